This design comes from an exercise in tuning for small area on the open sky130 flow, not from production work. RTL that was checked went through simulation tests only; none was proved equivalent to the original. Runs are listed by start time; runs that overlapped did not see each other's results, and the first one shown may already differ from the original design. Some runs may be left out. An edit can pass the tests and still lose a function that they never use. The RTL of runs 1 and 5 was laid out without a check of its function. The clock input has no modelled driver; a real chip could not lean on it and would need a root buffer or a full tree. Power is estimated from default activity; no workload was simulated.

### flow/design.v
module directional_traffic_controller (
    input wire clk, reset,
    input wire [1:0] north_ml_level, south_ml_level,
    input wire [1:0] east_ml_level, west_ml_level,
    input wire ml_prediction_valid,
    input wire emergency_override,
    input wire [1:0] emergency_direction,
    input wire [7:0] north_queue, south_queue,
    input wire [7:0] east_queue, west_queue,
    output reg [2:0] north_light, south_light, east_light, west_light,
    output reg [3:0] current_phase,
    output reg [31:0] phase_timer,   
    output reg [1:0] current_mode
);
    localparam ONE_SECOND = 50;
    localparam RED = 3'b100, YELLOW = 3'b010, GREEN = 3'b001;
    localparam PHASE_NS_GREEN = 4'd0;
    localparam PHASE_NS_YELLOW = 4'd1;
    localparam PHASE_ALL_RED_1 = 4'd2;
    localparam PHASE_EW_GREEN = 4'd3;
    localparam PHASE_EW_YELLOW = 4'd4;
    localparam PHASE_ALL_RED_2 = 4'd5;
    localparam MODE_NORMAL = 2'b00;
    localparam MODE_ADAPTIVE = 2'b01;
    localparam MODE_EMERGENCY = 2'b10;
    reg [1:0] stored_north_level, stored_south_level;
    reg [1:0] stored_east_level, stored_west_level;
    reg [31:0] green_time_ns, green_time_ew;
    reg [31:0] yellow_time, all_red_time;
    reg [31:0] cycle_counter;
    reg [31:0] phase_duration;
    reg adaptive_mode_active;
    always @(*) begin
        yellow_time = 3 * ONE_SECOND;
        all_red_time = 2 * ONE_SECOND;
        if (adaptive_mode_active) begin
            case (stored_north_level > stored_south_level ? stored_north_level : stored_south_level)
                2'b00: green_time_ns = 30 * ONE_SECOND;
                2'b01: green_time_ns = 40 * ONE_SECOND;
                2'b10: green_time_ns = 50 * ONE_SECOND;
                2'b11: green_time_ns = 60 * ONE_SECOND;
            endcase
            case (stored_east_level > stored_west_level ? stored_east_level : stored_west_level)
                2'b00: green_time_ew = 30 * ONE_SECOND;
                2'b01: green_time_ew = 40 * ONE_SECOND;
                2'b10: green_time_ew = 50 * ONE_SECOND;
                2'b11: green_time_ew = 60 * ONE_SECOND;
            endcase
            if (north_queue > south_queue + 20 || south_queue > north_queue + 20)
                green_time_ns = green_time_ns + (10 * ONE_SECOND);
            if (east_queue > west_queue + 20 || west_queue > east_queue + 20)
                green_time_ew = green_time_ew + (10 * ONE_SECOND);
        end else begin
            green_time_ns = 20 * ONE_SECOND;
            green_time_ew = 20 * ONE_SECOND;
        end
        case(current_phase)
            PHASE_NS_GREEN: phase_duration = green_time_ns;
            PHASE_NS_YELLOW: phase_duration = yellow_time;
            PHASE_ALL_RED_1: phase_duration = all_red_time;
            PHASE_EW_GREEN: phase_duration = green_time_ew;
            PHASE_EW_YELLOW: phase_duration = yellow_time;
            PHASE_ALL_RED_2: phase_duration = all_red_time;
            default: phase_duration = green_time_ns;
        endcase
    end
    always @(posedge clk or posedge reset) begin
        if (reset) begin
            stored_north_level <= 2'b00;
            stored_south_level <= 2'b00;
            stored_east_level <= 2'b00;
            stored_west_level <= 2'b00;
            adaptive_mode_active <= 0;
        end else begin
            if (ml_prediction_valid) begin
                stored_north_level <= north_ml_level;
                stored_south_level <= south_ml_level;
                stored_east_level <= east_ml_level;
                stored_west_level <= west_ml_level;
                adaptive_mode_active <= 1;
            end
        end
    end
    always @(posedge clk or posedge reset) begin
        if (reset) begin
            current_phase <= PHASE_NS_GREEN;
            cycle_counter <= 0;
            phase_timer <= 30;
            current_mode <= MODE_NORMAL;
            north_light <= GREEN;
            south_light <= GREEN;
            east_light <= RED;
            west_light <= RED;
        end else begin
            if (emergency_override) begin
                current_mode <= MODE_EMERGENCY;
                cycle_counter <= 0;
                phase_timer <= 999;
                case (emergency_direction)
                    2'b00: begin   
                        north_light <= GREEN;
                        south_light <= RED;
                        east_light <= RED;
                        west_light <= RED;
                    end
                    2'b01: begin   
                        north_light <= RED;
                        south_light <= GREEN;
                        east_light <= RED;
                        west_light <= RED;
                    end
                    2'b10: begin   
                        north_light <= RED;
                        south_light <= RED;
                        east_light <= GREEN;
                        west_light <= RED;
                    end
                    2'b11: begin   
                        north_light <= RED;
                        south_light <= RED;
                        east_light <= RED;
                        west_light <= GREEN;
                    end
                endcase
            end else begin
                current_mode <= adaptive_mode_active ? MODE_ADAPTIVE : MODE_NORMAL;
                if (cycle_counter == 0) begin
                    phase_timer <= phase_duration / ONE_SECOND;
                end else begin
                    phase_timer <= (phase_duration - cycle_counter) / ONE_SECOND;
                end
                cycle_counter <= cycle_counter + 1;
                case (current_phase)
                    PHASE_NS_GREEN: begin
                        north_light <= GREEN;
                        south_light <= GREEN;
                        east_light <= RED;
                        west_light <= RED;
                        if (cycle_counter >= phase_duration) begin
                            current_phase <= PHASE_NS_YELLOW;
                            cycle_counter <= 0;
                        end
                    end
                    PHASE_NS_YELLOW: begin
                        north_light <= YELLOW;
                        south_light <= YELLOW;
                        east_light <= RED;
                        west_light <= RED;
                        if (cycle_counter >= phase_duration) begin
                            current_phase <= PHASE_ALL_RED_1;
                            cycle_counter <= 0;
                        end
                    end
                    PHASE_ALL_RED_1: begin
                        north_light <= RED;
                        south_light <= RED;
                        east_light <= RED;
                        west_light <= RED;
                        if (cycle_counter >= phase_duration) begin
                            current_phase <= PHASE_EW_GREEN;
                            cycle_counter <= 0;
                        end
                    end
                    PHASE_EW_GREEN: begin
                        north_light <= RED;
                        south_light <= RED;
                        east_light <= GREEN;
                        west_light <= GREEN;
                        if (cycle_counter >= phase_duration) begin
                            current_phase <= PHASE_EW_YELLOW;
                            cycle_counter <= 0;
                        end
                    end
                    PHASE_EW_YELLOW: begin
                        north_light <= RED;
                        south_light <= RED;
                        east_light <= YELLOW;
                        west_light <= YELLOW;
                        if (cycle_counter >= phase_duration) begin
                            current_phase <= PHASE_ALL_RED_2;
                            cycle_counter <= 0;
                        end
                    end
                    PHASE_ALL_RED_2: begin
                        north_light <= RED;
                        south_light <= RED;
                        east_light <= RED;
                        west_light <= RED;
                        if (cycle_counter >= phase_duration) begin
                            current_phase <= PHASE_NS_GREEN;
                            cycle_counter <= 0;
                        end
                    end
                    default: begin
                        current_phase <= PHASE_NS_GREEN;
                        cycle_counter <= 0;
                    end
                endcase
            end
        end
    end
endmodule
### flow/run.sh
#!/bin/bash
# synth_recipe.tcl (not shown) runs the flow's synth.tcl, then flattens the netlist and writes it again
# the make line also repeats each setting of config.mk as NAME=value (left out here)
make -C /OpenROAD-flow-scripts/flow DESIGN_CONFIG=/design/flow/config.mk WORK_HOME=/design/flow/orfs CLKGATE_MAP_FILE= SYNTH_SCRIPT=/design/flow/synth_recipe.tcl finish
### flow/config.mk
export PLATFORM = sky130hd
export DESIGN_NAME = directional_traffic_controller
export DESIGN_NICKNAME = directional_traffic_controller
export VERILOG_FILES = /design/flow/design.v
export SDC_FILE = /design/flow/constraint.sdc
export NUM_CORES = 4
export LEC_CHECK = 0
export CAP_MARGIN = 20
export CORE_MARGIN = 2
export CORE_UTILIZATION = 40
export SLEW_MARGIN = 20
### flow/constraint.sdc
create_clock -name core_clock -period 30.0 [get_ports {clk}]
set_input_delay 6.0000 -clock core_clock [delete_from_list [all_inputs] [get_ports {clk}]]
set_output_delay 6.0000 -clock core_clock [all_outputs]
set_load 0.01 [all_outputs]
==> flow_metrics.env, run 1 <==
export IMPL_clockBufferDepth=2
export IMPL_fmax_mhz=35.2
export IMPL_drv_slew=0
export IMPL_rsz0062_at_grt="no"
export IMPL_post_route_drc_count=0
export IMPL_track_usage=0.221
export IMPL_drt_initial_drc_count=1314
export IMPL_cp_arrival_ns=28.66
export IMPL_gp_congestion=0.928
export IMPL_wire_per_inst_um=17.3
export IMPL_grt_pass1_wl_um=61900
export IMPL_status="finished clean"
export IMPL_post_synth_num_cell_types=133
export IMPL_seq_area_frac_synth=0.164
export IMPL_nFillCells=3099
export IMPL_cp_slowest_cell="a2bb2oi_1"
export IMPL_synth_edff_count=0
export IMPL_critPathKind="input pin to flop"
export IMPL_ios=96
export IMPL_timing_final_crit_share=0.948
export IMPL_period_minus_slack_ns=28.44
export IMPL_clockRootBuffer="clkbuf_16"
export IMPL_grt_max_degree=72
export IMPL_syn_inst=1680
export IMPL_drive_gt1_frac=0.102
export IMPL_htree_levels=3
export IMPL_critPathTopFamily="compound AO/OA/AOI/OAI gates"
export IMPL_dieHeight_um=182
export IMPL_synth_ff_type="dfrtp_1"
export IMPL_end_kind="flop"
export IMPL_antenna_found_initial=0
export IMPL_cts_tree="yes"
export IMPL_cts_sinks=83
export IMPL_synth_area_um2=12700
export IMPL_hpwlAfterDp_um=28500
export IMPL_drt_pass1_iter_count=6
export IMPL_rows=65
export IMPL_numCtsBuffers=9
export IMPL_relSlewSlack=0.335
export IMPL_critical_path_max_stage_delay_ns=0.53
export IMPL_crit_path_start_kind="input pin"
export IMPL_ant_nets=0
export IMPL_fin_tns_setup_ns=0
export IMPL_clk_latency_ns=0.36
export IMPL_avgSynthCellArea_um2=7.57
export IMPL_async_flop_share=1.00
export IMPL_die_area_um2=33200
export IMPL_wl_um=37400
export IMPL_finClkSkew_ns=0.00804
export IMPL_setup_viol=0
export IMPL_area_growth_pct=12.5
export IMPL_fp_coreArea_um2=31400
export IMPL_worst_path_buf_inv=4
export IMPL_path_max_fanout=12
export IMPL_diodes=0
export IMPL_fin_nets=1873
export IMPL_clkTransAtPathRegs_ns=0.07
export IMPL_via_per_inst=6.17
export IMPL_num_vias=13354
export IMPL_hp_class="flop to flop"
export IMPL_worstMarginPinSlew_ns=0.997
export IMPL_die_width_um=182
export IMPL_io_buffer_count=89
export IMPL_yosysWarnings=1
export IMPL_synth_seq_cells=83
export IMPL_drv_cap=0
export IMPL_start_util=0.405
export IMPL_crit_required_ns=30.22
export IMPL_first_global_vias=12339
export IMPL_grt_overflow_total=0
export IMPL_hold_viol=0
[worst reg2reg max path, delay by kind of cell (launching register included)]
family,cells,cell delay [ns]
compound gates,45,12.32
xor+xnor,1,0.15
fa+ha+maj,5,1.51
buf+inv,5,0.76
flops,1,0.36
mux,6,2.35
simple gates,19,4.43
[kinds of logic after synthesis]
family	count (synthesis)	synth area share
muxes	48	0.0423
buffers and inverters	126	0.0458
xor gates and xnor gates	74	0.0510
adders and majority gates	75	0.0734
and+or+nand+nor	657	0.254
DFF	83	0.164
other	1	0.000295
AOI/OAI and AO/OA	616	0.369
[final cells by class]
type	count	area, µm²	share of cell area
inverter	65	246	0.0172
tap	402	503	0.0352
multi-input combinational	1494	10200	0.711
clock inverter	6	53.8	0.00376
sequential	83	2090	0.146
timing repair buffer	104	998	0.0698
clock buffer	10	239	0.0167
[timing repair]
item | CTS | global route
endpoints found under the hold margin | 0 | 0
hold buffers | 0 | 0
resized for setup | 0 | 6
setup buffers | 0 | 3
setup endpoints to repair | 0 | 2
[cell usage in the layout, fill, tap and decap left out, types with 25 or more instances in the layout]
| cell | instances |
|---|---|
| nor3_1 | 48 |
| ha_1 | 69 |
| nand2_1 | 153 |
| nand3_1 | 62 |
| a211oi_1 | 25 |
| clkdlybuf4s50_1 | 88 |
| o21ai_0 | 80 |
| a21o_1 | 30 |
| a21oi_1 | 129 |
| dfrtp_1 | 75 |
| xnor2_1 | 48 |
| nor2_1 | 192 |
| inv_1 | 63 |
| o21ai_1 | 29 |
| and2_1 | 30 |
| xor2_1 | 26 |
[registers in the layout, indices dropped and copies added (netlist names), 3 cells and up]
register and flops:
north_light 3, phase_timer 27, cycle_counter 32, current_phase 3, east_light 3
[routing by layer]
| layer | GRT usage | share of wire |
|---|---|---|
| met1 | 0.306 | 0.47 |
| met2 | 0.373 | 0.48 |
| met3 | 0.0239 | 0.047 |
| met4 | 0.0406 | 0.012 |
| met5 | 0 | 0 |
[synthesized netlist by cell type, types with 21 or more instances]
cell      number  area share
xor2_1        26       0.018
a211oi_1      25       0.015
o211ai_1      22       0.013
a21o_1        30       0.018
xnor2_1       48       0.033
and3_1        21       0.010
a31oi_1       22       0.011
nand3_1       62       0.024
clkbuf_1      23      0.0068
nor2_1       192       0.057
o21ai_1       29       0.011
o21ai_0       80       0.031
buf_4         23       0.014
ha_1          69       0.068
a21oi_1      129       0.051
mux2i_1       23       0.018
dfrtp_1       75        0.15
nand2_1      153       0.045
nand4_1       22       0.011
and2_1        30       0.015
nor3_1        48       0.019
inv_1         64       0.019
[worst paths after layout]
kind                                 startpoint           endpoint  slack [ns]  cells past startpoint
setup reg to reg           stored_west_level[1]     phase_timer[0]        7.95                     81
hold / removal                    west_light[2]      west_light[2]        0.50                      2
max in group asynchronous                 reset  cycle_counter[18]       22.86                      3
min in group asynchronous                 reset    phase_timer[26]        5.90                      2
setup / recovery                  east_queue[2]     phase_timer[0]        1.56                     84
hold reg to reg                   west_light[2]      west_light[2]        0.50                      2
[through the flow]
step                      setup slack, ns  hold slack, ns  cell area [µm²]  utilization  cells
final                                1.56           0.497            14300        0.456   2164
after global routing               0.0618           0.534            14300        0.456   2164
after CTS                            1.04           0.497            14200        0.454   2161
after detailed placement            0.692           0.486            13900        0.444   2145
after global placement               1.25           0.484            13900        0.444   2145
after floorplan                      4.83           0.497            12800            -   1703
Power of run 1 is left out: the tool's default activity adds up to more than one toggle a clock period on the data nets, which glitch-free logic cannot reach.
==> run 2, diff against run 1 <==
==> flow/design.v (replaced) <==
module directional_traffic_controller (
    input wire clk, reset,
    input wire [1:0] north_ml_level, south_ml_level,
    input wire [1:0] east_ml_level, west_ml_level,
    input wire ml_prediction_valid,
    input wire emergency_override,
    input wire [1:0] emergency_direction,
    input wire [7:0] north_queue, south_queue,
    input wire [7:0] east_queue, west_queue,
    output wire [2:0] north_light, south_light, east_light, west_light,
    output wire [3:0] current_phase,
    output wire [31:0] phase_timer,
    output wire [1:0] current_mode
);
    function automatic [8:0] sub8(input [7:0] a, input [7:0] b, input bin);
        integer i;
        reg bw;
        begin
            bw = bin;
            for (i = 0; i < 8; i = i + 1) begin
                sub8[i] = a[i] ^ b[i] ^ bw;
                bw = (~a[i] & (b[i] | bw)) | (b[i] & bw);
            end
            sub8[8] = bw;
        end
    endfunction
    function automatic [7:0] sub7(input [6:0] a, input [6:0] b, input bin);
        integer i;
        reg bw;
        begin
            bw = bin;
            for (i = 0; i < 7; i = i + 1) begin
                sub7[i] = a[i] ^ b[i] ^ bw;
                bw = (~a[i] & (b[i] | bw)) | (b[i] & bw);
            end
            sub7[7] = bw;
        end
    endfunction
    function automatic [6:0] add7(input [6:0] a, input [6:0] b, input cin);
        integer i;
        reg cy;
        begin
            cy = cin;
            for (i = 0; i < 7; i = i + 1) begin
                add7[i] = a[i] ^ b[i] ^ cy;
                cy = (a[i] & b[i]) | (cy & (a[i] | b[i]));
            end
        end
    endfunction
    function automatic [6:0] inc7(input [6:0] a, input cin);
        integer i;
        reg cy;
        begin
            cy = cin;
            for (i = 0; i < 7; i = i + 1) begin
                inc7[i] = a[i] ^ cy;
                cy = cy & a[i];
            end
        end
    endfunction
    reg [2:0] ph;
    reg [5:0] r;
    reg [6:0] q;
    reg       adapt;
    reg [1:0] lvl_ns, lvl_ew;
    reg [6:0] tmr;
    reg       wrapq;
    reg       emq;
    reg       modeq;
    reg       jadv;
    reg [1:0] dirq;
    wire [8:0] ns_s = sub8(north_queue, south_queue, 1'b0);
    wire [8:0] ew_s = sub8(east_queue, west_queue, 1'b0);
    wire imb_ns = ns_s[8] ? ~(ns_s[7:0] > 8'd235) : (ns_s[7:0] > 8'd20);
    wire imb_ew = ew_s[8] ? ~(ew_s[7:0] > 8'd235) : (ew_s[7:0] > 8'd20);
    reg [6:0] d;
    always @(*) begin
        case (ph)
            3'd0: case ({adapt, lvl_ns, imb_ns})
                      4'b1000: d = 7'd30; 4'b1001: d = 7'd40;
                      4'b1010: d = 7'd40; 4'b1011: d = 7'd50;
                      4'b1100: d = 7'd50; 4'b1101: d = 7'd60;
                      4'b1110: d = 7'd60; 4'b1111: d = 7'd70;
                      default: d = 7'd20;
                  endcase
            3'd3: case ({adapt, lvl_ew, imb_ew})
                      4'b1000: d = 7'd30; 4'b1001: d = 7'd40;
                      4'b1010: d = 7'd40; 4'b1011: d = 7'd50;
                      4'b1100: d = 7'd50; 4'b1101: d = 7'd60;
                      4'b1110: d = 7'd60; 4'b1111: d = 7'd70;
                      default: d = 7'd20;
                  endcase
            3'd1, 3'd4: d = 7'd3;
            default: d = 7'd2;
        endcase
    end
    wire       rnz  = |r;
    wire       rhi  = r[5] & (r[4] | (r[3] & r[2] & r[1] & r[0]));   
    wire       rend = r[5] & r[4] & r[0];                            
    wire [7:0] df   = sub7(d, q, rnz);
    wire       wrap = df[7];
    wire       adv  = wrap | (~(|df[6:0]) & ~rnz);
    wire [6:0] tmr_n = wrap ? add7(df[6:0], 7'd81, rnz & ~rhi) : df[6:0];
    wire [1:0] max_ns = (north_ml_level > south_ml_level) ? north_ml_level : south_ml_level;
    wire [1:0] max_ew = (east_ml_level > west_ml_level) ? east_ml_level : west_ml_level;
    always @(posedge clk) begin
        dirq <= emergency_direction;
        if (ml_prediction_valid) begin
            lvl_ns <= max_ns;
            lvl_ew <= max_ew;
        end
    end
    always @(posedge clk or posedge reset) begin
        if (reset) begin
            adapt <= 1'b0;
        end else if (ml_prediction_valid) begin
            adapt <= 1'b1;
        end
    end
    always @(posedge clk or posedge reset) begin
        if (reset) begin
            ph    <= 3'd0;
            r     <= 6'd0;
            q     <= 7'd0;
            tmr   <= 7'd30;
            wrapq <= 1'b0;
            emq   <= 1'b0;
            modeq <= 1'b0;
            jadv  <= 1'b0;
        end else if (emergency_override) begin
            r     <= 6'd0;
            q     <= 7'd0;
            tmr   <= 7'd103;    
            wrapq <= 1'b0;
            emq   <= 1'b1;
            modeq <= 1'b0;
            jadv  <= 1'b0;
        end else begin
            tmr   <= tmr_n;
            wrapq <= wrap;
            emq   <= 1'b0;
            modeq <= adapt;
            jadv  <= adv;
            if (adv) begin
                case (ph)
                    3'd0: ph <= 3'd1;
                    3'd1: ph <= 3'd2;
                    3'd2: ph <= 3'd3;
                    3'd3: ph <= 3'd4;
                    3'd4: ph <= 3'd5;
                    default: ph <= 3'd0;
                endcase
                r  <= 6'd0;
                q  <= 7'd0;
            end else begin
                r  <= rend ? 6'd0 : inc7({1'b0, r}, 1'b1);
                q  <= inc7(q, rend);
            end
        end
    end
    wire ns_g = jadv ? (ph == 3'd1) : (ph == 3'd0);
    wire ns_y = jadv ? (ph == 3'd2) : (ph == 3'd1);
    wire ew_g = jadv ? (ph == 3'd4) : (ph == 3'd3);
    wire ew_y = jadv ? (ph == 3'd5) : (ph == 3'd4);
    assign north_light = emq ? {dirq != 2'd0, 1'b0, dirq == 2'd0} : {~(ns_g | ns_y), ns_y, ns_g};
    assign south_light = emq ? {dirq != 2'd1, 1'b0, dirq == 2'd1} : {~(ns_g | ns_y), ns_y, ns_g};
    assign east_light  = emq ? {dirq != 2'd2, 1'b0, dirq == 2'd2} : {~(ew_g | ew_y), ew_y, ew_g};
    assign west_light  = emq ? {dirq != 2'd3, 1'b0, dirq == 2'd3} : {~(ew_g | ew_y), ew_y, ew_g};
    assign current_phase = {1'b0, ph};
    assign current_mode  = {emq, modeq};
    assign phase_timer = {5'd0, wrapq, 1'b0, wrapq, 3'd0, wrapq, wrapq, wrapq, wrapq,
                          1'b0, wrapq, 1'b0, wrapq, wrapq, wrapq, 1'b0, emq, emq, emq, tmr};
endmodule
==> run 2 against run 1 <==
Flip-flop and latch count fell by 49. Global-route usage fell by 8.4 points. Die area fell by 75%. Register-to-register slack improved by 17 ns. Sequential share of layout area rose by 7.8 points. Final cell count fell by 78%. Synthesized cell count fell by 81%. Wire length fell by 86%. Critical endpoint is now r[5]. Highest routed layer unchanged.
==> flow_metrics.env, run 2 <==
export IMPL_status="finished clean"
export IMPL_clockBufferDepth=2
export IMPL_hold_viol=0
export IMPL_path_max_fanout=17
export IMPL_synth_ff_type="dfrtp_1"
export IMPL_avgSynthCellArea_um2=9.60
export IMPL_synth_area_um2=3050
export IMPL_ctsResizeCount=0
export IMPL_hp_class="flop to flop"
export IMPL_crit_path_start_kind="input pin"
export IMPL_synth_top_cell_area_share=0.197
export IMPL_end_kind="flop"
export IMPL_num_vias=2248
export IMPL_cts_setup_buffers=0
export IMPL_async_flop_share=0.824
export IMPL_final_common_cell="clkdlybuf4s50_1"
export IMPL_setup_viol=0
export IMPL_hpwlAfterDp_um=4500
export IMPL_cp_slowest_cell="nor3_1"
export IMPL_cp_common_cell="fa_1"
export IMPL_reg_largest_list="q: 7 flops, tmr: 7 flops, r: 6 flops"
export IMPL_drv_cap=0
export IMPL_drive_gt1_frac=0.0604
export IMPL_via_per_inst=4.68
export IMPL_clockRootBuffer="clkbuf_8"
export IMPL_drt_initial_drc_count=95
export IMPL_gp_congestion=0.794
export IMPL_die_area_um2=8350
export IMPL_cts_hold_buf=0
export IMPL_period_minus_slack_ns=13.63
export IMPL_synth_top_family_by_area="adder cells"
export IMPL_post_synth_num_cell_types=49
export IMPL_timing_final_crit_share=0.454
export IMPL_grt_pass1_wl_um=9380
export IMPL_grt_overflow_total=0
export IMPL_ios=96
export IMPL_io_buffer_count=82
export IMPL_ir_drop_mv=0.0214
export IMPL_post_route_drc_count=0
export IMPL_drv_slew=0
export IMPL_seq_area_frac_synth=0.284
export IMPL_die_width_um=91.4
export IMPL_synth_seq_cells=34
export IMPL_grt_max_degree=29
export IMPL_netlist_top_cells_area="dfrtp_1 (20%), fa_1 (14%), ha_1 (14%)"
export IMPL_synthSimpleGateAreaFrac=0.146
export IMPL_synth_edff_count=4
export IMPL_fin_tns_setup_ns=0
export IMPL_start_util=0.416
export IMPL_worstMarginPinSlew_ns=0.856
export IMPL_track_usage=0.136
export IMPL_p_per_area_nw_per_um2=58.8
export IMPL_drt_pass1_iter_count=4
export IMPL_layout_cells_non_filler=480
export IMPL_wl_um=5380
export IMPL_first_global_vias=2151
export IMPL_ys_top_cells_by_count="inv_1 (56), ha_1 (33), buf_4 (30), dfrtp_1 (24), fa_1 (21)"
export IMPL_fin_nets=480
export IMPL_numCtsBuffers=5
export IMPL_critical_path_max_stage_delay_ns=0.80
export IMPL_wire_per_inst_um=11.2
export IMPL_diodes=0
export IMPL_yosysWarnings=1
export IMPL_htree_levels=2
export IMPL_clk_latency_ns=0.29
export IMPL_nFillCells=653
export IMPL_clkTransAtPathRegs_ns=0.07
export IMPL_leakage_nw=1.86
export IMPL_dieHeight_um=91.4
export IMPL_place_inst=472
export IMPL_critPathKind="input pin to flop"
export IMPL_rows=31
export IMPL_relSlewSlack=0.425
export IMPL_finClkSkew_ns=0.00830
export IMPL_synth_fa_ha_area_frac=0.273
export IMPL_final_cell_mix="clkdlybuf4s50_1 (82), inv_1 (55), ha_1 (33), dfrtp_1 (24), fa_1 (21)"
export IMPL_fmax_mhz=73.4
export IMPL_yosysTopAreaCell="dfrtp_1"
export IMPL_cts_sinks=34
export IMPL_crit_required_ns=30.23
export IMPL_cts_tree="yes"
export IMPL_area_growth_pct=26.6
export IMPL_synthMuxAreaShare=0.0258
export IMPL_antenna_found_initial=0
export IMPL_synth_compound_gate_area_share=0.0992
export IMPL_ant_nets=0
export IMPL_synth_xor_area_frac=0.0172
export IMPL_post_synth_top_count_cell="inv_1"
export IMPL_fp_coreArea_um2=7330
export IMPL_syn_inst=318
export IMPL_cp_arrival_ns=13.86
export IMPL_rsz0062_at_grt="no"
[run 2: cell types whose count changed after synthesis, sizes merged, moves of 51 or more]
cell	previous run	this run
o21ai	114	11
nand3	64	4
nand2	156	9
dfrtp	75	24
nor2	197	20
a21oi	139	10
[run 2: cells by family (layout without fill, tap and decap cells)]
logic type               after synthesis  after routing
other                                  1             13
buffers and inverters                 95            146
AND/OR/NAND/NOR                       76             76
XOR/XNOR                               6              6
multiplexers                           7              7
AO/OA/AOI/OAI                         45             45
flip-flops                            34             34
adder cells (fa/ha/maj)               54             54
[run 2: per-layer routing]
metal	share of wire	GRT usage
met5	0	0
met4	0.014	0.0429
met3	0.050	0.0299
met2	0.49	0.232
met1	0.45	0.172
[run 2: area by class of cell]
class	count	area, µm²	area share
tap	99	124	0.0320
sequential	34	866	0.224
clock inverter	2	10.0	0.00259
multi-input combinational	201	1760	0.456
inverter	56	210	0.0544
clock buffer	6	72.6	0.0188
timing repair buffer	82	821	0.212
[run 2: final timing paths]
path	start	endpoint	slack, ns	depth (start not counted)
max	south_queue[0]	r[5]	16.37	29
min	r[0]	r[0]	0.55	1
max reg2reg	r[0]	r[5]	25.08	16
min reg2reg	r[0]	r[0]	0.55	1
max in group asynchronous	reset	q[3]	23.54	2
min in group asynchronous	reset	r[3]	6.08	2
[run 2: worst max-delay path, delay by kind of cell]
kind | cells | cell delay, ns
AO/OA/AOI/OAI | 4 | 0.53
adder cells (fa/ha/maj) | 15 | 5.10
buffers and inverters | 7 | 0.84
AND/OR/NAND/NOR | 3 | 1.39
[run 2: per-stage QoR]
stage / setup WS [ns] / hold slack [ns] / instance area [µm²] / power [W] / utilization
global route: 15.69 / 0.576 / 3860 / 0.000251 / 0.527
CTS: 16.31 / 0.545 / 3860 / 0.000231 / 0.527
detailed placement: 16.07 / 0.539 / 3780 / 0.000197 / 0.516
finish: 16.37 / 0.552 / 3860 / 0.000227 / 0.527
global placement: 16.21 / 0.538 / 3780 / 0.000195 / 0.516
floorplan: 17.25 / 0.486 / 3100 / 0.000156 / -
[run 2: report_power, final]
part | internal, W | switching [W] | leakage (nW)
clock | 0.0000160 | 0.0000159 | 0.0450
combinational | 0.0000669 | 0.0000636 | 1.41
sequential | 0.0000557 | 0.00000911 | 0.404
==> run 3, diff against run 2 <==
--- a/flow/config.mk
+++ b/flow/config.mk
@@ -6,4 +6,5 @@
 export NUM_CORES = 4
 export LEC_CHECK = 0
+export ABC_AREA = 1
 export CAP_MARGIN = 20
 export CORE_MARGIN = 2
==> run 3 against run 2 <==
Maximum frequency grew 3.8%. Register-to-register slack gained 0.65 ns. Critical path type unchanged. Combinational power grew 16%. Largest cell class unchanged. Critical endpoint is now q[2]. Count of clock-buffer cells in the layout shrank 1. First-iteration DRC count shrank 23%. Flip-flop and latch count is the same. Highest routed layer unchanged. Synthesized area shrank 0.45%. Synthesized cell count grew 15%. Non-clock buffer count is the same. Wire length grew 0.82%.
==> flow_metrics.env, run 3 <==
export IMPL_status="finished clean"
export IMPL_synth_seq_cells=34
export IMPL_final_common_cell="clkdlybuf4s50_1"
export IMPL_clk_latency_ns=0.29
export IMPL_cp_arrival_ns=13.30
export IMPL_r2r_end="q[2]"
export IMPL_cts_sinks=34
export IMPL_num_vias=2314
export IMPL_fin_nets=532
export IMPL_synth_edff_count=4
export IMPL_synth_area_um2=3040
export IMPL_seq_area_frac_synth=0.285
export IMPL_period_minus_slack_ns=13.13
export IMPL_finClkSkew_ns=0.00564
export IMPL_ir_drop_mv=0.0340
export IMPL_min_from="r[0]"
export IMPL_netlist_top_cells_area="dfrtp_1 (20%), fa_1 (14%), ha_1 (14%)"
export IMPL_async_flop_share=0.824
export IMPL_fin_hold_ws_ns=0.547
export IMPL_first_global_vias=2280
export IMPL_path_max_fanout=8
export IMPL_final_area_um2=3890
export IMPL_drv_slew=0
export IMPL_area_growth_pct=28.1
export IMPL_r2r_setup_slack_ns=25.73
export IMPL_hpwlAfterDp_um=4560
export IMPL_die_width_um=91.2
export IMPL_hp_class="flop to flop"
export IMPL_r2r_cells=23
export IMPL_critical_path_max_stage_delay_ns=0.53
export IMPL_cts_tree="yes"
export IMPL_synth_top_cell_area_share=0.198
export IMPL_power_w=0.000259
export IMPL_hold_viol=0
export IMPL_crit_path_start_kind="input pin"
export IMPL_relSlewSlack=0.584
export IMPL_cp_common_cell="fa_1"
export IMPL_synth_ff_type="dfrtp_1"
export IMPL_htree_levels=2
export IMPL_clockRootBuffer="clkbuf_8"
export IMPL_cp_slowest_cell="fa_1"
export IMPL_ios=96
export IMPL_drv_cap=0
export IMPL_numCtsBuffers=5
export IMPL_placed_cell_area_um2=3780
export IMPL_grt_overflow_total=0
export IMPL_post_synth_top_count_cell="inv_1"
export IMPL_antenna_found_initial=0
export IMPL_dieHeight_um=91.2
export IMPL_final_cell_mix="clkdlybuf4s50_1 (82), inv_1 (81), nand2_1 (45), ha_1 (33), nor2_1 (28)"
export IMPL_fmax_mhz=76.2
export IMPL_post_synth_num_cell_types=35
export IMPL_rsz0062_at_grt="no"
export IMPL_leakage_nw=1.92
export IMPL_die_area_um2=8310
export IMPL_clkTransAtPathRegs_ns=0.08
export IMPL_drt_initial_drc_count=73
export IMPL_setup_viol=0
export IMPL_clockBufferDepth=2
export IMPL_track_usage=0.139
export IMPL_hold_path_end="r[0]"
export IMPL_wl_um=5420
export IMPL_timing_final_crit_share=0.438
export IMPL_avgSynthCellArea_um2=8.33
export IMPL_syn_inst=365
export IMPL_ctsResizeCount=0
export IMPL_start_util=0.417
export IMPL_io_buffer_count=82
export IMPL_diodes=0
export IMPL_drt_pass1_iter_count=4
export IMPL_rows=31
export IMPL_via_per_inst=4.35
export IMPL_reg_largest_list="q: 7 flops, tmr: 7 flops, r: 6 flops"
export IMPL_post_route_drc_count=0
export IMPL_min_path_cells=1
export IMPL_grt_pass1_wl_um=9690
export IMPL_yosysTopAreaCell="dfrtp_1"
export IMPL_gp_congestion=0.830
export IMPL_grt_max_degree=29
export IMPL_fp_coreArea_um2=7290
export IMPL_cts_setup_buffers=0
export IMPL_rr_startpoint="ph[0]"
export IMPL_timing_final_ws_setup_ns=16.87
export IMPL_p_per_area_nw_per_um2=66.6
export IMPL_post_place_ws_ns=16.56
export IMPL_wire_per_inst_um=10.2
export IMPL_cts_hold_buf=0
export IMPL_worstMarginPinSlew_ns=0.618
export IMPL_startpoint="south_queue[0]"
export IMPL_yosysWarnings=1
export IMPL_drive_gt1_frac=0.0531
export IMPL_ant_nets=0
export IMPL_fin_tns_setup_ns=0
export IMPL_critPathKind="input pin to flop"
export IMPL_crit_required_ns=30.18
export IMPL_ys_top_cells_by_count="inv_1 (82), nand2_1 (45), ha_1 (33), buf_4 (32), nor2_1 (28)"
export IMPL_end_kind="flop"
==> run 3: metrics by stage <==
stage | utilization | cells
2_1_floorplan | - | 377
4_1_cts | 0.534 | 532
5_1_grt | 0.534 | 532
3_3_place_gp | 0.518 | 524
6_report | 0.534 | 532
3_5_place_dp | 0.518 | 524
==> run 3: how the worst max path moves through the flow <==
stage               cells after the start  slack, ns    to
floorplan                              37      17.43  r[0]
global placement                       37      16.66  q[1]
detailed placement                     37      16.56  q[6]
CTS                                    37      16.86  q[2]
global route                           38      16.37  q[2]
finish                                 37      16.87  q[2]
==> run 3: cell type report <==
type	count	area (µm²)
Clock buffer	5	68.8
Clock inverter	3	43.8
Fill cell	697	3400
Inverter	84	315
Multi-Input combinational cell	225	1650
Sequential cell	34	866
Tap cell	99	124
Timing Repair Buffer	82	821
==> run 3: layer usage <==
layer	track usage	wire length [µm]
met5	0	0
met4	0.0429	72
met3	0.0315	312
met2	0.238	2520
met1	0.176	2520
==> run 3: report_power, final <==
group          switching [W]  internal, W   total, W
combinational      0.0000799    0.0000715   0.000151
clock              0.0000178    0.0000248  0.0000425
sequential        0.00000894    0.0000565  0.0000654
==> run 3: cell families after synthesis <==
group                    Yosys count  synth area share
other                              1           0.00123
XOR/XNOR                           3           0.00865
AND/OR/NAND/NOR                  109             0.161
flip-flops                        34             0.285
buffers and inverters            118             0.186
AO/OA/AOI/OAI                     46            0.0848
adder cells (fa/ha/maj)           54             0.274
==> run 3: critical path, delay by kind of cell <==
kind,cells,cell delay [ns]
buffers and inverters,10,1.02
AO/OA/AOI/OAI,2,0.20
AND/OR/NAND/NOR,10,1.13
adder cells (fa/ha/maj),15,4.92
==> run 4, diff against run 3 <==
==> flow/flow/run.sh (new file) <==
#!/bin/bash
# Standard layout, with the smallest buffer on every input and output port.
set -euo pipefail
export BUFFER_PORTS_ARGS="-buffer_cell sky130_fd_sc_hd__buf_1"
bash standard.sh finish > standard_flow.log 2>&1
==> flow/standard.sh (new file) <==
#!/bin/bash
# synth_recipe.tcl (not shown) runs the flow's synth.tcl, then flattens the netlist and writes it again
# the make line also repeats each setting of config.mk as NAME=value (left out here)
make -C /OpenROAD-flow-scripts/flow DESIGN_CONFIG=/design/flow/config.mk WORK_HOME=/design/flow/orfs CLKGATE_MAP_FILE= SYNTH_SCRIPT=/design/flow/synth_recipe.tcl "${@:-finish}"
--- a/flow/config.mk
+++ b/flow/config.mk
@@ -6,5 +6,4 @@
 export NUM_CORES = 4
 export LEC_CHECK = 0
-export ABC_AREA = 1
 export CAP_MARGIN = 20
 export CORE_MARGIN = 2
removed: flow/run.sh
==> run 4 against run 3 <==
Critical endpoint is now r[4]. Final area down 14%. Register-to-register slack got worse by 0.69 ns. Sequential share of layout area is 3.5 points higher. Maximum frequency fell by 0.46%.
==> flow_metrics.env, run 4 <==
export IMPL_finClkSkew_ns=0.00524
export IMPL_area_growth_pct=10.2
export IMPL_leakage_nw=1.65
export IMPL_clockBufferDepth=2
export IMPL_cts_sinks=34
export IMPL_seq_area_frac_synth=0.284
export IMPL_layout_cells_non_filler=480
export IMPL_period_minus_slack_ns=13.19
export IMPL_first_global_vias=1971
export IMPL_clk_latency_ns=0.29
export IMPL_cp_slowest_cell="nor3_1"
export IMPL_hp_class="flop to flop"
export IMPL_relSlewSlack=0.413
export IMPL_via_per_inst=4.60
export IMPL_worstMarginPinSlew_ns=0.874
export IMPL_synth_ff_type="dfrtp_1"
export IMPL_hold_path_end="r[0]"
export IMPL_post_synth_num_cell_types=49
export IMPL_htree_levels=2
export IMPL_drt_pass1_iter_count=4
export IMPL_gp_congestion=0.804
export IMPL_setup_viol=0
export IMPL_ir_drop_mv=0.0199
export IMPL_netlist_top_cells_area="dfrtp_1 (20%), fa_1 (14%), ha_1 (14%)"
export IMPL_critical_path_max_stage_delay_ns=0.81
export IMPL_min_path_cells=1
export IMPL_synth_edff_count=4
export IMPL_synth_top_cell_area_share=0.197
export IMPL_grt_overflow_total=0
export IMPL_min_from="r[0]"
export IMPL_reg_largest_list="q: 7 flops, tmr: 7 flops, r: 6 flops"
export IMPL_hpwlAfterDp_um=4170
export IMPL_clkTransAtPathRegs_ns=0.07
export IMPL_cp_arrival_ns=13.42
export IMPL_crit_required_ns=30.23
export IMPL_track_usage=0.123
export IMPL_drive_gt1_frac=0.0630
export IMPL_async_flop_share=0.824
export IMPL_fmax_mhz=75.8
export IMPL_fp_coreArea_um2=7330
export IMPL_r2r_cells=16
export IMPL_fin_tns_setup_ns=0
export IMPL_yosysTopAreaCell="dfrtp_1"
export IMPL_rsz0062_at_grt="no"
export IMPL_start_util=0.416
export IMPL_cts_tree="yes"
export IMPL_synthMuxAreaShare=0.0258
export IMPL_antenna_found_initial=0
export IMPL_avgSynthCellArea_um2=9.60
export IMPL_drv_slew=0
export IMPL_swShare=0.418
export IMPL_syn_inst=318
export IMPL_drv_cap=0
export IMPL_end_kind="flop"
export IMPL_hold_viol=0
export IMPL_rr_startpoint="r[0]"
export IMPL_cts_setup_buffers=0
export IMPL_synth_xor_area_frac=0.0172
export IMPL_power_w=0.000212
export IMPL_synth_seq_cells=34
export IMPL_critPathKind="input pin to flop"
export IMPL_wire_per_inst_um=10.4
export IMPL_post_route_drc_count=0
export IMPL_path_max_fanout=17
export IMPL_diodes=0
export IMPL_synth_top_family_by_area="adder cells"
export IMPL_final_common_cell="buf_1"
export IMPL_status="finished clean"
export IMPL_yosysWarnings=1
export IMPL_fin_nets=480
export IMPL_final_util=0.459
export IMPL_p_per_area_nw_per_um2=63.2
export IMPL_synthSimpleGateAreaFrac=0.146
export IMPL_numCtsBuffers=5
export IMPL_multi_input_area_um2=1760
export IMPL_ios=96
export IMPL_r2r_setup_slack_ns=25.04
export IMPL_io_buffer_count=82
export IMPL_synth_area_um2=3050
export IMPL_seq_area_um2=866
export IMPL_r2r_end="r[4]"
export IMPL_ctsResizeCount=0
export IMPL_place_inst=472
export IMPL_rows=31
export IMPL_cts_hold_buf=0
export IMPL_timing_final_crit_share=0.440
export IMPL_nFillCells=729
export IMPL_dieHeight_um=91.4
export IMPL_power_frac_clock=0.165
export IMPL_switching_power_w=0.0000888
export IMPL_grt_max_degree=29
export IMPL_wl_um=5010
export IMPL_ys_top_cells_by_count="inv_1 (56), ha_1 (33), buf_4 (30), dfrtp_1 (24), fa_1 (21)"
export IMPL_die_area_um2=8350
export IMPL_die_width_um=91.4
export IMPL_grt_pass1_wl_um=8490
export IMPL_intPower_w=0.000124
export IMPL_final_cell_mix="buf_1 (82), inv_1 (55), ha_1 (33), dfrtp_1 (24), fa_1 (21)"
export IMPL_post_synth_top_count_cell="inv_1"
export IMPL_num_vias=2207
export IMPL_pwr_share_comb=0.532
export IMPL_ant_nets=0
export IMPL_drt_initial_drc_count=67
export IMPL_cp_common_cell="fa_1"
export IMPL_synth_compound_gate_area_share=0.0992
export IMPL_power_frac_seq=0.303
export IMPL_crit_path_start_kind="input pin"
export IMPL_synth_fa_ha_area_frac=0.273
export IMPL_clockRootBuffer="clkbuf_8"
==> run 4: logic make-up after synthesis <==
family	count (synthesis)
flip-flops	34
AO/OA/AOI/OAI	45
buffers and inverters	95
adder cells (fa/ha/maj)	54
other	1
multiplexers	7
AND/OR/NAND/NOR	76
XOR/XNOR	6
==> run 4: area by class of cell <==
cell class | instances | area share
multi-input cells | 201 | 0.524
clock inverters | 2 | 0.00335
inverters | 56 | 0.0625
clock buffers | 6 | 0.0246
well taps | 99 | 0.0368
repair buffers | 82 | 0.0915
flip-flops and latches | 34 | 0.257
==> run 4: how the worst max path moves through the flow <==
stage                         from    end  slack [ns]
detailed placement  north_queue[0]   r[4]       16.42
finish              north_queue[0]   r[4]       16.81
global route        north_queue[0]   r[2]       16.19
floorplan            east_queue[0]  ph[0]       17.25
global placement    north_queue[0]   r[5]       16.63
CTS                 north_queue[0]   r[4]       16.72
==> run 4: stage by stage <==
step	worst slack [ns]	cell area [µm²]	hold slack, ns
finish	16.81	3360	0.546
global route	16.19	3360	0.579
CTS	16.72	3360	0.554
detailed placement	16.42	3270	0.542
global placement	16.63	3270	0.528
floorplan	17.25	3100	0.486
==> run 4: per-layer routing <==
layer / vias to the layer above / GRT usage / wire (µm)
met5: - / 0 / 0
met4: 0 / 0.0379 / 53
met3: 6 / 0.0315 / 248
met2: 64 / 0.205 / 2440
met1: 1023 / 0.158 / 2260
li1: 1114 / - / -
==> run 4: power groups by stage <==
stage	combinational, W	clock (W)	sequential (W)
after floorplan	0.0000925	0	0.0000637
after global placement	0.000112	0	0.0000653
after detailed placement	0.000115	0	0.0000654
after CTS	0.000115	0.0000363	0.0000645
after global routing	0.000130	0.0000385	0.0000658
final	0.000113	0.0000351	0.0000644
==> run 4: worst max-delay path: cells and delay by family <==
kind                       cells  cell delay [ns]
AOI/OAI and AO/OA              4             0.48
adders and majority gates     15             5.04
buffers and inverters          8             0.50
and+or+nand+nor                3             1.38
==> run 5, diff against run 4 <==
==> flow/design.v (replaced) <==
module directional_traffic_controller (
    input wire clk, reset,
    input wire [1:0] north_ml_level, south_ml_level,
    input wire [1:0] east_ml_level, west_ml_level,
    input wire ml_prediction_valid,
    input wire emergency_override,
    input wire [1:0] emergency_direction,
    input wire [7:0] north_queue, south_queue,
    input wire [7:0] east_queue, west_queue,
    output wire [2:0] north_light, south_light, east_light, west_light,
    output wire [3:0] current_phase,
    output wire [31:0] phase_timer,
    output wire [1:0] current_mode
);
    function automatic [8:0] sub8(input [7:0] a, input [7:0] b);
        integer i;
        reg bw;
        begin
            bw = 1'b0;
            for (i = 0; i < 8; i = i + 1) begin
                sub8[i] = a[i] ^ b[i] ^ bw;
                bw = (~a[i] & (b[i] | bw)) | (b[i] & bw);
            end
            sub8[8] = bw;
        end
    endfunction
    function automatic [6:0] add7(input [6:0] a, input [6:0] b, input cin);
        integer i;
        reg cy;
        begin
            cy = cin;
            for (i = 0; i < 7; i = i + 1) begin
                add7[i] = a[i] ^ b[i] ^ cy;
                cy = (a[i] & b[i]) | (cy & (a[i] | b[i]));
            end
        end
    endfunction
    function automatic [6:0] step7(input [6:0] a, input en, input down);
        integer i;
        reg cy;
        begin
            cy = en;
            for (i = 0; i < 7; i = i + 1) begin
                step7[i] = a[i] ^ cy;
                cy = cy & (a[i] ^ down);
            end
        end
    endfunction
    function automatic [6:0] base(input [2:0] p);
        case (p)
            3'd0, 3'd3: base = 7'd20;
            3'd1, 3'd4: base = 7'd3;
            default:    base = 7'd2;
        endcase
    endfunction
    reg [2:0] ph;
    reg [5:0] r;
    reg [6:0] w;
    reg       adapt;
    reg [1:0] lvl_ns, lvl_ew;
    reg [6:0] tmr;
    reg       wrapq;
    reg       emq;
    reg       modeq;
    reg       jadv;
    reg [1:0] dirq;
    wire [7:0] qa = ph[0] ? east_queue : north_queue;
    wire [7:0] qb = ph[0] ? west_queue : south_queue;
    wire [8:0] qs = sub8(qa, qb);
    wire imb_q = qs[8] ? ~(qs[7:0] > 8'd235) : (qs[7:0] > 8'd20);
    wire       green = (ph == 3'd0) | (ph == 3'd3);
    wire [1:0] lvl   = ph[0] ? lvl_ew : lvl_ns;
    wire       imb   = imb_q;
    reg  [4:0] k5;
    always @(*) begin
        case ({lvl, imb})
            3'b000: k5 = 5'd5;
            3'b001, 3'b010: k5 = 5'd10;
            3'b011, 3'b100: k5 = 5'd15;
            3'b101, 3'b110: k5 = 5'd20;
            default: k5 = 5'd25;
        endcase
        if (~(green & adapt)) k5 = 5'd0;
    end
    wire       rz   = ~|r;
    wire       rhi  = r[5] & (r[4] | (r[3] & r[2] & r[1] & r[0]));   
    wire       rend = r[5] & r[4] & r[0];                            
    wire [6:0] t    = add7(w, {1'b0, k5, 1'b0}, 1'b0);
    wire       wrap = t[6] & (t[5] | t[4] | t[3]);                   
    wire       adv  = wrap | (rz & ~|t);
    wire [6:0] tmr_n = wrap ? add7(t, 7'd81, ~rz & ~rhi) : t;
    wire [2:0] nph = (ph == 3'd5) ? 3'd0 : ph + 3'd1;
    wire [1:0] max_ns = (north_ml_level > south_ml_level) ? north_ml_level : south_ml_level;
    wire [1:0] max_ew = (east_ml_level > west_ml_level) ? east_ml_level : west_ml_level;
    always @(posedge clk) begin
        dirq <= emergency_direction;
        if (ml_prediction_valid) begin
            lvl_ns <= max_ns;
            lvl_ew <= max_ew;
        end
    end
    always @(posedge clk or posedge reset) begin
        if (reset) begin
            adapt <= 1'b0;
        end else if (ml_prediction_valid) begin
            adapt <= 1'b1;
        end
    end
    always @(posedge clk or posedge reset) begin
        if (reset) begin
            ph    <= 3'd0;
            r     <= 6'd0;
            w     <= 7'd20;
            tmr   <= 7'd30;
            wrapq <= 1'b0;
            emq   <= 1'b0;
            modeq <= 1'b0;
            jadv  <= 1'b0;
        end else if (emergency_override) begin
            r     <= 6'd0;
            w     <= base(ph);
            tmr   <= 7'd103;    
            wrapq <= 1'b0;
            emq   <= 1'b1;
            modeq <= 1'b0;
            jadv  <= 1'b0;
        end else begin
            tmr   <= tmr_n;
            wrapq <= wrap;
            emq   <= 1'b0;
            modeq <= adapt;
            jadv  <= adv;
            if (adv) begin
                ph <= nph;
                r  <= 6'd0;
                w  <= base(nph);
            end else begin
                r  <= rend ? 6'd0 : step7({1'b0, r}, 1'b1, 1'b0);
                w  <= step7(w, rz, 1'b1);
            end
        end
    end
    wire ns_g = jadv ? (ph == 3'd1) : (ph == 3'd0);
    wire ns_y = jadv ? (ph == 3'd2) : (ph == 3'd1);
    wire ew_g = jadv ? (ph == 3'd4) : (ph == 3'd3);
    wire ew_y = jadv ? (ph == 3'd5) : (ph == 3'd4);
    assign north_light = emq ? {dirq != 2'd0, 1'b0, dirq == 2'd0} : {~(ns_g | ns_y), ns_y, ns_g};
    assign south_light = emq ? {dirq != 2'd1, 1'b0, dirq == 2'd1} : {~(ns_g | ns_y), ns_y, ns_g};
    assign east_light  = emq ? {dirq != 2'd2, 1'b0, dirq == 2'd2} : {~(ew_g | ew_y), ew_y, ew_g};
    assign west_light  = emq ? {dirq != 2'd3, 1'b0, dirq == 2'd3} : {~(ew_g | ew_y), ew_y, ew_g};
    assign current_phase = {1'b0, ph};
    assign current_mode  = {emq, modeq};
    assign phase_timer = {5'd0, wrapq, 1'b0, wrapq, 3'd0, wrapq, wrapq, wrapq, wrapq,
                          1'b0, wrapq, 1'b0, wrapq, wrapq, wrapq, 1'b0, emq, emq, emq, tmr};
endmodule
==> flow/flow/run.sh (replaced) <==
#!/bin/bash
# Standard synthesis, then the combinational logic re-mapped by ABC for area
# (registers untouched), then the standard layout with the smallest buffer
# (buf_1) on every input and output port. Each tool's output goes to its own log.
set -euo pipefail
export BUFFER_PORTS_ARGS="-buffer_cell sky130_fd_sc_hd__buf_1"
R=orfs/results/${FLOW_PLATFORM}/directional_traffic_controller/base
LIB=${FLOW_HOME}/platforms/${FLOW_PLATFORM}/lib/sky130_fd_sc_hd__tt_025C_1v80.lib
YOSYS=$(command -v yosys || echo ${FLOW_HOME}/../tools/install/yosys/bin/yosys)

bash standard.sh synth > 1_standard_synth.log 2>&1
cp $R/1_2_yosys.v $R/1_2_yosys_standard.v
sed -e "s#LIBFILE#${LIB}#g" -e "s#INFILE#$R/1_2_yosys_standard.v#" \
    -e "s#OUTFILE#$R/1_2_yosys.v#" -e "s#TOPNAME#${FLOW_TOP}#" \
    -e "s#ABCSCRIPT#$PWD/flow/area.abc#" flow/remap.ys > remap_run.ys
${YOSYS} -l 2_remap.log remap_run.ys > /dev/null 2>&1
rm -f $R/1_synth.odb $R/1_synth.sdc
bash standard.sh synth > 3_standard_resynth.log 2>&1
bash standard.sh finish > 4_standard_finish.log 2>&1
==> flow/flow/area.abc (new file) <==
strash
balance -l
resub -K 6 -l
rewrite -l
resub -K 6 -N 2 -l
refactor -l
resub -K 8 -l
balance -l
resub -K 8 -N 2 -l
rewrite -l
resub -K 10 -l
rewrite -z -l
resub -K 10 -N 2 -l
balance -l
resub -K 12 -l
refactor -z -l
resub -K 12 -N 2 -l
rewrite -z -l
balance -l
dch -f
amap
==> flow/flow/remap.ys (new file) <==
# Re-map the combinational logic of the standard synthesis for area.
# Registers (and tie cells) are kept as they are, with their names.
read_liberty -ignore_miss_func -ignore_miss_dir LIBFILE
blackbox sky130_fd_sc_hd__df* sky130_fd_sc_hd__edf* sky130_fd_sc_hd__sdf* sky130_fd_sc_hd__sedf* sky130_fd_sc_hd__dl* sky130_fd_sc_hd__conb*
read_verilog INFILE
hierarchy -top TOPNAME
flatten
opt -purge
abc -liberty LIBFILE -dont_use *lpflow* -dont_use *probe* -script ABCSCRIPT
opt_clean -purge
hilomap -singleton -hicell sky130_fd_sc_hd__conb_1 HI -locell sky130_fd_sc_hd__conb_1 LO
insbuf -buf sky130_fd_sc_hd__buf_4 A X
splitnets
opt_clean -purge
stat -liberty LIBFILE
write_verilog -noexpr -noattr -nohex -nodec OUTFILE
==> run 5 against run 4 <==
Synthesized area shrank 25%. Flip-flop and latch count unchanged. Non-clock buffer count did not move. Via count down 0.54%. Power is 6.1% higher. Largest power group unchanged. Clock skew is 0.00054 ns lower. First-iteration DRC count rose by 31%. Final cell count is 7.7% lower. Die area shrank 24%. Highest routed layer unchanged. Still clean. Maximum frequency is 17% higher.
==> flow_metrics.env, run 5 <==
export IMPL_status="finished clean"
export IMPL_end_kind="flop"
export IMPL_r2r_end="w[4]"
export IMPL_multi_input_area_um2=1130
export IMPL_gp_congestion=0.848
export IMPL_place_inst=435
export IMPL_grt_max_degree=29
export IMPL_critical_path_max_stage_delay_ns=0.43
export IMPL_intPower_w=0.000122
export IMPL_final_cell_mix="buf_1 (82), nor2_1 (53), nand2_1 (35), o21ai_0 (28), clkinv_1 (27)"
export IMPL_setup_viol=0
export IMPL_numCtsBuffers=5
export IMPL_cp_common_cell="nand2_1"
export IMPL_wl_um=4660
export IMPL_rsz0062_at_grt="no"
export IMPL_cts_hold_buf=0
export IMPL_avgSynthCellArea_um2=7.63
export IMPL_ir_drop_mv=0.0276
export IMPL_synth_area_um2=2300
export IMPL_hp_class="flop to flop"
export IMPL_p_per_area_nw_per_um2=86.9
export IMPL_diodes=0
export IMPL_post_route_drc_count=0
export IMPL_antenna_found_initial=0
export IMPL_cp_slowest_cell="or4_1"
export IMPL_seq_area_um2=868
export IMPL_switching_power_w=0.000104
export IMPL_ctsResizeCount=0
export IMPL_first_global_vias=1917
export IMPL_wire_per_inst_um=10.5
export IMPL_drt_initial_drc_count=88
export IMPL_power_frac_clock=0.156
export IMPL_cts_setup_buffers=0
export IMPL_hold_viol=0
export IMPL_grt_pass1_wl_um=7960
export IMPL_r2r_setup_slack_ns=22.79
export IMPL_grt_overflow_total=0
export IMPL_hold_path_end="adapt"
export IMPL_cts_tree="yes"
export IMPL_syn_inst=302
export IMPL_cts_sinks=34
export IMPL_fin_nets=416
export IMPL_nFillCells=584
export IMPL_r2r_cells=33
export IMPL_final_common_cell="buf_1"
export IMPL_period_minus_slack_ns=11.25
export IMPL_die_width_um=79.9
export IMPL_cp_arrival_ns=11.46
export IMPL_min_path_cells=1
export IMPL_ant_nets=0
export IMPL_area_growth_pct=12.6
export IMPL_yosysWarnings=1
export IMPL_drv_slew=0
export IMPL_power_frac_seq=0.315
export IMPL_clockBufferDepth=2
export IMPL_leakage_nw=0.992
export IMPL_reg_largest_list="tmr: 7 flops, w: 7 flops, r: 6 flops"
export IMPL_drive_gt1_frac=0.0404
export IMPL_fmax_mhz=88.9
export IMPL_clk_latency_ns=0.29
export IMPL_finClkSkew_ns=0.00470
export IMPL_drv_cap=0
export IMPL_num_vias=2195
export IMPL_fin_tns_setup_ns=0
export IMPL_rr_startpoint="ph[0]"
export IMPL_crit_path_start_kind="input pin"
export IMPL_die_area_um2=6380
export IMPL_ios=96
export IMPL_rows=27
export IMPL_htree_levels=2
export IMPL_layout_cells_non_filler=443
export IMPL_io_buffer_count=82
export IMPL_path_max_fanout=6
export IMPL_relSlewSlack=0.380
export IMPL_timing_final_crit_share=0.375
export IMPL_startpoint="east_queue[1]"
export IMPL_clockRootBuffer="clkbuf_8"
export IMPL_critPathKind="input pin to flop"
export IMPL_fin_hold_ws_ns=0.500
export IMPL_swShare=0.460
export IMPL_dieHeight_um=79.9
export IMPL_min_from="adapt"
export IMPL_pwr_share_comb=0.530
export IMPL_drt_pass1_iter_count=4
export IMPL_clkTransAtPathRegs_ns=0.07
export IMPL_start_util=0.416
export IMPL_hpwlAfterDp_um=3660
export IMPL_via_per_inst=4.95
export IMPL_worstMarginPinSlew_ns=0.907
export IMPL_crit_required_ns=30.21
export IMPL_fp_coreArea_um2=5540
export IMPL_track_usage=0.157
==> run 5: power groups by stage <==
stage | sequential (W) | clock (W) | combinational [W]
after floorplan | 0.0000711 | 0 | 0.0000978
after detailed placement | 0.0000719 | 0 | 0.000119
after global placement | 0.0000714 | 0 | 0.000118
after CTS | 0.0000711 | 0.0000363 | 0.000120
after global routing | 0.0000735 | 0.0000384 | 0.000138
final | 0.0000709 | 0.0000351 | 0.000119
==> run 5: per-layer routing <==
metal / global-route usage / vias to the layer above / part of all wire
met5: 0 / - / 0
met4: 0.0508 / 0 / 0.015
met3: 0.0407 / 6 / 0.063
met2: 0.263 / 67 / 0.46
met1: 0.197 / 969 / 0.46
li1: - / 1153 / -
==> run 5: worst max-delay path by stage <==
| stage | to | slack [ns] | cells past startpoint |
|---|---|---|---|
| 2_1_floorplan | w[2] | 19.18 | 31 |
| 3_3_place_gp | w[4] | 18.62 | 32 |
| 3_5_place_dp | w[2] | 18.47 | 33 |
| 4_1_cts | w[2] | 18.74 | 33 |
| 5_1_grt | w[4] | 18.03 | 33 |
| 6_report | w[4] | 18.75 | 33 |
==> run 5: final cells by class <==
type                            count  area share
Clock buffer                        6      0.0318
Clock inverter                      2     0.00482
Inverter                           28      0.0405
Multi-Input combinational cell    219       0.435
Sequential cell                    34       0.335
Tap cell                           72      0.0347
Timing Repair Buffer               82       0.119
==> run 5: worst max-delay path, delay by kind of cell <==
kind                   cells  cell delay (ns)
and+or+nand+nor           14             1.72
buffers and inverters      3             0.28
AOI/OAI and AO/OA         16             3.48
==> run 5: through the flow <==
stage          worst slack, ns  utilization  total power (W)  cell area (µm²)
2_1_floorplan            19.18            -         0.000169             2350
3_3_place_gp             18.62        0.451         0.000189             2500
6_report                 18.75        0.468         0.000225             2590
3_5_place_dp             18.47        0.451         0.000191             2500
4_1_cts                  18.74        0.468         0.000227             2590
5_1_grt                  18.03        0.468         0.000250             2590
==> run 6, diff against run 5 <==
--- a/flow/design.v
+++ b/flow/design.v
@@ -56,12 +56,10 @@
     reg [2:0] ph;
     reg [5:0] r;
-    reg [6:0] w;
+    reg [6:0] qc;
     reg       adapt;
     reg [1:0] lvl_ns, lvl_ew;
     reg [6:0] tmr;
-    reg       wrapq;
     reg       emq;
     reg       modeq;
-    reg       jadv;
     reg [1:0] dirq;
     wire [7:0] qa = ph[0] ? east_queue : north_queue;
@@ -72,19 +70,20 @@
     wire [1:0] lvl   = ph[0] ? lvl_ew : lvl_ns;
     wire       imb   = imb_q;
-    reg  [4:0] k5;
+    reg  [6:0] dt;
     always @(*) begin
-        case ({lvl, imb})
-            3'b000: k5 = 5'd5;
-            3'b001, 3'b010: k5 = 5'd10;
-            3'b011, 3'b100: k5 = 5'd15;
-            3'b101, 3'b110: k5 = 5'd20;
-            default: k5 = 5'd25;
-        endcase
-        if (~(green & adapt)) k5 = 5'd0;
+        if (green & adapt)
+            case ({lvl, imb})
+                3'b000: dt = 7'd30;
+                3'b001, 3'b010: dt = 7'd40;
+                3'b011, 3'b100: dt = 7'd50;
+                3'b101, 3'b110: dt = 7'd60;
+                default: dt = 7'd70;
+            endcase
+        else dt = base(ph);
     end
     wire       rz   = ~|r;
     wire       rhi  = r[5] & (r[4] | (r[3] & r[2] & r[1] & r[0]));   
     wire       rend = r[5] & r[4] & r[0];                            
-    wire [6:0] t    = add7(w, {1'b0, k5, 1'b0}, 1'b0);
+    wire [6:0] t    = add7(dt, ~qc, 1'b1);
     wire       wrap = t[6] & (t[5] | t[4] | t[3]);                   
     wire       adv  = wrap | (rz & ~|t);
@@ -111,34 +110,31 @@
             ph    <= 3'd0;
             r     <= 6'd0;
-            w     <= 7'd20;
+            qc    <= 7'd0;
             tmr   <= 7'd30;
-            wrapq <= 1'b0;
             emq   <= 1'b0;
             modeq <= 1'b0;
-            jadv  <= 1'b0;
         end else if (emergency_override) begin
             r     <= 6'd0;
-            w     <= base(ph);
+            qc    <= 7'd0;
             tmr   <= 7'd103;    
-            wrapq <= 1'b0;
             emq   <= 1'b1;
             modeq <= 1'b0;
-            jadv  <= 1'b0;
         end else begin
             tmr   <= tmr_n;
-            wrapq <= wrap;
             emq   <= 1'b0;
             modeq <= adapt;
-            jadv  <= adv;
             if (adv) begin
                 ph <= nph;
                 r  <= 6'd0;
-                w  <= base(nph);
+                qc <= 7'd0;
             end else begin
                 r  <= rend ? 6'd0 : step7({1'b0, r}, 1'b1, 1'b0);
-                w  <= step7(w, rz, 1'b1);
+                qc <= step7(qc, rz, 1'b0);
             end
         end
     end
+    wire cz    = rz & ~|qc;
+    wire jadv  = cz & ~emq & ~(tmr[4] & ~tmr[5] & ~tmr[6]);    
+    wire wrapq = cz & ~emq & (tmr[5] | tmr[6]);                
     wire ns_g = jadv ? (ph == 3'd1) : (ph == 3'd0);
     wire ns_y = jadv ? (ph == 3'd2) : (ph == 3'd1);
--- a/flow/flow/run.sh
+++ b/flow/flow/run.sh
@@ -2,7 +2,11 @@
 # Standard synthesis, then the combinational logic re-mapped by ABC for area
 # (registers untouched), then the standard layout with the smallest buffer
-# (buf_1) on every input and output port. Each tool's output goes to its own log.
+# (buf_1) on every input and output port, one tie cell for all constant
+# outputs, and a clock tree of small buffers. Each tool's output goes to its
+# own log in this folder.
 set -euo pipefail
 export BUFFER_PORTS_ARGS="-buffer_cell sky130_fd_sc_hd__buf_1"
+export SKIP_REPAIR_TIE_FANOUT=0
+export CTS_ARGS="-sink_clustering_enable -repair_clock_nets -dont_use_dummy_load -buf_list sky130_fd_sc_hd__clkbuf_8 -root_buf sky130_fd_sc_hd__clkbuf_8 -sink_clustering_size 40 -sink_clustering_max_diameter 200"
 R=orfs/results/${FLOW_PLATFORM}/directional_traffic_controller/base
 LIB=${FLOW_HOME}/platforms/${FLOW_PLATFORM}/lib/sky130_fd_sc_hd__tt_025C_1v80.lib
==> run 6 against run 5 <==
Core utilization decreased by 0.14 points. Power increased by 33%. Final cell count increased by 2.0%. Sequential share of layout area decreased by 1.9 points. Clock skew increased by 0.012 ns. First-iteration DRC count decreased by 23%. Flip-flop and latch count decreased by 2. Die area increased by 0.26%. Register-to-register slack improved by 0.05 ns. Synthesized cell count increased by 4.3%. Critical path type unchanged. Largest power group unchanged. Highest routed layer unchanged.
==> flow_metrics.env, run 6 <==
export IMPL_via_per_inst=4.89
export IMPL_io_buffer_count=82
export IMPL_setup_viol=0
export IMPL_yosysWarnings=1
export IMPL_fmax_mhz=88.0
export IMPL_fin_tns_setup_ns=0
export IMPL_fin_hold_ws_ns=0.483
export IMPL_drt_initial_drc_count=68
export IMPL_startpoint="east_queue[1]"
export IMPL_die_area_um2=6400
export IMPL_avgSynthCellArea_um2=7.34
export IMPL_ios=96
export IMPL_hp_class="flop to flop"
export IMPL_cts_setup_buffers=0
export IMPL_cts_hold_buf=0
export IMPL_place_inst=446
export IMPL_grtUsageMet1=0.198
export IMPL_post_route_drc_count=0
export IMPL_crit_required_ns=30.19
export IMPL_first_global_vias=1916
export IMPL_power_w=0.000299
export IMPL_cp_common_cell="nand2_1"
export IMPL_final_util=0.467
export IMPL_gp_congestion=0.826
export IMPL_grt_pass1_wl_um=8010
export IMPL_critPathKind="input pin to flop"
export IMPL_cp_endpoint="r[1]"
export IMPL_p_per_area_nw_per_um2=116
export IMPL_die_width_um=80.0
export IMPL_reg_largest_list="qc: 7 flops, tmr: 7 flops, r: 6 flops"
export IMPL_busiest_layer="met2"
export IMPL_track_usage=0.158
export IMPL_end_kind="flop"
export IMPL_status="finished clean"
export IMPL_hpwlAfterDp_um=3780
export IMPL_grt_overflow_total=0
export IMPL_critical_path_max_stage_delay_ns=0.41
export IMPL_met2_usage=0.270
export IMPL_crit_path_start_kind="input pin"
export IMPL_final_cell_mix="buf_1 (82), nor2_1 (50), nand2_1 (38), clkinv_1 (33), o21ai_0 (32)"
export IMPL_timing_final_crit_share=0.379
export IMPL_ctsResizeCount=0
export IMPL_hold_viol=0
export IMPL_antenna_found_initial=0
export IMPL_drv_slew=0
export IMPL_num_vias=2210
export IMPL_synth_area_um2=2310
export IMPL_htree_levels=2
export IMPL_wl_um=4720
export IMPL_ant_nets=0
export IMPL_area_growth_pct=12.0
export IMPL_grt_max_degree=27
export IMPL_drive_gt1_frac=0.0263
export IMPL_syn_inst=315
export IMPL_numCtsBuffers=5
export IMPL_r2r_end="r[1]"
export IMPL_path_max_fanout=9
export IMPL_final_common_cell="buf_1"
export IMPL_leakage_nw=0.997
export IMPL_rsz0062_at_grt="no"
export IMPL_clk_latency_ns=0.29
export IMPL_relSlewSlack=0.555
export IMPL_worstMarginPinSlew_ns=0.668
export IMPL_r2r_cells=41
export IMPL_cp_arrival_ns=11.56
export IMPL_r2r_setup_slack_ns=22.84
export IMPL_clockRootBuffer="clkbuf_8"
export IMPL_cts_sinks=32
export IMPL_met3_usage=0.0283
export IMPL_drt_pass1_iter_count=4
export IMPL_drv_cap=0
export IMPL_wire_per_inst_um=10.4
export IMPL_finClkSkew_ns=0.0170
export IMPL_clkTransAtPathRegs_ns=0.06
export IMPL_rows=27
export IMPL_fin_nets=428
export IMPL_clockBufferDepth=2
export IMPL_period_minus_slack_ns=11.36
export IMPL_diodes=0
export IMPL_cts_tree="yes"
export IMPL_dieHeight_um=80.0
export IMPL_start_util=0.417
export IMPL_ir_drop_mv=0.0517
export IMPL_rr_startpoint="ph[0]"
export IMPL_layout_cells_non_filler=452
export IMPL_cp_slowest_cell="or2_0"
export IMPL_fp_coreArea_um2=5540
-- run 6: cell count changes in the layout (fill, tap and decap cells not counted), moves of 2 or more --
| cell | previous run | this run |
|---|---|---|
| or2_0 | 4 | 8 |
| o21ai_0 | 28 | 32 |
| a31o_1 | 4 | 1 |
| clkinv_1 | 27 | 33 |
| and2_0 | 2 | 0 |
| and3_1 | 2 | 0 |
| o32a_1 | 2 | 0 |
| nand2_1 | 35 | 38 |
| dfstp_2 | 6 | 4 |
| nor2_1 | 53 | 50 |
| nand3_1 | 2 | 6 |
| a211oi_1 | 1 | 8 |
-- run 6: metrics by stage --
stage	setup slack, ns	instance area, µm²
5_1_grt	17.78	2590
3_5_place_dp	18.37	2490
3_3_place_gp	18.55	2490
4_1_cts	18.62	2560
6_report	18.64	2590
2_1_floorplan	19.27	2360
-- run 6: layout make-up --
cell class	count	area, µm²
Timing Repair Buffer	83	335
Clock buffer	5	68.8
Tap cell	72	90.1
Multi-Input combinational cell	227	1150
Inverter	33	124
Sequential cell	32	816
Fill cell	603	2950
-- run 6: worst min path at each step --
stage / from / end / slack (ns) / cells after the start
after floorplan: r[1] / r[1] / 0.45 / 1
after CTS: r[1] / r[1] / 0.49 / 1
after global routing: r[1] / r[1] / 0.51 / 1
after global placement: r[1] / r[1] / 0.47 / 1
final: r[1] / r[1] / 0.48 / 1
after detailed placement: r[1] / r[1] / 0.48 / 1
-- run 6: per-layer routing --
metal | wire length, µm | vias up
met1 | 2210 | 939
met5 | 0 | -
met3 | 304 | 8
li1 | - | 1188
met2 | 2120 | 75
met4 | 84 | 0
-- run 6: power breakdown --
group / switching [W] / leakage, nW / internal, W / total (W)
Combinational: 0.000136 / 0.583 / 0.0000704 / 0.000207
Clock: 0.0000136 / 0.0359 / 0.0000148 / 0.0000285
Sequential: 0.00000903 / 0.378 / 0.0000554 / 0.0000644
Total: 0.000159 / 0.997 / 0.000141 / 0.000299
-- run 6: worst max-delay path, delay by kind of cell --
family	cells	cell delay, ns
buffers and inverters	3	0.37
AO/OA/AOI/OAI	15	2.65
AND/OR/NAND/NOR	23	2.52
==> run 7, diff against run 6 <==
--- a/flow/flow/run.sh
+++ b/flow/flow/run.sh
@@ -7,6 +7,6 @@
 set -euo pipefail
 export BUFFER_PORTS_ARGS="-buffer_cell sky130_fd_sc_hd__buf_1"
-export SKIP_REPAIR_TIE_FANOUT=0
-export CTS_ARGS="-sink_clustering_enable -repair_clock_nets -dont_use_dummy_load -buf_list sky130_fd_sc_hd__clkbuf_8 -root_buf sky130_fd_sc_hd__clkbuf_8 -sink_clustering_size 40 -sink_clustering_max_diameter 200"
+export SKIP_REPAIR_TIE_FANOUT=1
+export CTS_ARGS="-sink_clustering_enable -repair_clock_nets -dont_use_dummy_load -buf_list sky130_fd_sc_hd__clkbuf_4 -root_buf sky130_fd_sc_hd__clkbuf_4 -sink_clustering_size 12 -sink_clustering_max_diameter 60"
 R=orfs/results/${FLOW_PLATFORM}/directional_traffic_controller/base
 LIB=${FLOW_HOME}/platforms/${FLOW_PLATFORM}/lib/sky130_fd_sc_hd__tt_025C_1v80.lib
==> run 7 against run 6 <==
Still clean. Non-clock buffer count down 1. Clock power fell by 27%. Combinational power about the same. Sequential power up 0.8%. Count of clock-buffer cells in the layout is the same. First-iteration DRC count stayed put. Sequential share of layout area increased by 1.3 points. Global-route usage down 0.51 points. Worst hold slack gained 0.0055 ns. Power fell by 2.2%. Critical path type unchanged. Critical endpoint unchanged. Largest cell class unchanged.
==> flow_metrics.env, run 7 <==
export IMPL_post_route_drc_count=0
export IMPL_nFillCells=581
export IMPL_clk_latency_ns=0.34
export IMPL_hp_class="flop to flop"
export IMPL_fin_hold_ws_ns=0.489
export IMPL_worst_path_buf_inv=3
export IMPL_clockBufferDepth=2
export IMPL_drive_gt1_frac=0.0245
export IMPL_syn_inst=315
export IMPL_drt_initial_drc_count=68
export IMPL_ios=96
export IMPL_die_width_um=80.0
export IMPL_status="finished clean"
export IMPL_met2_usage=0.262
export IMPL_drv_cap=0
export IMPL_grt_overflow_total=0
export IMPL_rr_startpoint="ph[0]"
export IMPL_worstMarginPinSlew_ns=0.923
export IMPL_track_usage=0.153
export IMPL_cts_sinks=32
export IMPL_end_kind="flop"
export IMPL_period_minus_slack_ns=11.26
export IMPL_path_max_fanout=9
export IMPL_gp_congestion=0.784
export IMPL_reg_largest_list="qc: 7 flops, tmr: 7 flops, r: 6 flops"
export IMPL_cp_slowest_cell="or2_0"
export IMPL_crit_required_ns=30.23
export IMPL_start_util=0.417
export IMPL_via_per_inst=5.01
export IMPL_min_from="r[1]"
export IMPL_grt_max_degree=27
export IMPL_fin_tns_setup_ns=0
export IMPL_cp_arrival_ns=11.50
export IMPL_io_buffer_count=82
export IMPL_timing_final_crit_share=0.375
export IMPL_critPathTopFamily="compound AO/OA/AOI/OAI gates"
export IMPL_grtUsageMet1=0.187
export IMPL_antenna_found_initial=0
export IMPL_fin_nets=415
export IMPL_ir_drop_mv=0.0544
export IMPL_num_vias=2198
export IMPL_finClkSkew_ns=0.0272
export IMPL_yosysWarnings=1
export IMPL_critPathKind="input pin to flop"
export IMPL_min_path_cells=1
export IMPL_drv_slew=0
export IMPL_avgSynthCellArea_um2=7.34
export IMPL_busiest_layer="met2"
export IMPL_rows=27
export IMPL_clockRootBuffer="clkbuf_4"
export IMPL_wire_per_inst_um=10.7
export IMPL_htree_levels=2
export IMPL_clkTransAtPathRegs_ns=0.09
export IMPL_hold_path_end="r[1]"
export IMPL_die_area_um2=6400
export IMPL_cp_num_cells=41
export IMPL_synth_area_um2=2310
export IMPL_crit_path_start_kind="input pin"
export IMPL_critical_path_max_stage_delay_ns=0.40
export IMPL_wl_um=4710
export IMPL_fmax_mhz=88.8
export IMPL_cts_tree="yes"
export IMPL_drt_pass1_iter_count=4
export IMPL_cp_common_cell="nand2_1"
export IMPL_ant_nets=0
export IMPL_r2r_cells=41
export IMPL_relSlewSlack=0.381
export IMPL_hpwlAfterDp_um=3750
export IMPL_final_common_cell="buf_1"
export IMPL_hold_viol=0
export IMPL_diodes=0
export IMPL_ctsResizeCount=0
export IMPL_dieHeight_um=80.0
export IMPL_cts_hold_buf=0
export IMPL_setup_viol=0
export IMPL_final_cell_mix="buf_1 (82), nor2_1 (50), nand2_1 (38), clkinv_1 (33), o21ai_0 (32)"
export IMPL_cts_setup_buffers=0
export IMPL_r2r_setup_slack_ns=22.87
export IMPL_rsz0062_at_grt="no"
export IMPL_leakage_nw=0.932
export IMPL_fp_coreArea_um2=5540
export IMPL_first_global_vias=1874
export IMPL_numCtsBuffers=5
export IMPL_p_per_area_nw_per_um2=118
export IMPL_area_growth_pct=7.47
export IMPL_met3_usage=0.0351
export IMPL_grt_pass1_wl_um=7770
export IMPL_r2r_end="r[1]"
==> run 7: where the power goes <==
part / leakage (nW) / internal [W] / switching, W
Sequential: 0.378 / 0.0000553 / 0.00000964
Clock: 0.0230 / 0.00000781 / 0.0000131
Combinational: 0.531 / 0.0000700 / 0.000137
Total: 0.932 / 0.000133 / 0.000160
==> run 7: worst max-delay path by stage <==
stage / from / end / slack, ns
3_3_place_gp: east_queue[1] / r[1] / 18.68
3_5_place_dp: east_queue[1] / r[1] / 18.47
2_1_floorplan: east_queue[1] / r[1] / 19.27
5_1_grt: east_queue[1] / r[1] / 17.95
6_report: east_queue[1] / r[1] / 18.74
4_1_cts: east_queue[1] / r[1] / 18.79
==> run 7: stage by stage <==
step                      cell area (µm²)  setup slack, ns  cells  utilization  power [W]
after floorplan                      2310            19.27    315            -   0.000241
after global placement               2450            18.68    434        0.442   0.000268
after detailed placement             2450            18.47    434        0.442   0.000272
after CTS                            2480            18.79    439        0.448   0.000294
after global routing                 2480            17.95    439        0.448   0.000329
final                                2480            18.74    439        0.448   0.000293
==> run 7: layer usage <==
metal  vias to the layer above  wire length (µm)  part of all wire
met5                         -                 0                 0
met4                         0                87             0.018
met3                         8               270             0.057
met2                        61              2100              0.45
met1                       957              2260              0.48
li1                       1172                 -                 -
==> run 7: area by class of cell <==
| class | instances | area (µm²) | share of cell area |
|---|---|---|---|
| clock buffer | 5 | 37.5 | 0.0151 |
| inverter | 33 | 124 | 0.0499 |
| multi-input combinational | 215 | 1110 | 0.446 |
| sequential | 32 | 816 | 0.328 |
| tap | 72 | 90.1 | 0.0363 |
| timing repair buffer | 82 | 308 | 0.124 |
==> run 7: worst reg2reg max path, delay by kind of cell (launching register included) <==
| family | cells | cell delay [ns] |
|---|---|---|
| compound gates | 15 | 2.78 |
| simple gates | 23 | 2.50 |
| buf+inv | 3 | 0.99 |
| flops | 1 | 0.79 |
==> run 8, diff against run 7 <==
--- a/flow/design.v
+++ b/flow/design.v
@@ -48,9 +48,10 @@
     endfunction
     function automatic [6:0] base(input [2:0] p);
-        case (p)
-            3'd0, 3'd3: base = 7'd20;
-            3'd1, 3'd4: base = 7'd3;
-            default:    base = 7'd2;
-        endcase
+        reg g, y;
+        begin
+            g = ~p[2] & ~(p[1] ^ p[0]);
+            y = (~p[1] & (p[2] ^ p[0]));
+            base = {2'b00, g, 1'b0, g, ~g, y};
+        end
     endfunction
     reg [2:0] ph;
@@ -67,5 +68,5 @@
     wire [8:0] qs = sub8(qa, qb);
     wire imb_q = qs[8] ? ~(qs[7:0] > 8'd235) : (qs[7:0] > 8'd20);
-    wire       green = (ph == 3'd0) | (ph == 3'd3);
+    wire       green = ~ph[2] & ~(ph[1] ^ ph[0]);               
     wire [1:0] lvl   = ph[0] ? lvl_ew : lvl_ns;
     wire       imb   = imb_q;
@@ -89,5 +90,5 @@
     wire       adv  = wrap | (rz & ~|t);
     wire [6:0] tmr_n = wrap ? add7(t, 7'd81, ~rz & ~rhi) : t;
-    wire [2:0] nph = (ph == 3'd5) ? 3'd0 : ph + 3'd1;
+    wire [2:0] nph = {(ph[1] & ph[0]) | (ph[2] & ~ph[0]), ~ph[2] & (ph[1] ^ ph[0]), ~ph[0]};
     wire [1:0] max_ns = (north_ml_level > south_ml_level) ? north_ml_level : south_ml_level;
     wire [1:0] max_ew = (east_ml_level > west_ml_level) ? east_ml_level : west_ml_level;
@@ -137,8 +138,8 @@
     wire jadv  = cz & ~emq & ~(tmr[4] & ~tmr[5] & ~tmr[6]);    
     wire wrapq = cz & ~emq & (tmr[5] | tmr[6]);                
-    wire ns_g = jadv ? (ph == 3'd1) : (ph == 3'd0);
-    wire ns_y = jadv ? (ph == 3'd2) : (ph == 3'd1);
-    wire ew_g = jadv ? (ph == 3'd4) : (ph == 3'd3);
-    wire ew_y = jadv ? (ph == 3'd5) : (ph == 3'd4);
+    wire ns_g = ~ph[2] & ~ph[1] & ~(ph[0] ^ jadv);                           
+    wire ns_y = ~ph[2] & (jadv ? (ph[1] & ~ph[0]) : (~ph[1] & ph[0]));       
+    wire ew_g = jadv ? (ph[2] & ~ph[0]) : (ph[1] & ph[0]);                   
+    wire ew_y = ph[2] & ~(ph[0] ^ jadv);                                     
     assign north_light = emq ? {dirq != 2'd0, 1'b0, dirq == 2'd0} : {~(ns_g | ns_y), ns_y, ns_g};
     assign south_light = emq ? {dirq != 2'd1, 1'b0, dirq == 2'd1} : {~(ns_g | ns_y), ns_y, ns_g};
==> flow/flow/run.sh (replaced) <==
#!/bin/bash
# Standard synthesis, then the combinational logic re-mapped by ABC for area
# (registers untouched; the smallest of a few ABC scripts is kept), then the
# standard layout with the smallest buffer (buf_1) on every input and output
# port, one tie cell for all constant outputs, and a clock tree of small
# buffers. Each tool's output goes to its own log in this folder.
set -euo pipefail
export BUFFER_PORTS_ARGS="-buffer_cell sky130_fd_sc_hd__buf_1"
export SKIP_REPAIR_TIE_FANOUT=1
export CTS_ARGS="-sink_clustering_enable -repair_clock_nets -dont_use_dummy_load -buf_list sky130_fd_sc_hd__clkbuf_4 -root_buf sky130_fd_sc_hd__clkbuf_4 -sink_clustering_size 12 -sink_clustering_max_diameter 60"
R=orfs/results/${FLOW_PLATFORM}/directional_traffic_controller/base
LIB=${FLOW_HOME}/platforms/${FLOW_PLATFORM}/lib/sky130_fd_sc_hd__tt_025C_1v80.lib
YOSYS=$(command -v yosys || echo ${FLOW_HOME}/../tools/install/yosys/bin/yosys)

bash standard.sh synth > 1_standard_synth.log 2>&1
cp $R/1_2_yosys.v $R/1_2_yosys_standard.v
best=""; best_area=""
for s in flow/area*.abc; do
  n=$(basename $s .abc)
  sed -e "s#LIBFILE#${LIB}#g" -e "s#INFILE#$R/1_2_yosys_standard.v#" \
      -e "s#OUTFILE#$R/remap_$n.v#" -e "s#TOPNAME#${FLOW_TOP}#" \
      -e "s#ABCSCRIPT#$PWD/$s#" flow/remap.ys > remap_$n.ys
  if ${YOSYS} -l 2_remap_$n.log remap_$n.ys > /dev/null 2>&1; then
    a=$(grep "Chip area for module" 2_remap_$n.log | tail -1 | awk '{print $NF}')
    echo "$n $a" >> 2_remap_areas.log
    if [[ -z "$best" ]] || awk -v a="$a" -v b="$best_area" 'BEGIN{exit !(a < b)}'; then
      best=$n; best_area=$a
    fi
  fi
done
echo "chosen $best $best_area" >> 2_remap_areas.log
if [[ -n "$best" ]]; then
  cp $R/remap_$best.v $R/1_2_yosys.v
  rm -f $R/1_synth.odb $R/1_synth.sdc
  bash standard.sh synth > 3_standard_resynth.log 2>&1
fi
bash standard.sh finish > 4_standard_finish.log 2>&1
==> flow/flow/area1.abc (new file) <==
strash
balance -l
resub -K 6 -l
rewrite -l
resub -K 6 -N 2 -l
refactor -l
resub -K 8 -l
balance -l
resub -K 8 -N 2 -l
rewrite -l
resub -K 10 -l
rewrite -z -l
resub -K 10 -N 2 -l
balance -l
resub -K 12 -l
refactor -z -l
resub -K 12 -N 2 -l
rewrite -z -l
balance -l
dch -f
amap
==> flow/flow/area2.abc (new file) <==
strash
balance -l
resub -K 6 -l
rewrite -l
resub -K 6 -N 2 -l
refactor -l
resub -K 8 -l
balance -l
resub -K 8 -N 2 -l
rewrite -l
resub -K 10 -l
rewrite -z -l
resub -K 10 -N 2 -l
balance -l
resub -K 12 -l
refactor -z -l
resub -K 12 -N 2 -l
rewrite -z -l
balance -l
balance -l
resub -K 6 -l
rewrite -l
resub -K 6 -N 2 -l
refactor -l
resub -K 8 -l
balance -l
resub -K 8 -N 2 -l
rewrite -l
resub -K 10 -l
rewrite -z -l
resub -K 10 -N 2 -l
balance -l
resub -K 12 -l
refactor -z -l
resub -K 12 -N 2 -l
rewrite -z -l
balance -l
dch -f
amap
==> flow/flow/area3.abc (new file) <==
strash
balance -l
resub -K 6 -l
rewrite -l
resub -K 6 -N 2 -l
refactor -l
resub -K 8 -l
balance -l
resub -K 8 -N 2 -l
rewrite -l
resub -K 10 -l
rewrite -z -l
resub -K 10 -N 2 -l
balance -l
resub -K 12 -l
refactor -z -l
resub -K 12 -N 2 -l
rewrite -z -l
balance -l
dch -f
amap -m
==> flow/flow/area4.abc (new file) <==
strash
balance -l
resub -K 6 -l
rewrite -l
resub -K 6 -N 2 -l
refactor -l
resub -K 8 -l
balance -l
resub -K 8 -N 2 -l
rewrite -l
resub -K 10 -l
rewrite -z -l
resub -K 10 -N 2 -l
balance -l
resub -K 12 -l
refactor -z -l
resub -K 12 -N 2 -l
rewrite -z -l
balance -l
dch
amap
removed: flow/flow/area.abc
==> run 8 against run 7 <==
Clock power barely moved. Critical path type unchanged. Die area is 0.15% higher. Still clean on timing, DRC and antenna. Highest routed layer unchanged. Non-clock buffer count is 1 higher.
==> flow_metrics.env, run 8 <==
export IMPL_status="finished clean"
export IMPL_ir_drop_mv=0.0413
export IMPL_hpwlAfterDp_um=3830
export IMPL_final_util=0.454
export IMPL_timing_final_ws_setup_ns=18.79
export IMPL_cp_common_cell="nand2_1"
export IMPL_hp_class="flop to flop"
export IMPL_final_common_cell="buf_1"
export IMPL_start_util=0.418
export IMPL_cts_setup_buffers=0
export IMPL_rows=27
export IMPL_diodes=0
export IMPL_placed_cell_area_um2=2450
export IMPL_p_per_area_nw_per_um2=94.9
export IMPL_final_area_um2=2510
export IMPL_end_kind="flop"
export IMPL_cp_slowest_cell="or4_1"
export IMPL_grt_pass1_wl_um=8160
export IMPL_nFillCells=587
export IMPL_wl_um=4880
export IMPL_drt_pass1_iter_count=5
export IMPL_first_global_vias=1893
export IMPL_cp_arrival_ns=11.45
export IMPL_drv_slew=0
export IMPL_post_route_drc_count=0
export IMPL_avgSynthCellArea_um2=7.44
export IMPL_worstMarginPinSlew_ns=0.643
export IMPL_ctsResizeCount=0
export IMPL_syn_inst=311
export IMPL_fin_nets=412
export IMPL_clockRootBuffer="clkbuf_4"
export IMPL_ios=96
export IMPL_area_growth_pct=8.65
export IMPL_period_minus_slack_ns=11.21
export IMPL_antenna_found_initial=0
export IMPL_fp_coreArea_um2=5540
export IMPL_crit_path_start_kind="input pin"
export IMPL_post_place_ws_ns=18.55
export IMPL_clkTransAtPathRegs_ns=0.10
export IMPL_cts_hold_buf=0
export IMPL_leakage_nw=0.958
export IMPL_relSlewSlack=0.572
export IMPL_track_usage=0.158
export IMPL_drive_gt1_frac=0.0275
export IMPL_cts_sinks=32
export IMPL_ant_nets=0
export IMPL_clockBufferDepth=2
export IMPL_num_vias=2231
export IMPL_io_buffer_count=82
export IMPL_htree_levels=2
export IMPL_dieHeight_um=80.1
export IMPL_finClkSkew_ns=0.0233
export IMPL_cts_tree="yes"
export IMPL_fmax_mhz=89.2
export IMPL_setup_viol=0
export IMPL_gp_congestion=0.813
export IMPL_final_cell_mix="buf_1 (82), nor2_1 (48), nand2_1 (41), clkinv_1 (32), o21ai_0 (26)"
export IMPL_grt_overflow_total=0
export IMPL_swShare=0.511
export IMPL_pwr_share_comb=0.644
export IMPL_critPathKind="input pin to flop"
export IMPL_wire_per_inst_um=11.2
export IMPL_switching_power_w=0.000122
export IMPL_yosysWarnings=1
export IMPL_power_frac_seq=0.268
export IMPL_fin_tns_setup_ns=0
export IMPL_intPower_w=0.000117
export IMPL_drv_cap=0
export IMPL_die_area_um2=6410
export IMPL_synth_area_um2=2310
export IMPL_reg_largest_list="qc: 7 flops, tmr: 7 flops, r: 6 flops"
export IMPL_critical_path_max_stage_delay_ns=0.39
export IMPL_timing_final_crit_share=0.374
export IMPL_path_max_fanout=9
export IMPL_drt_initial_drc_count=82
export IMPL_rsz0062_at_grt="no"
export IMPL_die_width_um=80.1
export IMPL_via_per_inst=5.12
export IMPL_grt_max_degree=27
export IMPL_crit_required_ns=30.23
export IMPL_hold_viol=0
export IMPL_numCtsBuffers=5
export IMPL_power_frac_clock=0.088
export IMPL_clk_latency_ns=0.33
-- run 8: path summary, 6_finish.rpt --
check                              start    end  slack, ns  depth (start not counted)
max                        west_queue[0]   r[1]      18.79                         39
max in group asynchronous          reset  ph[0]      24.04                          3
min reg2reg                        adapt  adapt       0.49                          1
max reg2reg                        ph[0]   r[1]      22.94                         40
min                                adapt  adapt       0.49                          1
min in group asynchronous          reset   r[5]       5.56                          2
-- run 8: routing by layer --
metal	vias to the layer above	global-route usage	wire (µm)
li1	1168	-	-
met1	993	0.210	2290
met2	68	0.265	2230
met3	2	0.0337	338
met4	0	0.0339	21
met5	-	0	0
-- run 8: final cells by class --
class	instances	area, µm²	share of cell area
sequential	32	816	0.324
tap	72	90.1	0.0358
timing repair buffer	83	335	0.133
multi-input combinational	212	1120	0.444
inverter	32	120	0.0478
clock buffer	5	37.5	0.0149
-- run 8: stage by stage --
step	power [W]	hold slack (ns)	cells
floorplan	0.000195	0.450	311
global placement	0.000216	0.472	430
detailed placement	0.000218	0.475	430
CTS	0.000240	0.493	435
global route	0.000269	0.510	436
finish	0.000239	0.488	436
-- run 8: critical path: cells and delay by family --
family | cells | cell delay (ns)
AOI/OAI and AO/OA | 15 | 2.92
buffers and inverters | 2 | 0.14
and+or+nand+nor | 22 | 2.39
-- run 8: power groups by stage --
stage | Combinational, W | Sequential, W | Clock (W)
after floorplan | 0.000131 | 0.0000642 | 0
after global placement | 0.000151 | 0.0000649 | 0
after detailed placement | 0.000153 | 0.0000651 | 0
after CTS | 0.000154 | 0.0000642 | 0.0000220
after global routing | 0.000179 | 0.0000663 | 0.0000238
final | 0.000154 | 0.0000640 | 0.0000209
==> run 9, diff against run 8 <==
--- a/flow/flow/run.sh
+++ b/flow/flow/run.sh
@@ -9,4 +9,5 @@
 export SKIP_REPAIR_TIE_FANOUT=1
 export CTS_ARGS="-sink_clustering_enable -repair_clock_nets -dont_use_dummy_load -buf_list sky130_fd_sc_hd__clkbuf_4 -root_buf sky130_fd_sc_hd__clkbuf_4 -sink_clustering_size 12 -sink_clustering_max_diameter 60"
+export POST_CTS_TCL="$PWD/flow/post_cts.tcl"
 R=orfs/results/${FLOW_PLATFORM}/directional_traffic_controller/base
 LIB=${FLOW_HOME}/platforms/${FLOW_PLATFORM}/lib/sky130_fd_sc_hd__tt_025C_1v80.lib
==> flow/flow/post_cts.tcl (new file) <==
set block [ord::get_db_block]
set port_net [[$block findBTerm clk] getNet]
set port_loads [$port_net getITerms]
if {[llength $port_loads] == 1} {
  set root [[lindex $port_loads 0] getInst]
  set root_out [[$root findITerm X] getNet]
  set leaves {}
  set ok 1
  foreach it [$root_out getITerms] {
    if {[$it getInst] == $root} { continue }
    if {![string match "sky130_fd_sc_hd__clkbuf_*" [[[$it getInst] getMaster] getName]]} { set ok 0 }
    lappend leaves $it
  }
  if {$ok && [llength $leaves] >= 1 && [llength $leaves] <= 4} {
    foreach it $leaves {
      $it disconnect
      $it connect $port_net
    }
    odb::dbInst_destroy $root
    odb::dbNet_destroy $root_out
    puts "post_cts: removed clock root buffer, clock port drives [llength $leaves] buffers"
  }
}
estimate_parasitics -placement
--- a/flow/flow/remap.ys
+++ b/flow/flow/remap.ys
@@ -8,4 +8,7 @@
 opt -purge
 abc -liberty LIBFILE -dont_use *lpflow* -dont_use *probe* -script ABCSCRIPT
+# the reset inverter drives every register's reset pin: give it a stronger
+# inverter of the same area
+chtype -set sky130_fd_sc_hd__inv_2 w:reset %co1 t:sky130_fd_sc_hd__clkinv_1 t:sky130_fd_sc_hd__inv_1 %u %i
 opt_clean -purge
 hilomap -singleton -hicell sky130_fd_sc_hd__conb_1 HI -locell sky130_fd_sc_hd__conb_1 LO
==> run 9 against run 8 <==
Sequential power barely moved. Largest cell class unchanged. Global-route usage fell by 0.26 points. Register-to-register slack got worse by 0.02 ns.
==> flow_metrics.env, run 9 <==
export IMPL_drt_pass1_iter_count=4
export IMPL_power_frac_seq=0.272
export IMPL_yosysWarnings=1
export IMPL_swShare=0.510
export IMPL_fp_coreArea_um2=5540
export IMPL_grt_max_degree=27
export IMPL_fmax_mhz=87.8
export IMPL_ios=96
export IMPL_intPower_w=0.000115
export IMPL_pwr_share_comb=0.655
export IMPL_fin_tns_setup_ns=0
export IMPL_placed_cell_area_um2=2450
export IMPL_switching_power_w=0.000120
export IMPL_syn_inst=311
export IMPL_hp_class="flop to flop"
export IMPL_hold_viol=0
export IMPL_leakage_nw=0.954
export IMPL_place_inst=430
export IMPL_num_vias=2228
export IMPL_reg_largest_list="qc: 7 flops, tmr: 7 flops, r: 6 flops"
export IMPL_post_route_drc_count=0
export IMPL_setup_viol=0
export IMPL_timing_final_crit_share=0.379
export IMPL_area_growth_pct=8.32
export IMPL_track_usage=0.155
export IMPL_final_area_um2=2510
export IMPL_rows=27
export IMPL_cp_slowest_cell="or4_1"
export IMPL_period_minus_slack_ns=11.38
export IMPL_ant_nets=0
export IMPL_crit_required_ns=30.07
export IMPL_final_cell_mix="buf_1 (82), nor2_1 (48), nand2_1 (41), clkinv_1 (32), o21ai_0 (26)"
export IMPL_io_buffer_count=82
export IMPL_fin_nets=411
export IMPL_dieHeight_um=80.1
export IMPL_p_per_area_nw_per_um2=93.8
export IMPL_avgSynthCellArea_um2=7.44
export IMPL_die_width_um=80.1
export IMPL_status="finished clean"
export IMPL_final_common_cell="buf_1"
export IMPL_critPathKind="input pin to flop"
export IMPL_relSlewSlack=0.570
export IMPL_die_area_um2=6410
export IMPL_wire_per_inst_um=11.1
export IMPL_cts_sinks=32
export IMPL_cp_arrival_ns=11.45
export IMPL_cp_common_cell="nand2_1"
export IMPL_drv_cap=0
export IMPL_rsz0062_at_grt="no"
export IMPL_start_util=0.418
export IMPL_end_kind="flop"
export IMPL_clk_latency_ns=0.16
export IMPL_power_frac_clock=0.073
export IMPL_crit_path_start_kind="input pin"
export IMPL_drt_initial_drc_count=65
export IMPL_path_max_fanout=9
export IMPL_gp_congestion=0.813
export IMPL_diodes=0
export IMPL_finClkSkew_ns=0.0220
export IMPL_via_per_inst=5.12
export IMPL_antenna_found_initial=0
export IMPL_startpoint="west_queue[0]"
export IMPL_grt_overflow_total=0
export IMPL_wl_um=4850
export IMPL_drv_slew=0
export IMPL_drive_gt1_frac=0.0248
export IMPL_ir_drop_mv=0.0413
export IMPL_worstMarginPinSlew_ns=0.645
export IMPL_layout_cells_non_filler=435
export IMPL_grt_pass1_wl_um=8090
export IMPL_clkTransAtPathRegs_ns=0.10
export IMPL_critical_path_max_stage_delay_ns=0.39
export IMPL_first_global_vias=1895
export IMPL_hpwlAfterDp_um=3830
export IMPL_synth_area_um2=2310
export IMPL_rr_startpoint="ph[0]"
export IMPL_min_from="adapt"
[run 9: changes by cell type in the layout (fill, tap and decap cells not counted)]
cell and delta:
clkbuf_4 -1
[run 9: cell type report]
cell class,count,area (µm²)
Clock buffer,4,30.0
Fill cell,587,3030
Tap cell,72,90.1
Multi-Input combinational cell,212,1120
Timing Repair Buffer,83,335
Sequential cell,32,816
Inverter,32,120
[run 9: worst max-delay path, delay by kind of cell]
kind,cells,cell delay (ns)
compound gates,15,2.92
buf+inv,2,0.14
simple gates,22,2.39
[run 9: path summary, 6_finish.rpt]
path	to	slack, ns	depth (start not counted)
max	r[1]	18.62	39
min	adapt	0.49	1
max reg2reg	r[1]	22.92	40
min reg2reg	adapt	0.49	1
max in group asynchronous	ph[0]	23.87	3
min in group asynchronous	r[5]	5.72	2
[run 9: metrics by stage]
| stage | setup WS [ns] | total power, W | utilization | hold slack [ns] |
|---|---|---|---|---|
| after detailed placement | 18.55 | 0.000218 | 0.442 | 0.475 |
| after global routing | 17.77 | 0.000265 | 0.453 | 0.510 |
| after floorplan | 19.34 | 0.000195 | - | 0.450 |
| after global placement | 18.79 | 0.000216 | 0.442 | 0.472 |
| final | 18.62 | 0.000235 | 0.453 | 0.487 |
[run 9: power groups by stage]
stage / Combinational, W / Sequential, W / Clock, W
finish: 0.000154 / 0.0000640 / 0.0000173
global route: 0.000179 / 0.0000663 / 0.0000198
detailed placement: 0.000153 / 0.0000651 / 0
global placement: 0.000151 / 0.0000649 / 0
floorplan: 0.000131 / 0.0000642 / 0
[run 9: routing by layer]
metal	GRT usage	share of wire	vias to the layer above
li1	-	-	1168
met1	0.209	0.48	993
met2	0.263	0.45	62
met3	0.0303	0.057	5
met4	0.0288	0.0097	0
met5	0	0	-
==> run 10, diff against run 9 <==
--- a/flow/flow/remap.ys
+++ b/flow/flow/remap.ys
@@ -8,7 +8,4 @@
 opt -purge
 abc -liberty LIBFILE -dont_use *lpflow* -dont_use *probe* -script ABCSCRIPT
-# the reset inverter drives every register's reset pin: give it a stronger
-# inverter of the same area
-chtype -set sky130_fd_sc_hd__inv_2 w:reset %co1 t:sky130_fd_sc_hd__clkinv_1 t:sky130_fd_sc_hd__inv_1 %u %i
 opt_clean -purge
 hilomap -singleton -hicell sky130_fd_sc_hd__conb_1 HI -locell sky130_fd_sc_hd__conb_1 LO
@@ -16,4 +13,12 @@
 splitnets
 opt_clean -purge
+write_verilog -noexpr -noattr -nohex -nodec OUTFILE
+# The reset inverter drives every register's reset pin: give it a stronger
+# inverter of the same area.
+design -reset
+read_liberty -lib LIBFILE
+read_verilog OUTFILE
+hierarchy -top TOPNAME
+chtype -set sky130_fd_sc_hd__inv_2 w:reset %co1 t:sky130_fd_sc_hd__clkinv_1 t:sky130_fd_sc_hd__inv_1 %u %i
 stat -liberty LIBFILE
 write_verilog -noexpr -noattr -nohex -nodec OUTFILE
==> run 10 against run 9 <==
Still clean on timing, DRC and antenna. Critical path depth up 1. Global-route usage down 0.41 points. Sequential power is essentially flat. Flip-flop and latch count did not move. Count of clock-buffer cells in the layout did not move. Via count shrank 2.5%. Setup slack improved by 0.10 ns. Final cell count fell by 0.23%. Critical path type unchanged. Critical endpoint unchanged. Largest power group unchanged.
==> flow_metrics.env, run 10 <==
export IMPL_hpwlAfterDp_um=3840
export IMPL_area_growth_pct=7.14
export IMPL_num_vias=2173
export IMPL_syn_inst=311
export IMPL_cp_slowest_cell="or4_1"
export IMPL_relSlewSlack=0.578
export IMPL_drive_gt1_frac=0.0249
export IMPL_rows=27
export IMPL_diodes=0
export IMPL_r2r_setup_slack_ns=23.02
export IMPL_gp_congestion=0.817
export IMPL_rsz0062_at_grt="no"
export IMPL_cts_sinks=32
export IMPL_setup_viol=0
export IMPL_hold_viol=0
export IMPL_cp_common_cell="nand2_1"
export IMPL_final_cell_mix="buf_1 (82), nor2_1 (48), nand2_1 (41), clkinv_1 (31), o21ai_0 (26)"
export IMPL_critPathKind="input pin to flop"
export IMPL_start_util=0.418
export IMPL_ant_nets=0
export IMPL_p_per_area_nw_per_um2=94.1
export IMPL_avgSynthCellArea_um2=7.44
export IMPL_end_kind="flop"
export IMPL_r2r_cells=40
export IMPL_yosysWarnings=1
export IMPL_fp_coreArea_um2=5540
export IMPL_die_area_um2=6410
export IMPL_cp_arrival_ns=11.37
export IMPL_leakage_nw=0.944
export IMPL_nFillCells=576
export IMPL_wl_um=4770
export IMPL_antenna_found_initial=0
export IMPL_ios=96
export IMPL_drv_cap=0
export IMPL_fmax_mhz=88.6
export IMPL_dieHeight_um=80.1
export IMPL_first_global_vias=1888
export IMPL_post_route_drc_count=0
export IMPL_io_buffer_count=82
export IMPL_min_path_cells=1
export IMPL_reg_largest_list="qc: 7 flops, tmr: 7 flops, r: 6 flops"
export IMPL_die_width_um=80.1
export IMPL_synth_area_um2=2310
export IMPL_hp_class="flop to flop"
export IMPL_min_from="adapt"
export IMPL_clkTransAtPathRegs_ns=0.11
export IMPL_final_common_cell="buf_1"
export IMPL_status="finished clean"
export IMPL_crit_required_ns=30.09
export IMPL_grt_pass1_wl_um=7820
export IMPL_period_minus_slack_ns=11.28
export IMPL_grt_overflow_total=0
export IMPL_ir_drop_mv=0.0460
export IMPL_wire_per_inst_um=11.0
export IMPL_power_w=0.000233
export IMPL_drt_pass1_iter_count=5
export IMPL_fin_tns_setup_ns=0
export IMPL_fin_hold_ws_ns=0.488
export IMPL_rr_startpoint="ph[0]"
export IMPL_r2r_end="r[1]"
export IMPL_crit_path_start_kind="input pin"
export IMPL_finClkSkew_ns=0.0324
export IMPL_clk_latency_ns=0.17
export IMPL_drv_slew=0
export IMPL_fin_nets=410
export IMPL_path_max_fanout=9
export IMPL_drt_initial_drc_count=57
export IMPL_worstMarginPinSlew_ns=0.633
export IMPL_track_usage=0.151
export IMPL_timing_final_crit_share=0.376
export IMPL_hold_path_end="adapt"
export IMPL_via_per_inst=5.01
export IMPL_critical_path_max_stage_delay_ns=0.39
export IMPL_grt_max_degree=27
## run 10: worst max-delay path: cells and delay by family
| kind | cells | cell delay (ns) |
|---|---|---|
| compound gates | 15 | 2.79 |
| buf+inv | 2 | 0.13 |
| simple gates | 23 | 2.43 |
## run 10: worst max path at each step
stage          slack [ns]      startpoint    to
2_1_floorplan       19.34   east_queue[1]  r[1]
3_3_place_gp        18.80   east_queue[1]  r[1]
3_5_place_dp        18.58  south_queue[1]  r[1]
5_1_grt             17.89  south_queue[1]  r[1]
6_report            18.72  south_queue[1]  r[1]
## run 10: per-stage QoR
step | worst slack (ns) | area, µm² | cells | utilization
after floorplan | 19.34 | 2310 | 311 | -
after global placement | 18.80 | 2450 | 430 | 0.442
after detailed placement | 18.58 | 2450 | 430 | 0.442
after global routing | 17.89 | 2480 | 434 | 0.448
final | 18.72 | 2480 | 434 | 0.448
## run 10: metal layers
metal	global-route usage	part of all wire	up-vias	routed length, µm
li1	-	-	1168	-
met1	0.194	0.49	940	2350
met2	0.260	0.44	61	2100
met3	0.0360	0.058	4	277
met4	0.0322	0.0098	0	47
met5	0	0	-	0
## run 10: cell type report
cell class	instances	area, µm²	area share
multi-input cells	212	1120	0.450
clock buffers	4	30.0	0.0121
inverters	32	120	0.0484
flip-flops and latches	32	816	0.329
well taps	72	90.1	0.0363
repair buffers	82	308	0.124
## run 10: where the power goes
| part | leakage [nW] | switching, W | internal, W |
|---|---|---|---|
| Combinational | 0.548 | 0.0000984 | 0.0000539 |
| Clock | 0.0184 | 0.0000107 | 0.00000638 |
| Sequential | 0.377 | 0.00000937 | 0.0000546 |
| Total | 0.944 | 0.000118 | 0.000115 |
==> run 11, diff against run 10 <==
--- a/flow/flow/run.sh
+++ b/flow/flow/run.sh
@@ -1,8 +1,3 @@
 #!/bin/bash
-# Standard synthesis, then the combinational logic re-mapped by ABC for area
-# (registers untouched; the smallest of a few ABC scripts is kept), then the
-# standard layout with the smallest buffer (buf_1) on every input and output
-# port, one tie cell for all constant outputs, and a clock tree of small
-# buffers. Each tool's output goes to its own log in this folder.
 set -euo pipefail
 export BUFFER_PORTS_ARGS="-buffer_cell sky130_fd_sc_hd__buf_1"
==> run 11 against run 10 <==
Synthesized area is the same. Still clean on timing, DRC and antenna. Sequential share of layout area is the same. Synthesized cell count is the same. Setup slack is the same. Final cell count is the same. Via count is the same. Highest routed layer unchanged. Flip-flop and latch count is the same. Clock power is essentially flat. Power is the same. Sequential power is essentially flat. Wire length is the same. Combinational power is essentially flat.
==> flow_metrics.env, run 11 <==
export IMPL_track_usage=0.151
export IMPL_relSlewSlack=0.578
export IMPL_timing_final_crit_share=0.376
export IMPL_power_frac_clock=0.073
export IMPL_grt_pass1_wl_um=7820
export IMPL_yosysWarnings=1
export IMPL_drv_cap=0
export IMPL_hp_class="flop to flop"
export IMPL_wl_um=4770
export IMPL_cts_sinks=32
export IMPL_post_route_drc_count=0
export IMPL_rows=27
export IMPL_intPower_w=0.000115
export IMPL_worstMarginPinSlew_ns=0.633
export IMPL_die_area_um2=6410
export IMPL_r2r_cells=40
export IMPL_rsz0062_at_grt="no"
export IMPL_io_buffer_count=82
export IMPL_drv_slew=0
export IMPL_cp_slowest_cell="or4_1"
export IMPL_critPathKind="input pin to flop"
export IMPL_crit_path_start_kind="input pin"
export IMPL_start_util=0.418
export IMPL_grt_max_degree=27
export IMPL_syn_inst=311
export IMPL_final_common_cell="buf_1"
export IMPL_clk_latency_ns=0.17
export IMPL_fin_tns_setup_ns=0
export IMPL_ios=96
export IMPL_leakage_nw=0.944
export IMPL_cp_common_cell="nand2_1"
export IMPL_end_kind="flop"
export IMPL_crit_required_ns=30.09
export IMPL_nFillCells=576
export IMPL_grt_overflow_total=0
export IMPL_fmax_mhz=88.6
export IMPL_multi_input_area_um2=1120
export IMPL_period_minus_slack_ns=11.28
export IMPL_dieHeight_um=80.1
export IMPL_r2r_setup_slack_ns=23.02
export IMPL_drive_gt1_frac=0.0249
export IMPL_gp_congestion=0.817
export IMPL_fp_coreArea_um2=5540
export IMPL_ant_nets=0
export IMPL_seq_area_um2=816
export IMPL_num_vias=2173
export IMPL_setup_viol=0
export IMPL_final_cell_mix="buf_1 (82), nor2_1 (48), nand2_1 (41), clkinv_1 (31), o21ai_0 (26)"
export IMPL_antenna_found_initial=0
export IMPL_cp_arrival_ns=11.37
export IMPL_first_global_vias=1888
export IMPL_reg_largest_list="qc: 7 flops, tmr: 7 flops, r: 6 flops"
export IMPL_status="finished clean"
export IMPL_critical_path_max_stage_delay_ns=0.39
export IMPL_ir_drop_mv=0.0460
export IMPL_hold_viol=0
export IMPL_drt_pass1_iter_count=5
export IMPL_startpoint="south_queue[1]"
export IMPL_power_frac_seq=0.274
export IMPL_synth_area_um2=2310
export IMPL_finClkSkew_ns=0.0324
export IMPL_power_w=0.000233
export IMPL_avgSynthCellArea_um2=7.44
export IMPL_drt_initial_drc_count=57
export IMPL_cp_endpoint="r[1]"
export IMPL_via_per_inst=5.01
export IMPL_diodes=0
export IMPL_path_max_fanout=9
export IMPL_area_growth_pct=7.14
export IMPL_switching_power_w=0.000118
export IMPL_pwr_share_comb=0.653
export IMPL_clkTransAtPathRegs_ns=0.11
export IMPL_die_width_um=80.1
export IMPL_p_per_area_nw_per_um2=94.1
export IMPL_r2r_end="r[1]"
export IMPL_hpwlAfterDp_um=3840
export IMPL_wire_per_inst_um=11.0
export IMPL_rr_startpoint="ph[0]"
export IMPL_fin_nets=410
export IMPL_swShare=0.507
-- run 11: cell counts in the layout (fill, tap and decap cells not counted) --
No cell type changed its count.
-- run 11: worst min path at each step --
| stage | startpoint | to | slack (ns) | cells past startpoint |
|---|---|---|---|---|
| finish | adapt | adapt | 0.49 | 1 |
| global route | adapt | adapt | 0.53 | 1 |
| detailed placement | r[1] | r[1] | 0.48 | 1 |
| global placement | adapt | adapt | 0.47 | 1 |
| floorplan | r[1] | r[1] | 0.45 | 1 |
-- run 11: power by group through the flow --
stage               combinational, W  sequential (W)   clock, W
finish                      0.000152       0.0000640  0.0000171
global route                0.000177       0.0000658  0.0000196
detailed placement          0.000152       0.0000650          0
global placement            0.000151       0.0000647          0
floorplan                   0.000131       0.0000642          0
-- run 11: metal layers --
layer | share of wire | up-vias | track usage | wire length [µm]
met4 | 0.0098 | 0 | 0.0322 | 47
met2 | 0.44 | 61 | 0.260 | 2100
met3 | 0.058 | 4 | 0.0360 | 277
li1 | - | 1168 | - | -
met1 | 0.49 | 940 | 0.194 | 2350
met5 | 0 | - | 0 | 0
-- run 11: area by class of cell --
class                           count  share of cell area
Multi-Input combinational cell    212               0.450
Tap cell                           72              0.0363
Inverter                           32              0.0484
Timing Repair Buffer               82               0.124
Sequential cell                    32               0.329
Clock buffer                        4              0.0121
-- run 11: critical path, delay by kind of cell --
family                 cells  cell delay [ns]
AND/OR/NAND/NOR           23             2.43
buffers and inverters      2             0.13
AO/OA/AOI/OAI             15             2.79
-- run 11: per-stage QoR --
stage / utilization / setup slack, ns / std cells / hold slack (ns) / cell area (µm²)
after floorplan: - / 19.34 / 311 / 0.450 / 2310
after global placement: 0.442 / 18.80 / 430 / 0.471 / 2450
after detailed placement: 0.442 / 18.58 / 430 / 0.476 / 2450
after global routing: 0.448 / 17.89 / 434 / 0.525 / 2480
final: 0.448 / 18.72 / 434 / 0.488 / 2480
==> run 12, diff against run 11 <==
--- a/flow/design.v
+++ b/flow/design.v
@@ -36,5 +36,5 @@
         end
     endfunction
-    function automatic [6:0] step7(input [6:0] a, input en, input down);
+    function automatic [6:0] inc7(input [6:0] a, input en);
         integer i;
         reg cy;
@@ -42,6 +42,6 @@
             cy = en;
             for (i = 0; i < 7; i = i + 1) begin
-                step7[i] = a[i] ^ cy;
-                cy = cy & (a[i] ^ down);
+                inc7[i] = a[i] ^ cy;
+                cy = cy & a[i];
             end
         end
@@ -63,5 +63,4 @@
     reg       emq;
     reg       modeq;
-    reg [1:0] dirq;
     wire [7:0] qa = ph[0] ? east_queue : north_queue;
     wire [7:0] qb = ph[0] ? west_queue : south_queue;
@@ -70,9 +69,8 @@
     wire       green = ~ph[2] & ~(ph[1] ^ ph[0]);               
     wire [1:0] lvl   = ph[0] ? lvl_ew : lvl_ns;
-    wire       imb   = imb_q;
     reg  [6:0] dt;
     always @(*) begin
         if (green & adapt)
-            case ({lvl, imb})
+            case ({lvl, imb_q})
                 3'b000: dt = 7'd30;
                 3'b001, 3'b010: dt = 7'd40;
@@ -94,5 +92,4 @@
     wire [1:0] max_ew = (east_ml_level > west_ml_level) ? east_ml_level : west_ml_level;
     always @(posedge clk) begin
-        dirq <= emergency_direction;
         if (ml_prediction_valid) begin
             lvl_ns <= max_ns;
@@ -118,5 +115,5 @@
             r     <= 6'd0;
             qc    <= 7'd0;
-            tmr   <= 7'd103;    
+            tmr   <= {tmr_n[6:2], emergency_direction};
             emq   <= 1'b1;
             modeq <= 1'b0;
@@ -130,6 +127,6 @@
                 qc <= 7'd0;
             end else begin
-                r  <= rend ? 6'd0 : step7({1'b0, r}, 1'b1, 1'b0);
-                qc <= step7(qc, rz, 1'b0);
+                r  <= rend ? 6'd0 : inc7({1'b0, r}, 1'b1);
+                qc <= inc7(qc, rz);
             end
         end
@@ -142,4 +139,5 @@
     wire ew_g = jadv ? (ph[2] & ~ph[0]) : (ph[1] & ph[0]);                   
     wire ew_y = ph[2] & ~(ph[0] ^ jadv);                                     
+    wire [1:0] dirq = tmr[1:0];
     assign north_light = emq ? {dirq != 2'd0, 1'b0, dirq == 2'd0} : {~(ns_g | ns_y), ns_y, ns_g};
     assign south_light = emq ? {dirq != 2'd1, 1'b0, dirq == 2'd1} : {~(ns_g | ns_y), ns_y, ns_g};
@@ -149,4 +147,5 @@
     assign current_mode  = {emq, modeq};
     assign phase_timer = {5'd0, wrapq, 1'b0, wrapq, 3'd0, wrapq, wrapq, wrapq, wrapq,
-                          1'b0, wrapq, 1'b0, wrapq, wrapq, wrapq, 1'b0, emq, emq, emq, tmr};
+                          1'b0, wrapq, 1'b0, wrapq, wrapq, wrapq, 1'b0, emq, emq, emq,
+                          tmr[6:5] | {2{emq}}, tmr[4:3] & ~{2{emq}}, tmr[2:0] | {3{emq}}};
 endmodule
==> flow/flow/area5.abc (new file) <==
strash
balance -l
resub -K 6 -l
rewrite -l
resub -K 6 -N 2 -l
refactor -l
resub -K 8 -l
balance -l
resub -K 8 -N 2 -l
rewrite -l
resub -K 10 -l
rewrite -z -l
resub -K 10 -N 2 -l
balance -l
resub -K 12 -l
refactor -z -l
resub -K 12 -N 2 -l
rewrite -z -l
balance -l
dch -r
amap
==> flow/flow/area6.abc (new file) <==
strash
balance -l
resub -K 6 -l
rewrite -l
resub -K 6 -N 2 -l
refactor -l
resub -K 8 -l
balance -l
resub -K 8 -N 2 -l
rewrite -l
resub -K 10 -l
rewrite -z -l
resub -K 10 -N 2 -l
balance -l
resub -K 12 -l
refactor -z -l
resub -K 12 -N 2 -l
rewrite -z -l
balance -l
dch -f
amap -E 0.5
==> flow/flow/area7.abc (new file) <==
strash
refactor -N 12 -l
balance -l
resub -K 6 -l
rewrite -l
resub -K 6 -N 2 -l
refactor -l
resub -K 8 -l
balance -l
resub -K 8 -N 2 -l
rewrite -l
resub -K 10 -l
rewrite -z -l
resub -K 10 -N 2 -l
balance -l
resub -K 12 -l
refactor -z -l
resub -K 12 -N 2 -l
rewrite -z -l
balance -l
dch -f
amap
==> flow/flow/area8.abc (new file) <==
strash
balance -l
resub -K 6 -l
rewrite -l
resub -K 6 -N 2 -l
refactor -l
resub -K 8 -l
balance -l
resub -K 8 -N 2 -l
rewrite -l
resub -K 10 -l
rewrite -z -l
resub -K 10 -N 2 -l
balance -l
resub -K 12 -l
refactor -z -l
resub -K 12 -N 2 -l
rewrite -z -l
balance -l
balance -l
resub -K 6 -l
rewrite -l
resub -K 6 -N 2 -l
refactor -l
resub -K 8 -l
balance -l
resub -K 8 -N 2 -l
rewrite -l
resub -K 10 -l
rewrite -z -l
resub -K 10 -N 2 -l
balance -l
resub -K 12 -l
refactor -z -l
resub -K 12 -N 2 -l
rewrite -z -l
balance -l
dch -r
amap
==> run 12 against run 11 <==
Wire length fell by 1.1%. Critical path type unchanged. Largest power group unchanged. Flip-flop and latch count shrank 2. Die area shrank 2.1%. Critical path depth decreased by 3.
==> flow_metrics.env, run 12 <==
export IMPL_critical_path_max_stage_delay_ns=0.40
export IMPL_p_per_area_nw_per_um2=100
export IMPL_relSlewSlack=0.535
export IMPL_cp_arrival_ns=11.43
export IMPL_worstMarginPinSlew_ns=0.697
export IMPL_hold_viol=0
export IMPL_clkTransAtPathRegs_ns=0.10
export IMPL_final_cell_mix="buf_1 (82), nor2_1 (52), nand2_1 (40), o21ai_0 (32), clkinv_1 (24)"
export IMPL_drv_cap=0
export IMPL_hpwlAfterDp_um=3800
export IMPL_synth_area_um2=2260
export IMPL_cp_common_cell="nand2_1"
export IMPL_post_route_drc_count=0
export IMPL_crit_path_start_kind="input pin"
export IMPL_num_vias=2155
export IMPL_yosysWarnings=1
export IMPL_ant_nets=0
export IMPL_dieHeight_um=79.2
export IMPL_rsz0062_at_grt="no"
export IMPL_first_global_vias=1982
export IMPL_drive_gt1_frac=0.0247
export IMPL_start_util=0.414
export IMPL_fin_nets=412
export IMPL_grt_pass1_wl_um=8080
export IMPL_clk_latency_ns=0.16
export IMPL_min_path_cells=1
export IMPL_nFillCells=581
export IMPL_die_area_um2=6280
export IMPL_wire_per_inst_um=10.8
export IMPL_cp_slowest_cell="or4_1"
export IMPL_hp_class="flop to flop"
export IMPL_reg_largest_list="qc: 7 flops, tmr: 7 flops, r: 6 flops"
export IMPL_finClkSkew_ns=0.0232
export IMPL_antenna_found_initial=0
export IMPL_r2r_cells=37
export IMPL_placed_cell_area_um2=2420
export IMPL_wl_um=4720
export IMPL_period_minus_slack_ns=11.35
export IMPL_path_max_fanout=9
export IMPL_fmax_mhz=88.1
export IMPL_crit_required_ns=30.08
export IMPL_area_growth_pct=8.29
export IMPL_avgSynthCellArea_um2=7.30
export IMPL_via_per_inst=4.94
export IMPL_ios=96
export IMPL_drt_initial_drc_count=73
export IMPL_rows=27
export IMPL_gp_congestion=0.834
export IMPL_r2r_setup_slack_ns=22.96
export IMPL_leakage_nw=0.930
export IMPL_final_area_um2=2450
export IMPL_die_width_um=79.2
export IMPL_drv_slew=0
export IMPL_end_kind="flop"
export IMPL_fp_coreArea_um2=5470
export IMPL_critPathKind="input pin to flop"
export IMPL_syn_inst=310
export IMPL_diodes=0
export IMPL_grt_overflow_total=0
export IMPL_status="finished clean"
export IMPL_fin_tns_setup_ns=0
export IMPL_io_buffer_count=82
export IMPL_final_common_cell="buf_1"
export IMPL_drt_pass1_iter_count=4
export IMPL_ir_drop_mv=0.0343
export IMPL_setup_viol=0
export IMPL_cts_sinks=30
export IMPL_grt_max_degree=27
export IMPL_timing_final_crit_share=0.378
export IMPL_track_usage=0.157
run 12: layer usage:
layer / part of all wire / vias up / GRT usage
met5: 0 / - / 0
met4: 0.0064 / 0 / 0.0310
met3: 0.052 / 2 / 0.0284
met2: 0.49 / 50 / 0.292
met1: 0.45 / 944 / 0.188
li1: - / 1159 / -
run 12: area by class of cell:
type,count,area (µm²),share of cell area
multi-input cells,223,1150,0.471
flip-flops and latches,30,776,0.316
repair buffers,82,308,0.126
inverters,25,93.8,0.0383
well taps,72,90.1,0.0368
clock buffers,4,30.0,0.0123
run 12: through the flow:
stage                     hold slack, ns  instances  worst slack (ns)  utilization  power (W)
after floorplan                    0.452        310             19.23            -   0.000199
after global placement             0.472        432             18.69        0.442   0.000228
after detailed placement           0.475        432             18.50        0.442   0.000229
after global routing               0.523        436             17.75        0.448   0.000276
final                              0.492        436             18.65        0.448   0.000245
run 12: worst paths after layout:
path / from / end
max reg2reg: ph[0] / r[2]
max in group asynchronous: reset / adapt
min reg2reg: adapt / adapt
min in group asynchronous: reset / r[4]
min: adapt / adapt
max: west_queue[0] / r[2]
run 12: where the power goes:
part	internal, W	leakage (nW)	switching, W	total (W)
Sequential	0.0000522	0.363	0.0000105	0.0000626
Combinational	0.0000601	0.549	0.000106	0.000166
Clock	0.00000637	0.0184	0.0000101	0.0000164
run 12: worst max-delay path: cells and delay by family:
family	cells	cell delay (ns)
AND/OR/NAND/NOR	22	2.86
AO/OA/AOI/OAI	14	2.51
buffers and inverters	1	0.07

static timing again, ports no longer ideal:
Ports are ideal in the flow. The routed layouts listed here were re-timed in OpenROAD. Step 1: set_driving_cell puts a clkbuf_16 on clk and a buf_2 on each other input, an assumption about the parent block. Step 2 adds t to the input delays and takes it off the output delays; t is the mean of the earliest and latest rising clock arrival at the registers after step 1. Input paths then give back, and output paths get back, about the clock's delay inside the block. Three values: ideal, step 1, step 2; two values: the first two.
run | t (ns) | slack for setup (ns) | worst setup path at the end | worst data-port slew with drivers (ns) | cell pins on the clock port's net
run 1 | 0.402 | 1.565 / 1.583 / 1.180 | input to register | 0.05 | 1
run 2 | 0.312 | 16.371 / 16.374 / 16.062 | input to register | 0.04 | 1
run 3 | 0.313 | 16.871 / 16.863 / 16.550 | input to register | 0.04 | 1
run 4 | 0.310 | 16.810 / 16.809 / 16.499 | input to register | 0.04 | 1
run 5 | 0.313 | 18.748 / 18.755 / 18.442 | input to register | 0.03 | 1
run 6 | 0.305 | 18.636 / 18.639 / 18.333 | input to register | 0.03 | 1
run 7 | 0.347 | 18.736 / 18.740 / 18.394 | input to register | 0.04 | 1
run 8 | 0.338 | 18.787 / 18.790 / 18.452 | input to register | 0.03 | 1
run 9 | 0.192 | 18.616 / 18.638 / 18.446 | input to register | 0.03 | 4
run 10 | 0.198 | 18.719 / 18.740 / 18.542 | input to register | 0.04 | 4
run 11 | 0.198 | 18.719 / 18.740 / 18.542 | input to register | 0.04 | 4
run 12 | 0.190 | 18.650 / 18.672 / 18.483 | input to register | 0.03 | 4
After both steps setup and hold are still met in every run listed. The setup slack of run 1, which loses most, moves by +0.018 ns with the drivers and by -0.385 ns with both steps.
